What follows belongs to an exercise in optimizing a design on an open flow for a short achievable clock period and few clock cycles; a production flow would make more cautious choices. Function was checked by simulation only, so behaviour that the tests miss may differ from the original. Order is by start time. A run may have started before the one above it ended, and the first run may already hold edits. The series may have gaps, and a smaller design here may also do less where the tests do not look. No activity file was given, so power comes from the tool's default toggle rates.

--- flow/config.mk ---
export PLATFORM = sky130hd
export DESIGN_NAME = bird
export DESIGN_NICKNAME = bird
export VERILOG_FILES = /design/flow/design.v
export SDC_FILE = /design/flow/constraint.sdc
export NUM_CORES = 4
export LEC_CHECK = 0
export CAP_MARGIN = 20
export CORE_MARGIN = 2
export CORE_UTILIZATION = 40
export SLEW_MARGIN = 20
--- flow/constraint.sdc ---
create_clock -name core_clock -period 7.0 [get_ports {clk}]
set_input_delay 1.4000 -clock core_clock [delete_from_list [all_inputs] [get_ports {clk}]]
set_output_delay 1.4000 -clock core_clock [all_outputs]
set_load 0.01 [all_outputs]
--- flow/design.v ---
module bird (
		input clk,
		input [15:0] data_in,
		output reg [15:0] data_out,
		output reg [15:0] address,
		output memwt,
		input rst
		);
reg [15:0] pc, ir;  
reg [4:0] state;  
reg [15:0] regbank [7:0]; 
reg zeroflag;  
reg [15:0] result;  
localparam	FETCH=4'b0000,
		LDI=4'b0001, 	 
		LD=4'b0010,		 
		ST=4'b0011,		 
		JZ=4'b0100,		 
		JMP=4'b0101,	 
		JMP2=4'b0110,	 
		ALU=4'b0111,	 
		PUSH=4'b1000,	 
		POP1=4'b1001,	 
		CALL=4'b1010,	 
		RET1=4'b1011,	 
		POP2=4'b1100,	 
		RET2=4'b1101,	 
		CALL2=4'b1110;	 
wire zeroresult; 
always @(posedge clk)
	if (rst)
		begin
			state <= FETCH;
			zeroflag <= 0;
			pc <= 0;
		end
	else
	case(state) 
		FETCH: 
			begin
				if ( data_in[15:12]==JZ)  
					if (zeroflag)   
						state <= JMP;
					else
						state <= FETCH;  
			else
				state <= data_in[15:12];  
				ir<=data_in;  
				pc<=pc+1;  
			end
		LDI:
			begin
				regbank[ ir[2:0] ] <= data_in;  
				pc<=pc+1;  
				state <= FETCH;
			end
		LD:
			begin
				regbank[ir[2:0]] <= data_in;
				state <= FETCH;  
				end 
		ST:
			begin
				state <= FETCH;  
			end
		JMP:
            begin
                pc <= pc+data_in;
                state <= FETCH;
            end
		ALU:
			begin
				regbank[ir[2:0]]<=result;
				zeroflag<=zeroresult;
				state <= FETCH;
			end
		PUSH:
			begin
				 regbank[7]<=regbank[7]-1;
				 state <= FETCH;
			end
		POP1:
			begin
				regbank[7]<=regbank[7]+1;
				state <= POP2;
			end
		POP2: 
			begin
				regbank[ir[2:0]] <= data_in;
				state <= FETCH;
			end
		CALL: 
			begin
				regbank[7] <=regbank[7] - 1; 
				state <= CALL2;
			end 
		CALL2:
			begin
				pc <= pc+data_in;
				state <= FETCH;
			end
		RET1:  
			begin 
				regbank[7]<=regbank[7]+1;
				state <= RET2;
			end
		RET2:  
			begin
				pc <= data_in;
				state <= FETCH;
			end
		default:
			begin
				state<= FETCH;
			end
	endcase
always @*
	case (state)
		LD:	address=regbank[ir[5:3]];
		ST:	address=regbank[ir[5:3]];
		PUSH:	address=regbank[7];
		POP2:	address=regbank[7];	 
		CALL:	address=regbank[7];	 
		RET2:	address=regbank[7];	 
		default: address=pc;
	endcase
assign memwt=(state==ST)|| (state==CALL) || (state==PUSH);  
always @*
	case (state)
		CALL: data_out = pc;  
		default: data_out = regbank[ir[8:6]];
	endcase
always @*  
	case (ir[11:9])
		3'h0: result = regbank[ir[8:6]]+regbank[ir[5:3]];  
		3'h1: result = regbank[ir[8:6]]-regbank[ir[5:3]];  
		3'h2: result = regbank[ir[8:6]]&regbank[ir[5:3]];  
		3'h3: result = regbank[ir[8:6]]|regbank[ir[5:3]];  
		3'h4: result = regbank[ir[8:6]]^regbank[ir[5:3]];  
		3'h7: case (ir[8:6])
			3'h0: result = !regbank[ir[5:3]];
			3'h1: result = regbank[ir[5:3]];
			3'h2: result = regbank[ir[5:3]]+1;
			3'h3: result = regbank[ir[5:3]]-1;
			default: result=16'h0000;
		     endcase
		default: result=16'h0000;
	endcase
assign zeroresult = ~|result;
endmodule
--- flow/run.sh ---
#!/bin/bash
# synth_recipe.tcl (not shown) runs the flow's synth.tcl, then flattens the netlist and writes it again
# the make line also repeats each setting of config.mk as NAME=value (left out here)
make -C /OpenROAD-flow-scripts/flow DESIGN_CONFIG=/design/flow/config.mk WORK_HOME=/design/flow/orfs CLKGATE_MAP_FILE= SYNTH_SCRIPT=/design/flow/synth_recipe.tcl finish
==> results of run 1 <==
==> kinds of logic (layout without fill, tap and decap cells) <==
group / after synthesis / count (layout) / synth area share (%)
xor gates and xnor gates: 51 / 51 / 3.59
DFF: 167 / 167 / 38.2
AOI/OAI and AO/OA: 301 / 301 / 15.6
adders and majority gates: 81 / 81 / 8.33
and+or+nand+nor: 347 / 347 / 13.7
buffers and inverters: 122 / 170 / 3.94
muxes: 119 / 119 / 16.7
==> stage by stage <==
stage / utilization, % / power [mW] / setup slack, ns
after detailed placement: 43.9 / 2.88 / 1.21
after floorplan: - / 2.36 / 2.27
after global placement: 43.9 / 2.87 / 1.26
after CTS: 45.9 / 3.85 / 1.16
final: 45.9 / 3.87 / 1.10
after global routing: 45.9 / 4.07 / 0.694
==> flip-flops by register name, summed over array words and instances (netlist names), named ones only <==
| signal | cells |
|---|---|
| pc | 16 |
| zeroflag | 1 |
| state | 4 |
| ir | 12 |
| regbank | 128 |
==> power by group <==
group	leakage, nW	internal (mW)	total (mW)	switching, mW
Combinational	3.44	0.720	1.68	0.962
Clock	0.300	0.491	0.972	0.481
Sequential	1.49	1.13	1.21	0.0881
Total	5.23	2.34	3.87	1.53
==> tightest hold or removal path: cells and delay by family (launching register included) <==
family	cells	cell delay, ns
flip-flops	1	0.32
AND/OR/NAND/NOR	2	0.10
==> area by class of cell <==
type	count	share of cell area, %
Clock inverter	15	1.40
Timing Repair Buffer	86	5.49
Clock buffer	17	3.03
Sequential cell	167	33.8
Inverter	52	1.41
Multi-Input combinational cell	899	51.3
Tap cell	396	3.53
==> routing by layer <==
layer	part of all wire (%)	wire length, µm	GRT usage (%)	vias to the layer above
met5	0	0	0	-
met4	3.5	1390	9.16	0
met3	7.0	2790	3.78	78
met1	42	16700	32.0	5057
met2	48	19200	40.8	476
li1	-	-	-	4617
==> cell usage after synthesis (18+ instances only) <==
master and number:
a21oi_1 79, a22oi_1 32, and3_1 18, clkbuf_1 53, dfxtp_1 27, edfxtp_1 140, ha_1 78, inv_1 48
mux2i_1 46, mux4_2 58, nand2_1 99, nand3_1 20, nor2_1 107, o21ai_0 80, xnor2_1 40
==> cell usage in the layout, fill, tap and decap left out, types with 6 or more instances in the layout <==
cell type,instances
xnor2_1,40
a21o_1,11
nor4_1,8
a31oi_1,12
mux4_1,6
nor3_1,13
or3_1,9
o211ai_1,7
o21ai_0,79
ha_1,78
buf_4,36
xor2_1,11
nor2b_1,12
nor2_1,105
clkbuf_16,17
nand3_1,20
nand2_1,99
dfxtp_1,24
clkdlybuf4s50_1,50
a41oi_1,7
a21oi_1,79
inv_1,48
nand4_1,7
a22oi_1,32
nand2b_1,14
mux4_2,58
mux2i_1,46
edfxtp_1,140
clkinv_8,6
and3_1,17
==> final timing paths <==
check	startpoint	to	slack [ns]	cells past startpoint
max	flip-flop	regbank[2][13]	1.10	17
min	ir[5]	flip-flop	0.45	2
max reg2reg	flip-flop	regbank[2][13]	1.10	17
min reg2reg	ir[5]	flip-flop	0.45	2
==> results by group, run 1 <==
Clock tree
  • Post-CTS Setup Inserts: 0
  • Hold bufs inserted after CTS: 0
  • Root Buffer: clkbuf_16
  • Clock latency on the worst-skew pair: approximately 0.45 ns
  • CTS sink count: 167
  • CTS tree: yes
  • Clock Pin Slew Worst Setup and Hold Paths: 0.07 ns
  • H-tree levels: 4
  • Cts repair resizes: 0
  • Clock Tree Buf Depth: 2
  • Total CTS buffers: 17

Yosys
  • Yosys top cell by area: edfxtp_1
  • Synth unique cells: 86
  • Post-synthesis async set-or-reset flop share: 0%
  • Synth top area share: around a third
  • Post-synthesis sequential element count: 167
  • Main synth FF type: edfxtp_1
  • Largest cells by area after synthesis: edfxtp_1 34%, mux4_2 11%, ha_1 7.9%, dfxtp_1 4.3%, mux2i_1 3.7%
  • Cells after Synth: approximately 1,200
  • Post-synthesis sequential area ratio: between 30% and 40%
  • Ys Warns: 1
  • Avg Cell Area, Syn: about 10 µm²
  • EDFF count, synth: between 100 and 150
  • Cell area after technology mapping: roughly 0.012 mm²
  • Syn Nets: about 1,300

STA
  • Clk_skew: 0.0109 ns
  • Fmax achieved: 169 MHz
  • Period utilization: a little over four fifths
  • RSZ-0062 raised after global routing: no
  • Final slew viol count: 0
  • Final worst path period need: just under 6 ns
  • TNS Setup: 0 ns
  • Final hold violation count: 0
  • Slew @ Worst Pin: around 1.1 ns
  • Setup-failing EPs final: 0
  • Worst hold slack: approximately 0.45 ns
  • Slew HR: a little over a quarter

Critical path
  • Worst path cell trace: buf_4, mux4_2, mux2i_1, nand4_1, nor3_1, nor2_1, xnor2_1, ha_1, and3_1, a21oi_1, o21ai_0, nor2_1, xor2_1, nor2_1, or4_4, mux2i_1, o21ai_0
  • Top delay family on crit path: simple AND/OR/NAND/NOR gates
  • Worst-path fanout max: 17
  • CP max-delay cell: dfxtp_2
  • CP arrival: around 6.0 ns
  • Worst Path Buf+Inv: 1
  • Most common cell on crit path: nor2_1
  • Worst setup EP type: flip-flop
  • Crit path largest cell delay: 0.72 ns
  • Critical Path RT: ~7.1 ns
  • Setup Crit Path Kind: flip-flop to flip-flop
  • CP Launch Type: flip-flop

Final layout
  • Diode count: 0
  • Share of layout cells above drive strength 1: between 10% and 20%
  • Final Cell Area: roughly 0.014 mm²
  • Non-Filler Instances: between 1,500 and 2,000
  • Area Overhead vs Synth: 13.0%
  • Fill cell count: 2,845
  • Reg area: around 0.0047 mm²
  • Multi-input logic area: between 0.007 and 0.008 mm²
  • Final nets: approximately 1,300

Power and ir drop
  • P_leak: 5.23 nW
  • Pwr dens: 275 mW/mm²
  • VDD IR max: roughly 0.2 mV

Floorplan
  • Die Wd: roughly 180 µm
  • Row count: 64
  • # IOs: approximately 50
  • Core area: just over 0.03 mm²
  • Starting density of the core: 40.6%
  • Die area: about 0.033 mm²
  • Die H: ~180 µm

Global routing
  • First-pass GRT wire length: approximately 60,000 µm
  • Grt ovf: 0
  • Pin count of the biggest net entering global routing: 33
  • Initial antenna violation count: 0
  • Total GRT Usage: 24.4%
  • Vias in the first global route: between 9,000 and 10,000

Placed design
  • DP Area: 0.0134 mm²
  • Dpl cells: roughly 1,600
  • HPWL Detailed: ~29,000 µm
  • I/O Buffers: 50
  • RD Place Congestion: approximately 0.9

Routing
  • ANT nets after route: 0
  • Drt pass-1 iters: 5
  • 1st-iter DRT viols: about 1,000
  • DRC Markers: 0
  • Routed WL: roughly 40,000 µm
  • Routed via count: about 10,000
  • Via/cell ratio: ~6.3
  • Drt wl/cell: between 20 and 25 µm

Flow run
  • Max-cap violations: 0

Outcome
  • Outcome: no timing/DRC/antenna violations

Worst hold path
  • Class of the worst hold path: flip-flop to flip-flop
Testbench counts, summed over its fixed seeds: cycles 112,848.
==> inputs of run 2 (changes only) <==
==> flow/design.v (replaced) <==
module bird (
		input clk,
		input [15:0] data_in,
		output reg [15:0] data_out,
		output reg [15:0] address,
		output memwt,
		input rst
		);
reg sF;      
reg sIMM;    
reg sLDD;    
reg sSTW;    
reg sPUSH;   
reg sPOPR;   
reg sCALLW;  
reg sOFF;    
reg sRETR;   
reg sFIX;    
reg fix_ret;
reg [15:0] pc;
reg [127:0] rf;           
reg [15:0] r7p1;          
reg r7s;
reg zf;
reg as_pc, as_p1;
reg [7:0] as_r;
reg ds_pc;
reg [7:0] ds_r;
reg wt_q;
reg [7:0] rd_oh;          
reg exv;
reg [2:0] ex_f, ex_u, ex_rd;
reg [7:0] ex_rd_oh;
reg [15:0] opa, opb, res_q;
reg fwda, fwdb;
localparam CW = 4;
localparam CN = 1 << CW;
reg [CN-1:0] c_v, c_call;
reg [16-CW-1:0] c_tag [0:CN-1];
reg [15:0] c_d [0:CN-1];
reg [15:0] c_d1 [0:CN-1];
function [15:0] rsel(input [127:0] v, input [2:0] i);
	rsel = v[16*i +: 16];
endfunction
function [7:0] oh8(input [2:0] i);
	oh8 = 8'd1 << i;
endfunction
wire [15:0] r7 = rf[127:112];
integer k;
always @* begin
	address = ({16{as_pc}} & pc) | ({16{as_p1}} & r7p1);
	data_out = {16{ds_pc}} & pc;
	for (k = 0; k < 8; k = k + 1) begin
		address = address | ({16{as_r[k]}} & rf[16*k +: 16]);
		data_out = data_out | ({16{ds_r[k]}} & rf[16*k +: 16]);
	end
end
assign memwt = wt_q;
wire [15:0] a = fwda ? res_q : opa;
wire [15:0] b = fwdb ? res_q : opb;
reg [15:0] result;
reg zres;
always @* begin
	case (ex_f)
		3'h0: result = a + b;
		3'h1: result = a - b;
		3'h2: result = a & b;
		3'h3: result = a | b;
		3'h4: result = a ^ b;
		3'h7: case (ex_u)
			3'h0: result = {15'd0, b == 16'd0};
			3'h1: result = b;
			3'h2: result = b + 16'd1;
			3'h3: result = b - 16'd1;
			default: result = 16'h0000;
			endcase
		default: result = 16'h0000;
	endcase
	case (ex_f)
		3'h0: zres = (a ^ b) == {a[14:0] | b[14:0], 1'b0};
		3'h1: zres = a == b;
		3'h2: zres = (a & b) == 16'd0;
		3'h3: zres = (a | b) == 16'd0;
		3'h4: zres = a == b;
		3'h7: case (ex_u)
			3'h0: zres = b != 16'd0;
			3'h1: zres = b == 16'd0;
			3'h2: zres = b == 16'hFFFF;
			3'h3: zres = b == 16'd1;
			default: zres = 1'b1;
			endcase
		default: zres = 1'b1;
	endcase
end
wire zf_now = exv ? zres : zf;
wire [3:0] op = data_in[15:12];
wire isLDI = op == 4'd1;
wire isLD  = op == 4'd2;
wire isST  = op == 4'd3;
wire isJZ  = op == 4'd4;
wire isJMP = op == 4'd5;
wire isALU = op == 4'd7;
wire isPUSH = op == 4'd8;
wire isPOP = op == 4'd9;
wire isCALL = op == 4'd10;
wire isRET = op == 4'd11;
wire [CW-1:0] cidx = r7p1[CW-1:0];
wire chit = c_v[cidx] && c_tag[cidx] == r7p1[15:CW];
wire [15:0] cd = c_d[cidx];
wire [15:0] cd1 = c_d1[cidx];
wire ccall = c_call[cidx];
wire r7busy = r7s | (exv & ex_rd_oh[7]);
wire pop_fast = sF & isPOP & ~r7busy & chit;
wire ret_fast = sF & isRET & ~r7busy & chit & ccall;
wire jz_skip = isJZ & ~zf_now;
wire [2:0] d_rd = data_in[2:0];
wire [2:0] d_ra = data_in[5:3];
wire [2:0] d_rs = data_in[8:6];
reg nF, nIMM, nLDD, nSTW, nPUSH, nPOPR, nCALLW, nOFF, nRETR, nFIX;
always @* begin
	{nF, nIMM, nLDD, nSTW, nPUSH, nPOPR, nCALLW, nOFF, nRETR, nFIX} = 10'd0;
	if (sF) begin
		if (isLDI) nIMM = 1;
		else if (isLD) nLDD = 1;
		else if (isST) nSTW = 1;
		else if (isJZ) begin
			if (zf_now) nOFF = 1; else nF = 1;
		end
		else if (isJMP) nOFF = 1;
		else if (isPUSH) nPUSH = 1;
		else if (isPOP) begin
			if (r7busy) nFIX = 1; else if (chit) nF = 1; else nPOPR = 1;
		end
		else if (isCALL) nCALLW = 1;
		else if (isRET) begin
			if (r7busy) nFIX = 1; else if (chit & ccall) nF = 1; else nRETR = 1;
		end
		else nF = 1;
	end
	else if (sFIX) begin
		if (fix_ret) nRETR = 1; else nPOPR = 1;
	end
	else if (sCALLW) nOFF = 1;
	else nF = 1;
end
integer i;
reg [15:0] wd;
always @(posedge clk) begin
	if (rst) begin
		{sF, sIMM, sLDD, sSTW, sPUSH, sPOPR, sCALLW, sOFF, sRETR, sFIX} <= 10'b1000000000;
		pc <= 16'd0;
		zf <= 1'b0;
		exv <= 1'b0;
		r7s <= 1'b1;
		as_pc <= 1'b1; as_p1 <= 1'b0; as_r <= 8'd0;
		ds_pc <= 1'b0;
		wt_q <= 1'b0;
		c_v <= {CN{1'b0}};
	end else begin
		{sF, sIMM, sLDD, sSTW, sPUSH, sPOPR, sCALLW, sOFF, sRETR, sFIX} <=
			{nF, nIMM, nLDD, nSTW, nPUSH, nPOPR, nCALLW, nOFF, nRETR, nFIX};
		as_pc <= nF | nIMM | nOFF | nFIX;
		as_p1 <= nPOPR | nRETR;
		as_r <= ({8{nLDD | nSTW}} & oh8(d_ra)) | {nPUSH | nCALLW, 7'd0};
		ds_pc <= nCALLW;
		wt_q <= nSTW | nPUSH | nCALLW;
		if (sF) begin
			if (isJZ & ~zf_now) pc <= pc + 16'd2;
			else if (ret_fast) pc <= cd1;
			else pc <= pc + 16'd1;
		end
		else if (sIMM) pc <= pc + 16'd1;
		else if (sOFF) pc <= pc + data_in;
		else if (sRETR) pc <= data_in;
		exv <= sF & isALU;
		if (exv) begin
			zf <= zres;
			res_q <= result;
		end
		if (pop_fast | ret_fast | sPOPR | sRETR) r7p1 <= r7p1 + 16'd1;
		else if (sPUSH | sCALLW) r7p1 <= r7;
		else if (sFIX) r7p1 <= r7 + 16'd1;
		if (sPUSH | sCALLW | sFIX) r7s <= 1'b0;
		else if ((exv & ex_rd_oh[7] & ~pop_fast & ~ret_fast) |
		         ((sIMM | sLDD | sPOPR) & rd_oh[7]) | (pop_fast & d_rd == 3'd7))
			r7s <= 1'b1;
		if (wt_q) begin
			if (sPUSH | sCALLW) begin
				c_v[address[CW-1:0]] <= 1'b1;
				c_tag[address[CW-1:0]] <= address[15:CW];
				c_d[address[CW-1:0]] <= data_out;
				c_d1[address[CW-1:0]] <= pc + 16'd1;
				c_call[address[CW-1:0]] <= sCALLW;
			end else if (c_v[address[CW-1:0]] && c_tag[address[CW-1:0]] == address[15:CW]) begin
				c_d[address[CW-1:0]] <= data_out;
				c_call[address[CW-1:0]] <= 1'b0;
			end
		end
	end
	if (sF) fix_ret <= isRET;
	if (sF) begin
		rd_oh <= oh8(d_rd);
		ds_r <= isCALL ? 8'd0 : oh8(d_rs);
	end
	if (sF & isALU) begin
		ex_f <= data_in[11:9];
		ex_u <= data_in[8:6];
		ex_rd <= d_rd;
		ex_rd_oh <= oh8(d_rd);
		opa <= rsel(rf, d_rs);
		opb <= rsel(rf, d_ra);
		fwda <= exv & (ex_rd == d_rs);
		fwdb <= exv & (ex_rd == d_ra);
	end
	for (i = 0; i < 8; i = i + 1) begin
		if (exv & ex_rd_oh[i] & ~(pop_fast & d_rd == i))
			rf[16*i +: 16] <= result;
		else if (pop_fast & d_rd == i)
			rf[16*i +: 16] <= cd;
		else if ((sIMM | sLDD | sPOPR) & rd_oh[i])
			rf[16*i +: 16] <= data_in;
		else if (i == 7) begin
			if (pop_fast | ret_fast | sPOPR | sRETR) rf[127:112] <= r7p1;
			else if (sPUSH | sCALLW) rf[127:112] <= r7 - 16'd1;
		end
	end
end
endmodule
==> results by group, run 2 <==
Routing
  • Routed WL: 191,000 µm (+380%)
  • DRC Markers: 0 (unchanged)
  • 1st-iter DRT viols: 5,832 (+480%)
  • Routed via count: 38,800 (+280%)
  • Via/cell ratio: 6.53 (+4.3%)
  • ANT nets after route: 0 (unchanged)
  • Drt pass-1 iters: 8 (+3)
  • Drt wl/cell: 32.3 µm (+31%)

Outcome
  • Outcome: no timing/DRC/antenna violations

Global routing
  • Pin count of the biggest net entering global routing: 86 (+160%)
  • Initial antenna violation count: 9 (+9)
  • Total GRT Usage: 27.6% (+3.2 points)
  • First-pass GRT wire length: 273,000 µm (+350%)
  • Grt ovf: 0 (unchanged)
  • Vias in the first global route: 37,200 (+280%)

Critical path
  • Crit path largest cell delay: 0.87 ns (+0.15 ns)
  • Setup Crit Path Kind: flip-flop to flip-flop
  • Worst path cell trace: a22oi_1, nand3_1, nor2_4, inv_2, buf_4, a2111oi_0, or4_1, o21ai_0, a2111o_1, a211oi_1, nand4_1, buf_4, a211oi_4
  • Critical Path RT: 7.36 ns (+0.27 ns)
  • Worst setup EP type: flip-flop
  • CP Launch Type: flip-flop
  • Most common cell on crit path: buf_4
  • CP arrival: 6.29 ns (+0.30 ns)
  • Worst-path fanout max: 42 (+25)
  • CP max-delay cell: a211oi_4

Final layout
  • Reg area: 0.0297 mm² (+520%)
  • Share of layout cells above drive strength 1: 18.2% (+4.8 points)
  • Non-Filler Instances: 5,933 (+260%)
  • Fill cell count: 11,700 (+310%)
  • Diode count: 0 (unchanged)
  • Area Overhead vs Synth: 12.3%
  • Multi-input logic area: 0.0222 mm² (+210%)
  • Commonest non-fill, non-tap cell in the layout: edfxtp_1
  • Commonest cells after routing, fill and taps aside: 948 x edfxtp_1, 283 x nand2_1, 269 x mux4_2
  • Final nets: 4,194 (+220%)
  • Final Core Density: 45.4% (-0.54 points)

Placed design
  • RD Place Congestion: 1.03 (+11%)
  • I/O Buffers: 50 (unchanged)
  • HPWL Detailed: 128,000 µm (+340%)
  • Dpl cells: 5,748 (+260%)

STA
  • Final hold violation count: 0 (unchanged)
  • Clk_skew: 0.0392 ns (+0.0284 ns)
  • Slew HR: 22.7% (-3.4 points)
  • TNS Setup: 0 ns (unchanged)
  • RSZ-0062 raised after global routing: no
  • Period utilization: 84.8% (+0.52 points)
  • Fmax achieved: 168 MHz (-0.61%)
  • Slew @ Worst Pin: 1.16 ns (+0.0482 ns)
  • Final slew viol count: 0 (unchanged)
  • Final worst path period need: 5.94 ns (+0.0363 ns)
  • Setup-failing EPs final: 0 (unchanged)

Yosys
  • EDFF count, synth: 948 (+580%)
  • Main synth FF type: edfxtp_1
  • Avg Cell Area, Syn: 12.9 µm² (+24%)
  • Synth unique cells: 91 (+5.8%)
  • Synth top cells by count: 948 x edfxtp_1, 283 x nand2_1, 269 x mux4_2, 255 x nor2_1, 241 x clkbuf_1
  • Post-synthesis mux area share: 14.9% (-1.8 points)
  • Post-synthesis async set-or-reset flop share: 0% (unchanged)
  • Compound-Gate Fraction of Synth Area: 12.4% (-3.2 points)
  • Synth Area in Adders: 1.92% (-6.4 points)
  • Post-synthesis sequential area ratio: 55.7% (+18 points)
  • Syn Nets: 4,212 (+230%)
  • Post-Synth XOR/XNOR Area: 2.40% (-1.2 points)
  • Combinational family with the most area after synthesis: multiplexers
  • Yosys top cell by area: edfxtp_1
  • Ys Warns: 1 (unchanged)
  • Cell area after technology mapping: 0.0532 mm² (+330%)
  • Count leader, synth: edfxtp_1
  • Synth top area share: 53.5% (+20 points)
  • Post-synthesis simple-gate area fraction: 9.26% (-4.4 points)
  • Post-synthesis sequential element count: 1,007 (+500%)
  • Largest cells by area after synthesis: edfxtp_1 53%, mux4_2 11%, dfxtp_1 2.2%, o21ai_0 2.1%, nand2_1 2.0%
  • Cells after Synth: 4,114 (+250%)

Clock tree
  • Clock latency on the worst-skew pair: 0.75 ns (+0.30 ns)
  • CTS sink count: 1,007 (+500%)
  • Clock Pin Slew Worst Setup and Hold Paths: 0.06 ns (about the same)
  • H-tree levels: 3 (-1)
  • Post-CTS Setup Inserts: 0 (unchanged)
  • Clock Tree Buf Depth: 3 (+1)
  • Hold bufs inserted after CTS: 0 (unchanged)
  • Total CTS buffers: 101 (+84)
  • Cts repair resizes: 0 (unchanged)
  • CTS tree: yes
  • Root Buffer: clkbuf_16

Floorplan
  • Core area: 0.132 mm² (+330%)
  • Starting density of the core: 40.4% (-0.25 points)
  • Die area: 0.136 mm² (+320%)
  • Row count: 133 (+110%)
  • Die H: 369 µm (+100%)
  • Die Wd: 369 µm (+100%)
  • # IOs: 51 (unchanged)

Power and ir drop
  • P_leak: 19.5 nW (+270%)
  • VDD IR max: 0.230 mV (+17%)
  • Pwr dens: 247 mW/mm² (-10%)

Flow run
  • Max-cap violations: 0 (unchanged)

Worst hold path
  • Class of the worst hold path: flip-flop to flip-flop
==> run 2: changes by cell type after synthesis, sizes merged, moves of 58 or more <==
cell,delta
nor3,+86
o22ai,+58
o21ai,+151
xnor2,+63
a211oi,+63
mux4,+205
clkbuf,+188
nor2,+148
nand2,+184
inv,+65
edfxtp,+808
buf,+85
mux2,+68
nand3,+84
==> run 2: metrics by stage <==
step           setup WS, ns  hold WS [ns]  power, mW  cell area (µm²)
2_1_floorplan          1.42         0.443       8.14            53200
3_3_place_gp           1.34         0.465       9.01            56200
3_5_place_dp           1.26         0.471       9.03            56200
4_1_cts                1.28         0.482       14.8            59800
5_1_grt               0.927         0.498       15.2            59800
6_report               1.06         0.486       14.8            59800
==> run 2: worst paths after layout <==
path              slack [ns]  startpoint  cells past startpoint          to
setup / recovery        1.06     as_r[4]                     13  c_d[2][14]
setup reg to reg        1.06     as_r[4]                     13  c_d[2][14]
hold reg to reg         0.49      c_v[0]                      2      c_v[0]
hold / removal          0.49      c_v[0]                      2      c_v[0]
==> run 2: critical path, delay by kind of cell (launching register included) <==
family | cells | cell delay (ns)
AOI/OAI and AO/OA | 6 | 2.72
buffers and inverters | 3 | 0.65
DFF | 1 | 0.63
and+or+nand+nor | 4 | 1.43
==> run 2: routing by layer <==
| metal | up-vias | share of wire [%] | routed length (µm) | GRT usage, % |
|---|---|---|---|---|
| met1 | 19600 | 40 | 76100 | 37.5 |
| met4 | 10 | 5.0 | 9660 | 12.7 |
| met2 | 2409 | 45 | 85300 | 41.8 |
| li1 | 16200 | - | - | - |
| met3 | 508 | 10 | 20100 | 6.72 |
| met5 | - | 0.070 | 133 | 0.356 |
==> run 2: kinds of logic (layout without fill, tap and decap cells) <==
group | after synthesis | in the layout
AND/OR/NAND/NOR | 1024 | 1024
AO/OA/AOI/OAI | 951 | 951
adder cells (fa/ha/maj) | 80 | 80
XOR/XNOR | 146 | 146
flip-flops | 1007 | 1007
multiplexers | 446 | 446
buffers and inverters | 460 | 524
==> run 2: power breakdown <==
group	leakage (nW)	switching (mW)	internal, mW
Sequential	9.11	0.144	6.78
Combinational	8.69	1.35	0.687
Clock	1.70	2.46	3.36
==> run 2: area by class of cell <==
class                           instances  area share (%)
Sequential cell                      1007            49.6
Multi-Input combinational cell       2647            37.1
Clock buffer                          121            4.44
Tap cell                             1755            3.67
Timing Repair Buffer                  222            2.97
Clock inverter                         64            1.46
Inverter                              117           0.739
Testbench counts for the RTL of run 2, summed over its fixed seeds: cycles 82,373.
==> inputs of run 3 (changes only) <==
--- a/flow/config.mk
+++ b/flow/config.mk
@@ -6,6 +6,8 @@
 export NUM_CORES = 4
 export LEC_CHECK = 0
+export ABC_CLOCK_PERIOD_IN_PS = 3000
 export CAP_MARGIN = 20
 export CORE_MARGIN = 2
 export CORE_UTILIZATION = 40
+export SETUP_SLACK_MARGIN = 4
 export SLEW_MARGIN = 20
==> results by group, run 3 <==
Power and ir drop
  • Flop pwr share: 43.7% (-3.1 points)
  • VDD IR max: 0.228 mV (-0.81%)
  • Internal power: 11.3 mW (+4.7%)
  • P_leak: 24.6 nW (+26%)
  • Pwr dens: 219 mW/mm² (-11%)
  • Net Sw Frac: 28.0% (+1.3 points)
  • Combinational share of power: 19.5% (+5.7 points)
  • Clk pwr share: 36.8% (-2.5 points)
  • Switch Pwr: 4.41 mW (+12%)

Global routing
  • Initial antenna violation count: 17 (+8)
  • First-pass GRT wire length: 301,000 µm (+10%)
  • Vias in the first global route: 41,300 (+11%)
  • Total GRT Usage: 30.6% (+3.0 points)
  • Grt ovf: 0 (unchanged)
  • Pin count of the biggest net entering global routing: 53 (-38%)

Floorplan
  • Die Wd: 369 µm (unchanged)
  • # IOs: 51 (unchanged)
  • Row count: 133 (unchanged)
  • Core area: 0.132 mm² (unchanged)
  • Starting density of the core: 40.4% (unchanged)
  • Die area: 0.136 mm² (unchanged)
  • Die H: 369 µm (unchanged)

Worst hold path
  • Hold EP: c_v[15]
  • Min-delay src: c_v[15]
  • Number of instances on the worst hold path: 2 (unchanged)
  • Class of the worst hold path: flip-flop to flip-flop

Yosys
  • Synth unique cells: 91 (unchanged)
  • Avg Cell Area, Syn: 12.9 µm² (unchanged)
  • Synth top cells by count: 948 x edfxtp_1, 283 x nand2_1, 269 x mux4_2, 255 x nor2_1, 241 x clkbuf_1
  • Post-synthesis sequential element count: 1,007 (unchanged)
  • Main synth FF type: edfxtp_1
  • Synth top area share: 53.5% (unchanged)
  • Largest cells by area after synthesis: edfxtp_1 53%, mux4_2 11%, dfxtp_1 2.2%, o21ai_0 2.1%, nand2_1 2.0%
  • Cells after Synth: 4,114 (unchanged)
  • EDFF count, synth: 948 (unchanged)
  • Post-synthesis async set-or-reset flop share: 0% (unchanged)
  • Count leader, synth: edfxtp_1
  • Cell area after technology mapping: 0.0532 mm² (unchanged)
  • Yosys top cell by area: edfxtp_1
  • Ys Warns: 1 (unchanged)
  • Syn Nets: 4,212 (unchanged)
  • Post-synthesis sequential area ratio: 55.7% (unchanged)

Routing
  • ANT nets after route: 0 (unchanged)
  • 1st-iter DRT viols: 6,645 (+14%)
  • Drt wl/cell: 33.2 µm (+2.9%)
  • DRC Markers: 0 (unchanged)
  • Via/cell ratio: 6.69 (+2.4%)
  • Drt pass-1 iters: 12 (+4)
  • Routed via count: 44,200 (+14%)
  • Routed WL: 219,000 µm (+15%)

Critical path
  • CP arrival: 4.79 ns (-1.50 ns)
  • Setup Crit Path Kind: flip-flop to flip-flop
  • Reg2reg end: c_d[7][15]
  • Crit path largest cell delay: 0.48 ns (-0.39 ns)
  • RR Startpoint: rf[19]
  • CP max-delay cell: edfxtp_1
  • Worst-path fanout max: 10 (-76%)
  • Critical Path RT: 7.44 ns (+0.08 ns)
  • CP Launch Type: flip-flop
  • Worst setup EP type: flip-flop
  • Worst path cell trace: a22oi_2, and2_4, buf_4, bufbuf_16, and3_1, a2111oi_4, nor4_2, o221ai_1, a2bb2oi_1, a211oi_2, nand4_1, buf_6, buf_12, a211oi_4, buf_4, buf_12
  • Reg-to-reg setup timing slack: 2.64 ns (+1.58 ns)
  • Path depth of the worst reg2reg path: 16 (+3)

STA
  • Final slew viol count: 0 (unchanged)
  • Slew HR: 20.2% (-2.5 points)
  • Period utilization: 62.3% (-23 points)
  • Final hold violation count: 0 (unchanged)
  • Clk_skew: 0.0621 ns (+0.0229 ns)
  • Slew @ Worst Pin: 1.19 ns (+0.0327 ns)
  • Fmax achieved: 229 MHz (+36%)
  • Final worst path period need: 4.36 ns (-1.58 ns)
  • Setup-failing EPs final: 0 (unchanged)
  • Post-layout worst setup margin: 2.64 ns (+1.58 ns)
  • TNS Setup: 0 ns (unchanged)
  • RSZ-0062 raised after global routing: yes

Clock tree
  • CTS tree: yes
  • Root Buffer: clkbuf_16
  • Clock Pin Slew Worst Setup and Hold Paths: 0.06 ns (about the same)
  • Total CTS buffers: 103 (+2.0%)
  • Clock Tree Buf Depth: 3 (unchanged)
  • Clock latency on the worst-skew pair: 0.78 ns (+0.03 ns)
  • H-tree levels: 3 (unchanged)
  • CTS sink count: 1,007 (unchanged)
  • Hold bufs inserted after CTS: 0 (unchanged)

Final layout
  • Final Cell Area: 0.0719 mm² (+20%)
  • Share of layout cells above drive strength 1: 40.2% (+22 points)
  • Commonest non-fill, non-tap cell in the layout: edfxtp_1
  • Commonest cells after routing, fill and taps aside: 948 x edfxtp_1, 443 x buf_4, 269 x mux4_2
  • Final nets: 4,863 (+16%)
  • Area Overhead vs Synth: 35.0%

Placed design
  • DP Area: 0.0574 mm² (+2.0%)
  • Dpl ws: 1.47 ns (+0.211 ns)
  • HPWL Detailed: 123,000 µm (-3.8%)
  • I/O Buffers: 50 (unchanged)
  • RD Place Congestion: 0.987 (-4.3%)

Flow run
  • Max-cap violations: 0 (unchanged)

Outcome
  • Outcome: no timing/DRC/antenna violations
## run 3: stage by stage
| step | util (%) | power, mW | std cells | hold WS [ns] |
|---|---|---|---|---|
| 2_1_floorplan | - | 8.25 | 4114 | 0.443 |
| 3_3_place_gp | 43.5 | 9.01 | 5761 | 0.480 |
| 3_5_place_dp | 43.5 | 9.02 | 5763 | 0.485 |
| 4_1_cts | 52.5 | 15.4 | 6456 | 0.499 |
| 5_1_grt | 54.5 | 16.1 | 6606 | 0.521 |
| 6_report | 54.5 | 15.7 | 6610 | 0.506 |
## run 3: cell families after synthesis
family,count (synthesis),share of synthesized area (%)
adder cells (fa/ha/maj),80,1.92
XOR/XNOR,146,2.40
buffers and inverters,460,3.46
AND/OR/NAND/NOR,1024,9.26
AO/OA/AOI/OAI,951,12.4
flip-flops,1007,55.7
multiplexers,446,14.9
## run 3: area by class of cell
cell class                 instances  area [µm²]
timing repair buffer             848        9720
timing repair inverter             7        60.1
clock buffer                     120        2650
tap                             1755        2200
fill                           10500       59900
sequential                      1007       29700
inverter                         117         547
multi-input combinational       2681       26100
clock inverter                    71         850
antenna                            4        10.0
## run 3: what timing repair did
action	CTS	global route
resized for setup	910	298
cloned	66	14
pin swaps	247	173
endpoints found under the setup margin	1137	1060
buffers inserted	436	134
## run 3: worst max path at each step
stage                      from          end  slack, ns  cells after the start
floorplan               r7p1[3]    c_d[2][0]       2.84                     13
CTS                     r7p1[1]  c_d[15][15]       2.87                     14
global placement    data_in[14]      rf[123]       1.55                     10
finish                   rf[19]   c_d[7][15]       2.64                     16
detailed placement  data_in[14]      rf[123]       1.47                     10
global route            r7p1[1]    flip-flop       2.68                     14
## run 3: routing by layer
layer	track usage (%)	share of wire, %	wire length (µm)
met5	0	0.060	131
met2	45.5	43	93400
met3	11.3	14	30800
met1	37.6	35	76200
met4	19.3	8.6	18900
## run 3: critical path, delay by kind of cell (launching register included)
kind | cells | cell delay, ns
buffers and inverters | 6 | 1.09
AND/OR/NAND/NOR | 4 | 1.05
AO/OA/AOI/OAI | 6 | 1.38
flip-flops | 1 | 0.48
## run 3: power groups by stage
stage          registers, mW  logic [mW]  clock network [mW]
2_1_floorplan           6.94        1.32                   0
6_report                6.87        3.07                5.79
5_1_grt                 6.87        3.15                6.05
3_3_place_gp            7.01        2.00                   0
4_1_cts                 6.86        2.72                5.82
3_5_place_dp            7.01        2.01                   0
==> inputs of run 4 (changes only) <==
--- a/flow/design.v
+++ b/flow/design.v
@@ -23,8 +23,7 @@
 reg r7s;
 reg zf;
-reg as_pc, as_p1;
-reg [7:0] as_r;
-reg ds_pc;
-reg [7:0] ds_r;
+reg as_pc;
+reg [15:0] aq;            
+reg [15:0] dq;            
 reg wt_q;
 reg [7:0] rd_oh;          
@@ -32,10 +31,8 @@
 reg [2:0] ex_f, ex_u, ex_rd;
 reg [7:0] ex_rd_oh;
-reg [15:0] opa, opb, res_q;
-reg fwda, fwdb;
-localparam CW = 4;
-localparam CN = 1 << CW;
+reg [15:0] opa, opb;       
+localparam CN = 16;
 reg [CN-1:0] c_v, c_call;
-reg [16-CW-1:0] c_tag [0:CN-1];
+reg [15:0] c_a [0:CN-1];
 reg [15:0] c_d [0:CN-1];
 reg [15:0] c_d1 [0:CN-1];
@@ -47,16 +44,11 @@
 endfunction
 wire [15:0] r7 = rf[127:112];
-integer k;
 always @* begin
-	address = ({16{as_pc}} & pc) | ({16{as_p1}} & r7p1);
-	data_out = {16{ds_pc}} & pc;
-	for (k = 0; k < 8; k = k + 1) begin
-		address = address | ({16{as_r[k]}} & rf[16*k +: 16]);
-		data_out = data_out | ({16{ds_r[k]}} & rf[16*k +: 16]);
-	end
+	address = as_pc ? pc : aq;
+	data_out = dq;
 end
 assign memwt = wt_q;
-wire [15:0] a = fwda ? res_q : opa;
-wire [15:0] b = fwdb ? res_q : opb;
+wire [15:0] a = opa;
+wire [15:0] b = opb;
 reg [15:0] result;
 reg zres;
@@ -94,4 +86,7 @@
 end
 wire zf_now = exv ? zres : zf;
+wire [15:0] opa_n = (exv & ex_rd == data_in[8:6]) ? result : rsel(rf, data_in[8:6]);
+wire [15:0] opb_n = (exv & ex_rd == data_in[5:3]) ? result : rsel(rf, data_in[5:3]);
+wire [15:0] r7_n = (exv & ex_rd_oh[7]) ? result : r7;
 wire [3:0] op = data_in[15:12];
 wire isLDI = op == 4'd1;
@@ -105,11 +100,11 @@
 wire isCALL = op == 4'd10;
 wire isRET = op == 4'd11;
-wire [CW-1:0] cidx = r7p1[CW-1:0];
-wire chit = c_v[cidx] && c_tag[cidx] == r7p1[15:CW];
+wire [3:0] cidx = r7p1[3:0];
+wire chit = c_v[cidx];
 wire [15:0] cd = c_d[cidx];
 wire [15:0] cd1 = c_d1[cidx];
 wire ccall = c_call[cidx];
 wire r7busy = r7s | (exv & ex_rd_oh[7]);
-wire pop_fast = sF & isPOP & ~r7busy & chit;
+wire pop_fast = sF & isPOP & ~r7busy & chit & ~(exv & ex_rd == d_rd);
 wire ret_fast = sF & isRET & ~r7busy & chit & ccall;
 wire jz_skip = isJZ & ~zf_now;
@@ -130,5 +125,5 @@
 		else if (isPUSH) nPUSH = 1;
 		else if (isPOP) begin
-			if (r7busy) nFIX = 1; else if (chit) nF = 1; else nPOPR = 1;
+			if (r7busy) nFIX = 1; else if (chit & ~(exv & ex_rd == d_rd)) nF = 1; else nPOPR = 1;
 		end
 		else if (isCALL) nCALLW = 1;
@@ -153,6 +148,5 @@
 		exv <= 1'b0;
 		r7s <= 1'b1;
-		as_pc <= 1'b1; as_p1 <= 1'b0; as_r <= 8'd0;
-		ds_pc <= 1'b0;
+		as_pc <= 1'b1;
 		wt_q <= 1'b0;
 		c_v <= {CN{1'b0}};
@@ -161,7 +155,4 @@
 			{nF, nIMM, nLDD, nSTW, nPUSH, nPOPR, nCALLW, nOFF, nRETR, nFIX};
 		as_pc <= nF | nIMM | nOFF | nFIX;
-		as_p1 <= nPOPR | nRETR;
-		as_r <= ({8{nLDD | nSTW}} & oh8(d_ra)) | {nPUSH | nCALLW, 7'd0};
-		ds_pc <= nCALLW;
 		wt_q <= nSTW | nPUSH | nCALLW;
 		if (sF) begin
@@ -174,8 +165,5 @@
 		else if (sRETR) pc <= data_in;
 		exv <= sF & isALU;
-		if (exv) begin
-			zf <= zres;
-			res_q <= result;
-		end
+		if (exv) zf <= zres;
 		if (pop_fast | ret_fast | sPOPR | sRETR) r7p1 <= r7p1 + 16'd1;
 		else if (sPUSH | sCALLW) r7p1 <= r7;
@@ -185,22 +173,29 @@
 		         ((sIMM | sLDD | sPOPR) & rd_oh[7]) | (pop_fast & d_rd == 3'd7))
 			r7s <= 1'b1;
-		if (wt_q) begin
-			if (sPUSH | sCALLW) begin
-				c_v[address[CW-1:0]] <= 1'b1;
-				c_tag[address[CW-1:0]] <= address[15:CW];
-				c_d[address[CW-1:0]] <= data_out;
-				c_d1[address[CW-1:0]] <= pc + 16'd1;
-				c_call[address[CW-1:0]] <= sCALLW;
-			end else if (c_v[address[CW-1:0]] && c_tag[address[CW-1:0]] == address[15:CW]) begin
-				c_d[address[CW-1:0]] <= data_out;
-				c_call[address[CW-1:0]] <= 1'b0;
-			end
-		end
+		if ((exv & ex_rd_oh[7]) | ((sIMM | sLDD | sPOPR) & rd_oh[7]) | (pop_fast & d_rd == 3'd7))
+			c_v <= {CN{1'b0}};
+		else begin
+			if (sPUSH | sCALLW) c_v[r7[3:0]] <= 1'b1;
+			if (pop_fast | ret_fast | sPOPR | sRETR) c_v[cidx] <= 1'b0;
+			if (sSTW)
+				for (i = 0; i < CN; i = i + 1)
+					if (c_a[i] == aq) c_v[i] <= 1'b0;
+		end
+	end
+	if (sPUSH | sCALLW) begin
+		c_call[r7[3:0]] <= sCALLW;
+		c_a[r7[3:0]] <= r7;
+		c_d[r7[3:0]] <= dq;
+		c_d1[r7[3:0]] <= pc + 16'd1;
 	end
 	if (sF) fix_ret <= isRET;
 	if (sF) begin
 		rd_oh <= oh8(d_rd);
-		ds_r <= isCALL ? 8'd0 : oh8(d_rs);
-	end
+		dq <= isCALL ? pc + 16'd1 : opa_n;
+		if (isLD | isST) aq <= opb_n;
+		else if (isPUSH | isCALL) aq <= r7_n;
+		else aq <= r7p1;
+	end
+	else if (sFIX) aq <= r7 + 16'd1;
 	if (sF & isALU) begin
 		ex_f <= data_in[11:9];
@@ -208,11 +203,9 @@
 		ex_rd <= d_rd;
 		ex_rd_oh <= oh8(d_rd);
-		opa <= rsel(rf, d_rs);
-		opb <= rsel(rf, d_ra);
-		fwda <= exv & (ex_rd == d_rs);
-		fwdb <= exv & (ex_rd == d_ra);
+		opa <= opa_n;
+		opb <= opb_n;
 	end
 	for (i = 0; i < 8; i = i + 1) begin
-		if (exv & ex_rd_oh[i] & ~(pop_fast & d_rd == i))
+		if (exv & ex_rd_oh[i])
 			rf[16*i +: 16] <= result;
 		else if (pop_fast & d_rd == i)
==> results by group, run 4 <==
Critical path
  • RR Startpoint: opa[0]
  • Crit path largest cell delay: 0.46 ns (-0.02 ns)
  • Worst setup EP type: flip-flop
  • Crit path launch: opa[0]
  • Critical Path RT: 7.62 ns (+0.18 ns)
  • Most common cell on crit path: mux2_4
  • Worst-path fanout max: 3 (-7)
  • CP Launch Type: flip-flop
  • CP max-delay cell: or4_4
  • Setup Crit Path Kind: flip-flop to flip-flop
  • CP arrival: 4.11 ns (-0.68 ns)
  • Worst path cell trace: ha_4, fa_2, a21o_1, a41o_1, or4_4, buf_4, a31o_1, a21oi_2, mux2_4, and3_4, mux2i_4, mux2_4

Placed design
  • I/O Buffers: 50 (unchanged)
  • HPWL Detailed: 104,000 µm (-16%)
  • RD Place Congestion: 0.907 (-8.1%)
  • Dpl ws: 1.86 ns (+0.393 ns)

Global routing
  • Grt ovf: 0 (unchanged)
  • First-pass GRT wire length: 260,000 µm (-14%)
  • Initial antenna violation count: 9 (-8)
  • Total GRT Usage: 26.6% (-4.0 points)
  • Pin count of the biggest net entering global routing: 51 (-3.8%)
  • Vias in the first global route: 35,100 (-15%)

Clock tree
  • Clock Tree Buf Depth: 3 (unchanged)
  • Clock latency on the worst-skew pair: 0.76 ns (-0.02 ns)
  • Root Buffer: clkbuf_16
  • H-tree levels: 3 (unchanged)
  • Hold bufs inserted after CTS: 0 (unchanged)
  • CTS sink count: 1,069 (+6.2%)
  • CTS tree: yes
  • Total CTS buffers: 112 (+8.7%)
  • Clock Pin Slew Worst Setup and Hold Paths: 0.06 ns (about the same)

Power and ir drop
  • Clk pwr share: 39.1% (+2.3 points)
  • Switch Pwr: 4.12 mW (-6.6%)
  • Internal power: 11.6 mW (+2.8%)
  • P_leak: 22.8 nW (-7.4%)
  • Flop pwr share: 46.5% (+2.8 points)
  • Total power: 15.8 mW (+0.13%)
  • Pwr dens: 235 mW/mm² (+7.5%)
  • Combinational share of power: 14.4% (-5.1 points)
  • Net Sw Frac: 26.1% (-1.9 points)
  • VDD IR max: 0.213 mV (-6.6%)

Routing
  • DRC Markers: 0 (unchanged)
  • Routed WL: 188,000 µm (-14%)
  • 1st-iter DRT viols: 5,719 (-14%)
  • Via/cell ratio: 6.19 (-7.4%)
  • ANT nets after route: 0 (unchanged)
  • Routed via count: 37,900 (-14%)
  • Drt pass-1 iters: 6 (-6)
  • Drt wl/cell: 30.7 µm (-7.4%)

Final layout
  • Commonest cells after routing, fill and taps aside: 1,018 x edfxtp_1, 348 x xnor2_1, 286 x buf_4
  • Share of layout cells above drive strength 1: 33.5% (-6.7 points)
  • Commonest non-fill, non-tap cell in the layout: edfxtp_1
  • Final nets: 4,363 (-10%)
  • Area Overhead vs Synth: 26.2%

Outcome
  • Outcome: no timing/DRC/antenna violations

STA
  • TNS Setup: 0 ns (unchanged)
  • Clk_skew: 0.0579 ns (-0.00421 ns)
  • Final worst path period need: 3.49 ns (-0.869 ns)
  • Final hold violation count: 0 (unchanged)
  • Slew @ Worst Pin: 1.06 ns (-0.125 ns)
  • Setup-failing EPs final: 0 (unchanged)
  • RSZ-0062 raised after global routing: yes
  • Post-layout worst setup margin: 3.51 ns (+0.869 ns)
  • Slew HR: 28.4% (+8.2 points)
  • Period utilization: 49.8% (-12 points)
  • Fmax achieved: 287 MHz (+25%)
  • Final slew viol count: 0 (unchanged)

Yosys
  • Compound-Gate Fraction of Synth Area: 6.84% (-5.5 points)
  • Synth Area in Adders: 1.95% (+0.030 points)
  • Synth top cells by count: 1,018 x edfxtp_1, 351 x xnor2_1, 289 x nand2_1, 233 x mux4_2, 228 x nor2_1
  • Count leader, synth: edfxtp_1
  • Synth unique cells: 89 (-2.2%)
  • EDFF count, synth: 1,018 (+7.4%)
  • Avg Cell Area, Syn: 13.8 µm² (+6.4%)
  • Largest cells by area after synthesis: edfxtp_1 58%, mux4_2 9.9%, xnor2_1 5.8%, mux2i_1 2.4%, nand2_1 2.0%
  • Cell area after technology mapping: 0.0531 mm² (-0.32%)
  • Ys Warns: 1 (unchanged)
  • Main synth FF type: edfxtp_1
  • Synth top area share: 57.6% (+4.1 points)
  • Post-synthesis sequential element count: 1,069 (+6.2%)
  • Yosys top cell by area: edfxtp_1
  • Syn Nets: 3,954 (-6.1%)
  • Post-Synth XOR/XNOR Area: 6.60% (+4.2 points)
  • Post-synthesis mux area share: 14.1% (-0.79 points)
  • Post-synthesis sequential area ratio: 59.5% (+3.8 points)
  • Cells after Synth: 3,855 (-6.3%)
  • Post-synthesis simple-gate area fraction: 8.31% (-0.95 points)
  • Combinational family with the most area after synthesis: multiplexers
  • Post-synthesis async set-or-reset flop share: 0% (unchanged)

Floorplan
  • Die H: 368 µm (-0.16%)
  • Core area: 0.132 mm² (-0.13%)
  • Starting density of the core: 40.3% (-0.078 points)
  • Row count: 133 (unchanged)
  • # IOs: 51 (unchanged)
  • Die Wd: 368 µm (-0.16%)
  • Die area: 0.136 mm² (-0.31%)

Flow run
  • Max-cap violations: 0 (unchanged)

Worst hold path
  • Min-delay src: c_call[3]
  • Class of the worst hold path: flip-flop to flip-flop
[run 4: cells by family after synthesis]
logic type,Yosys count
flip-flops,1069
AND/OR/NAND/NOR,922
AO/OA/AOI/OAI,586
multiplexers,445
XOR/XNOR,400
buffers and inverters,352
adder cells (fa/ha/maj),81
[run 4: final cells by class]
type                    instances  area, µm²
multi-input cells            2452      22800
well taps                    1755       2200
diodes                          1       2.50
flip-flops and latches       1069      31600
clock inverters                77        850
inverters                      71        289
fillers                     10900      64700
repair buffers                558       6240
clock buffers                 134       2930
[run 4: worst paths after layout]
path,end,slack (ns),cells after the start
setup / recovery,dq[10],3.51,12
hold / removal,c_call[3],0.56,2
setup reg to reg,dq[10],3.51,12
hold reg to reg,c_call[3],0.56,2
[run 4: repair_timing]
action	in CTS	in global routing
cloned	29	15
pin swaps	112	118
endpoints found under the setup margin	1024	833
resized for setup	630	267
setup buffers	251	115
[run 4: worst max-delay path, delay by kind of cell (launching register included)]
kind                       cells  cell delay [ns]
adders and majority gates      2             0.55
muxes                          3             0.78
AOI/OAI and AO/OA              4             0.78
and+or+nand+nor                2             0.68
buffers and inverters          1             0.17
DFF                            1             0.43
[run 4: layer usage]
metal  up-vias  global-route usage (%)  share of wire [%]
li1      15700                       -                  -
met1     19200                    37.7                 39
met2      2492                    39.4                 44
met3       496                    5.98                 12
met4        10                    11.2                5.1
met5         -                       0              0.054
[run 4: per-stage QoR]
stage | instances | utilization [%] | hold WS (ns) | cell area, µm²
2_1_floorplan | 3855 | - | 0.514 | 53900
3_3_place_gp | 5494 | 42.6 | 0.534 | 56100
3_5_place_dp | 5495 | 42.6 | 0.545 | 56100
4_1_cts | 5986 | 49.1 | 0.559 | 64600
5_1_grt | 6116 | 50.9 | 0.590 | 66900
6_report | 6117 | 50.9 | 0.560 | 66900
[run 4: power groups by stage]
stage | logic, mW | registers, mW | clock network [mW]
detailed placement | 1.74 | 7.51 | 0
global placement | 1.73 | 7.51 | 0
floorplan | 1.14 | 7.42 | 0
finish | 2.27 | 7.33 | 6.15
CTS | 2.11 | 7.32 | 6.21
global route | 2.37 | 7.33 | 6.47
Testbench counts for the RTL of run 4, summed over its fixed seeds: cycles 82,427.
==> inputs of run 5 (changes only) <==
==> flow/design.v (replaced) <==
module bird (
		input clk,
		input [15:0] data_in,
		output reg [15:0] data_out,
		output reg [15:0] address,
		output memwt,
		input rst
		);
reg sF;      
reg sIMM;    
reg sLDD;    
reg sSTW;    
reg sPUSH;   
reg sPOPR;   
reg sCALLW;  
reg sOFF;    
reg sRETR;   
reg sFIX;    
reg fix_ret;
reg [15:0] pc;
reg [15:0] rf [0:7];      
reg [15:0] r7p1;          
reg r7s;
reg zf;
reg as_pc;                
reg [15:0] aq;
reg [15:0] dq;
reg wt_q;
reg [7:0] rd_oh;          
reg exv;
reg [2:0] ex_f, ex_u;
reg [7:0] ex_rd_oh;
reg [15:0] opa, opb;      
localparam CN = 16;
reg [CN-1:0] c_v, c_call;
reg [15:0] c_a [0:CN-1];
reg [15:0] c_d [0:CN-1];
reg [15:0] c_d1 [0:CN-1];
wire [15:0] r7 = rf[7];
always @* begin
	address = as_pc ? pc : aq;
	data_out = dq;
end
assign memwt = wt_q;
wire [15:0] a = opa;
wire [15:0] b = opb;
reg [15:0] result;
reg zres;
always @* begin
	case (ex_f)
		3'h0: result = a + b;
		3'h1: result = a - b;
		3'h2: result = a & b;
		3'h3: result = a | b;
		3'h4: result = a ^ b;
		3'h7: case (ex_u)
			3'h0: result = {15'd0, b == 16'd0};
			3'h1: result = b;
			3'h2: result = b + 16'd1;
			3'h3: result = b - 16'd1;
			default: result = 16'h0000;
			endcase
		default: result = 16'h0000;
	endcase
	case (ex_f)
		3'h0: zres = (a ^ b) == {a[14:0] | b[14:0], 1'b0};
		3'h1: zres = a == b;
		3'h2: zres = (a & b) == 16'd0;
		3'h3: zres = (a | b) == 16'd0;
		3'h4: zres = a == b;
		3'h7: case (ex_u)
			3'h0: zres = b != 16'd0;
			3'h1: zres = b == 16'd0;
			3'h2: zres = b == 16'hFFFF;
			3'h3: zres = b == 16'd1;
			default: zres = 1'b1;
			endcase
		default: zres = 1'b1;
	endcase
end
wire zf_now = exv ? zres : zf;
wire [3:0] op = data_in[15:12];
wire isLDI = op == 4'd1;
wire isLD  = op == 4'd2;
wire isST  = op == 4'd3;
wire isJZ  = op == 4'd4;
wire isJMP = op == 4'd5;
wire isALU = op == 4'd7;
wire isPUSH = op == 4'd8;
wire isPOP = op == 4'd9;
wire isCALL = op == 4'd10;
wire isRET = op == 4'd11;
wire [2:0] d_rd = data_in[2:0];
wire [2:0] d_ra = data_in[5:3];
wire [2:0] d_rs = data_in[8:6];
wire [15:0] opa_n = (exv & ex_rd_oh[d_rs]) ? result : rf[d_rs];
wire [15:0] opb_n = (exv & ex_rd_oh[d_ra]) ? result : rf[d_ra];
wire [15:0] r7_n = (exv & ex_rd_oh[7]) ? result : r7;
wire [3:0] cidx = r7p1[3:0];
wire chit = c_v[cidx];
wire [15:0] cd = c_d[cidx];
wire [15:0] cd1 = c_d1[cidx];
wire ccall = c_call[cidx];
wire r7busy = r7s | (exv & ex_rd_oh[7]);
wire popok = sF & ~r7busy & chit;
wire retok = sF & ~r7busy & chit & ccall;
wire [15:0] pc1 = pc + 16'd1;
wire [15:0] pc2 = pc + 16'd2;
wire [15:0] r7p2 = r7p1 + 16'd1;
wire pop_fast = isPOP & popok;
wire ret_fast = isRET & retok;
wire stk_fast = pop_fast | ret_fast;
wire nIMM = sF & isLDI;
wire nLDD = sF & isLD;
wire nSTW = sF & isST;
wire nPUSH = sF & isPUSH;
wire nCALLW = sF & isCALL;
wire nOFF = sF & ((isJZ & zf_now) | isJMP) | sCALLW;
wire nFIX = sF & (isPOP | isRET) & r7busy;
wire nPOPR = sF & isPOP & ~r7busy & ~chit | sFIX & ~fix_ret;
wire nRETR = sF & isRET & ~r7busy & ~(chit & ccall) | sFIX & fix_ret;
wire nF = ~(nIMM | nLDD | nSTW | nPUSH | nCALLW | nOFF | nFIX | nPOPR | nRETR);
integer i;
always @(posedge clk) begin
	if (rst) begin
		{sF, sIMM, sLDD, sSTW, sPUSH, sPOPR, sCALLW, sOFF, sRETR, sFIX} <= 10'b1000000000;
		pc <= 16'd0;
		zf <= 1'b0;
		exv <= 1'b0;
		r7s <= 1'b1;
		as_pc <= 1'b1;
		wt_q <= 1'b0;
		c_v <= {CN{1'b0}};
	end else begin
		{sF, sIMM, sLDD, sSTW, sPUSH, sPOPR, sCALLW, sOFF, sRETR, sFIX} <=
			{nF, nIMM, nLDD, nSTW, nPUSH, nPOPR, nCALLW, nOFF, nRETR, nFIX};
		as_pc <= nF | nIMM | nOFF | nFIX;
		wt_q <= nSTW | nPUSH | nCALLW;
		if (sF)
			pc <= isJZ ? (zf_now ? pc1 : pc2) : ret_fast ? cd1 : pc1;
		else if (sIMM) pc <= pc1;
		else if (sOFF) pc <= pc + data_in;
		else if (sRETR) pc <= data_in;
		exv <= sF & isALU;
		if (exv) zf <= zres;
		if (stk_fast | sPOPR | sRETR) r7p1 <= r7p2;
		else if (sPUSH | sCALLW) r7p1 <= r7;
		else if (sFIX) r7p1 <= r7 + 16'd1;
		if (sPUSH | sCALLW | sFIX) r7s <= 1'b0;
		else if ((exv & ex_rd_oh[7]) | ((sIMM | sLDD | sPOPR) & rd_oh[7]) | (pop_fast & d_rd == 3'd7))
			r7s <= 1'b1;
		if ((exv & ex_rd_oh[7]) | ((sIMM | sLDD | sPOPR) & rd_oh[7]) | (pop_fast & d_rd == 3'd7))
			c_v <= {CN{1'b0}};
		else begin
			if (sPUSH | sCALLW) c_v[r7[3:0]] <= 1'b1;
			if (stk_fast | sPOPR | sRETR) c_v[cidx] <= 1'b0;
			if (sSTW)
				for (i = 0; i < CN; i = i + 1)
					if (c_a[i] == aq) c_v[i] <= 1'b0;
		end
	end
	if (sPUSH | sCALLW) begin
		c_call[r7[3:0]] <= sCALLW;
		c_a[r7[3:0]] <= r7;
		c_d[r7[3:0]] <= dq;
		c_d1[r7[3:0]] <= pc1;
	end
	if (sF) begin
		fix_ret <= isRET;
		rd_oh <= 8'd1 << d_rd;
		dq <= isCALL ? pc1 : opa_n;
		aq <= (isLD | isST) ? opb_n : (isPUSH | isCALL) ? r7_n : r7p1;
	end
	else if (sFIX) aq <= r7 + 16'd1;
	if (sF & isALU) begin
		ex_f <= data_in[11:9];
		ex_u <= data_in[8:6];
		ex_rd_oh <= 8'd1 << d_rd;
		opa <= opa_n;
		opb <= opb_n;
	end
	for (i = 0; i < 8; i = i + 1) begin
		if (pop_fast & d_rd == i)
			rf[i] <= cd;
		else if (exv & ex_rd_oh[i])
			rf[i] <= result;
		else if ((sIMM | sLDD | sPOPR) & rd_oh[i])
			rf[i] <= data_in;
		else if (i == 7) begin
			if (stk_fast | sPOPR | sRETR) rf[7] <= r7p1;
			else if (sPUSH | sCALLW) rf[7] <= r7 - 16'd1;
		end
	end
end
endmodule
==> results by group, run 5 <==
STA
  • Final slew viol count: 0 (unchanged)
  • Final hold violation count: 0 (unchanged)
  • TNS Setup: 0 ns (unchanged)
  • Period utilization: 52.6% (+2.8 points)
  • Fmax achieved: 271 MHz (-5.3%)
  • Slew @ Worst Pin: 1.21 ns (+0.146 ns)
  • RSZ-0062 raised after global routing: yes
  • Post-layout worst setup margin: 3.32 ns (-0.195 ns)
  • Setup-failing EPs final: 0 (unchanged)
  • Slew HR: 19.3% (-9.1 points)
  • Worst hold slack: 0.518 ns (-0.0427 ns)
  • Final worst path period need: 3.68 ns (+0.195 ns)
  • Clk_skew: 0.0367 ns (-0.0212 ns)

Critical path
  • Reg-to-reg setup timing slack: 3.32 ns (-0.20 ns)
  • Worst setup EP type: flip-flop
  • Worst-path fanout max: 3 (unchanged)
  • CP arrival: 4.18 ns (+0.07 ns)
  • Path depth of the worst reg2reg path: 13 (+1)
  • Critical Path RT: 7.49 ns (-0.13 ns)
  • Reg2reg end: dq[15]
  • Setup Crit Path Kind: flip-flop to flip-flop
  • RR Startpoint: opb[8]
  • CP Launch Type: flip-flop

Yosys
  • Avg Cell Area, Syn: 13.0 µm² (-5.7%)
  • Count leader, synth: edfxtp_1
  • Post-synthesis sequential element count: 1,066 (-0.28%)
  • Syn Nets: 4,206 (+6.4%)
  • Synth unique cells: 87 (-2.2%)
  • Ys Warns: 2 (+1)
  • EDFF count, synth: 1,015 (-0.29%)
  • Synth top cells by count: 1,015 x edfxtp_1, 336 x nand2_1, 330 x xnor2_1, 263 x nor2_1, 248 x o21ai_0
  • Synth top area share: 57.2% (-0.43 points)
  • Cells after Synth: 4,107 (+6.5%)
  • Yosys top cell by area: edfxtp_1
  • Post-synthesis async set-or-reset flop share: 0% (unchanged)
  • Main synth FF type: edfxtp_1
  • Largest cells by area after synthesis: edfxtp_1 57%, mux4_2 7.7%, xnor2_1 5.4%, mux2i_1 2.6%, nand2_1 2.4%
  • Post-synthesis sequential area ratio: 59.1% (-0.44 points)
  • Cell area after technology mapping: 0.0533 mm² (+0.46%)

Final layout
  • Non-Filler Instances: 6,286 (+2.8%)
  • Fill cell count: 11,100 (+2.2%)
  • Final nets: 4,531 (+3.9%)
  • Final Cell Area: 0.0665 mm² (-0.61%)
  • Area Overhead vs Synth: 24.8%
  • Commonest cells after routing, fill and taps aside: 1,015 x edfxtp_1, 324 x xnor2_1, 287 x nand2_1
  • Final Core Density: 50.5% (-0.37 points)
  • Commonest non-fill, non-tap cell in the layout: edfxtp_1
  • Share of layout cells above drive strength 1: 28.6% (-4.8 points)

Placed design
  • I/O Buffers: 50 (unchanged)
  • Dpl ws: 1.71 ns (-0.154 ns)
  • DP Area: 0.0565 mm² (+0.63%)
  • HPWL Detailed: 110,000 µm (+5.8%)
  • Dpl cells: 5,727 (+4.2%)
  • RD Place Congestion: 0.969 (+6.8%)

Power and ir drop
  • P_leak: 22.3 nW (-2.1%)
  • Total power: 15.5 mW (-1.8%)
  • VDD IR max: 0.218 mV (+2.4%)
  • Pwr dens: 232 mW/mm² (-1.2%)

Clock tree
  • H-tree levels: 3 (unchanged)
  • Clock Tree Buf Depth: 3 (unchanged)
  • Clock Pin Slew Worst Setup and Hold Paths: 0.06 ns (about the same)
  • Root Buffer: clkbuf_16
  • CTS sink count: 1,066 (-0.28%)
  • CTS tree: yes
  • Clock latency on the worst-skew pair: 0.77 ns (about the same)
  • Total CTS buffers: 111 (-0.89%)

Floorplan
  • Die H: 369 µm (+0.23%)
  • Die Wd: 369 µm (+0.23%)
  • Starting density of the core: 40.4% (+0.13 points)
  • Die area: 0.136 mm² (+0.45%)
  • Row count: 133 (unchanged)
  • Core area: 0.132 mm² (+0.13%)
  • # IOs: 51 (unchanged)

Routing
  • Routed WL: 193,000 µm (+2.6%)
  • Drt pass-1 iters: 6 (unchanged)
  • DRC Markers: 0 (unchanged)
  • ANT nets after route: 0 (unchanged)
  • Via/cell ratio: 6.29 (+1.6%)
  • Drt wl/cell: 30.7 µm (-0.17%)
  • Routed via count: 39,500 (+4.4%)
  • 1st-iter DRT viols: 5,934 (+3.8%)

Worst hold path
  • Min-delay src: r7s
  • Number of instances on the worst hold path: 2 (unchanged)
  • Hold EP: r7s
  • Class of the worst hold path: flip-flop to flip-flop

Global routing
  • Total GRT Usage: 27.5% (+0.92 points)
  • Initial antenna violation count: 8 (-1)
  • Vias in the first global route: 37,600 (+7.1%)
  • Grt ovf: 0 (unchanged)
  • Pin count of the biggest net entering global routing: 49 (-3.9%)
  • First-pass GRT wire length: 272,000 µm (+4.4%)

Flow run
  • Max-cap violations: 0 (unchanged)

Outcome
  • Outcome: no timing/DRC/antenna violations
[run 5: cell types whose count changed after synthesis, moves of 24 or more]
| cell | previous run | this run |
|---|---|---|
| o21ai_0 | 106 | 248 |
| mux4_2 | 233 | 182 |
| o21ai_1 | 53 | 4 |
| nand2_1 | 289 | 336 |
| clkbuf_1 | 209 | 244 |
| nor2_1 | 228 | 263 |
| inv_1 | 68 | 94 |
| buf_2 | 36 | 12 |
| mux2_1 | 24 | 0 |
[run 5: critical path, stage by stage, from the launching register on]
cell and delay [ns]:
edfxtp_1 0.49, inv_2 0.14, ha_4 0.22, or3_4 0.39, or4_4 0.43, or3b_1 0.40
o211ai_1 0.13, buf_4 0.17, a21oi_2 0.05, mux2i_1 0.15, o211ai_1 0.17, buf_6 0.19
o21a_4 0.24, mux2_4 0.26
[run 5: worst max-delay path by stage]
stage / startpoint / end / slack (ns) / cells past startpoint
after floorplan: data_in[13] / rf[7][0] / 3.28 / 9
after global placement: data_in[14] / rf[7][2] / 1.78 / 9
after detailed placement: data_in[14] / rf[7][3] / 1.71 / 9
after CTS: opb[8] / dq[13] / 3.35 / 12
after global routing: opb[8] / dq[15] / 3.27 / 13
final: opb[8] / dq[15] / 3.32 / 13
[run 5: power by group]
part	leakage [nW]	switching (mW)	total, mW	internal, mW
clock	1.75	2.60	5.96	3.36
combinational	10.9	1.34	2.23	0.888
sequential	9.74	0.124	7.28	7.16
total	22.3	4.07	15.5	11.4
[run 5: logic make-up after synthesis]
group | Yosys count | share of synthesized area (%)
DFF | 1066 | 59.1
and+or+nand+nor | 1006 | 8.90
AOI/OAI and AO/OA | 801 | 9.56
buffers and inverters | 404 | 2.94
xor gates and xnor gates | 380 | 6.24
muxes | 369 | 11.3
adders and majority gates | 81 | 1.94
[run 5: what timing repair did]
action / 4_1_cts / 5_1_grt
setup buffers: 261 / 42
resized for setup: 643 / 263
hold buffers: 0 / 0
endpoints found under the setup margin: 615 / 764
gates cloned: 36 / 8
pin swaps: 157 / 109
[run 5: area by class of cell]
| cell class | instances | area [µm²] | share of cell area, % |
|---|---|---|---|
| Inverter | 98 | 397 | 0.596 |
| Sequential cell | 1066 | 31500 | 47.4 |
| Antenna cell | 3 | 7.51 | 0.0113 |
| Tap cell | 1755 | 2200 | 3.30 |
| Multi-Input combinational cell | 2652 | 23100 | 34.7 |
| Clock inverter | 68 | 697 | 1.05 |
| Clock buffer | 141 | 2940 | 4.42 |
| Timing Repair Buffer | 503 | 5690 | 8.55 |
[run 5: routing by layer]
metal | routed length [µm] | vias to the layer above | GRT usage (%)
met5 | 44 | - | 0
met4 | 8120 | 6 | 11.0
met3 | 22000 | 505 | 6.72
met2 | 86600 | 2630 | 42.4
met1 | 76000 | 20000 | 37.4
li1 | - | 16400 | -
Testbench counts for the RTL of run 5, summed over its fixed seeds: cycles 82,373.
==> inputs of run 6 (changes only) <==
--- a/flow/design.v
+++ b/flow/design.v
@@ -29,7 +29,9 @@
 reg [7:0] rd_oh;          
 reg exv;
-reg [2:0] ex_f, ex_u;
 reg [7:0] ex_rd_oh;
 reg [15:0] opa, opb;      
+reg [15:0] opx, opy;      
+reg cin;
+reg s_arith, s_and, s_or, s_xor, s_mov, s_not;   
 localparam CN = 16;
 reg [CN-1:0] c_v, c_call;
@@ -43,40 +45,34 @@
 end
 assign memwt = wt_q;
+function [15:0] ksadd(input [15:0] x, input [15:0] y, input cin);
+	reg [15:0] g, p, gn, pn;
+	integer d, j;
+	begin
+		p = x ^ y;
+		g = x & y;
+		g[0] = g[0] | (p[0] & cin);
+		for (d = 1; d < 16; d = d * 2) begin
+			gn = g; pn = p;
+			for (j = d; j < 16; j = j + 1) begin
+				gn[j] = g[j] | (p[j] & g[j-d]);
+				pn[j] = p[j] & p[j-d];
+			end
+			g = gn; p = pn;
+		end
+		ksadd = (x ^ y) ^ {g[14:0], cin};
+	end
+endfunction
 wire [15:0] a = opa;
 wire [15:0] b = opb;
-reg [15:0] result;
-reg zres;
-always @* begin
-	case (ex_f)
-		3'h0: result = a + b;
-		3'h1: result = a - b;
-		3'h2: result = a & b;
-		3'h3: result = a | b;
-		3'h4: result = a ^ b;
-		3'h7: case (ex_u)
-			3'h0: result = {15'd0, b == 16'd0};
-			3'h1: result = b;
-			3'h2: result = b + 16'd1;
-			3'h3: result = b - 16'd1;
-			default: result = 16'h0000;
-			endcase
-		default: result = 16'h0000;
-	endcase
-	case (ex_f)
-		3'h0: zres = (a ^ b) == {a[14:0] | b[14:0], 1'b0};
-		3'h1: zres = a == b;
-		3'h2: zres = (a & b) == 16'd0;
-		3'h3: zres = (a | b) == 16'd0;
-		3'h4: zres = a == b;
-		3'h7: case (ex_u)
-			3'h0: zres = b != 16'd0;
-			3'h1: zres = b == 16'd0;
-			3'h2: zres = b == 16'hFFFF;
-			3'h3: zres = b == 16'd1;
-			default: zres = 1'b1;
-			endcase
-		default: zres = 1'b1;
-	endcase
-end
+wire [15:0] sum = ksadd(opx, opy, cin);
+wire [15:0] result = ({16{s_arith}} & sum) | ({16{s_and}} & (a & b)) |
+	({16{s_or}} & (a | b)) | ({16{s_xor}} & (a ^ b)) | ({16{s_mov}} & b) |
+	{15'd0, s_not & (b == 16'd0)};
+wire zres = s_arith ? ((opx ^ opy) == {opx[14:0] | opy[14:0], cin}) :
+	s_and ? ((a & b) == 16'd0) :
+	s_or ? ((a | b) == 16'd0) :
+	s_xor ? (a == b) :
+	s_mov ? (b == 16'd0) :
+	s_not ? (b != 16'd0) : 1'b1;
 wire zf_now = exv ? zres : zf;
 wire [3:0] op = data_in[15:12];
@@ -94,4 +90,6 @@
 wire [2:0] d_ra = data_in[5:3];
 wire [2:0] d_rs = data_in[8:6];
+wire [2:0] d_f = data_in[11:9];
+wire [2:0] d_u = data_in[8:6];
 wire [15:0] opa_n = (exv & ex_rd_oh[d_rs]) ? result : rf[d_rs];
 wire [15:0] opb_n = (exv & ex_rd_oh[d_ra]) ? result : rf[d_ra];
@@ -140,5 +138,5 @@
 			pc <= isJZ ? (zf_now ? pc1 : pc2) : ret_fast ? cd1 : pc1;
 		else if (sIMM) pc <= pc1;
-		else if (sOFF) pc <= pc + data_in;
+		else if (sOFF) pc <= ksadd(pc, data_in, 1'b0);
 		else if (sRETR) pc <= data_in;
 		exv <= sF & isALU;
@@ -174,9 +172,16 @@
 	else if (sFIX) aq <= r7 + 16'd1;
 	if (sF & isALU) begin
-		ex_f <= data_in[11:9];
-		ex_u <= data_in[8:6];
 		ex_rd_oh <= 8'd1 << d_rd;
 		opa <= opa_n;
 		opb <= opb_n;
+		opx <= (d_f == 3'd7) ? {16{d_u == 3'd3}} : opa_n;
+		opy <= (d_f == 3'd1) ? ~opb_n : opb_n;
+		cin <= (d_f == 3'd1) | (d_f == 3'd7 & d_u == 3'd2);
+		s_arith <= (d_f == 3'd0) | (d_f == 3'd1) | (d_f == 3'd7 & (d_u == 3'd2 | d_u == 3'd3));
+		s_and <= d_f == 3'd2;
+		s_or <= d_f == 3'd3;
+		s_xor <= d_f == 3'd4;
+		s_mov <= d_f == 3'd7 & d_u == 3'd1;
+		s_not <= d_f == 3'd7 & d_u == 3'd0;
 	end
 	for (i = 0; i < 8; i = i + 1) begin
==> results by group, run 6 <==
Critical path
  • CP arrival: 3.74 ns (-0.44 ns)
  • RR Startpoint: cin
  • CP Launch Type: flip-flop
  • Setup Crit Path Kind: flip-flop to flip-flop
  • Critical Path RT: 7.46 ns (-0.03 ns)
  • Reg2reg end: aq[12]
  • Path depth of the worst reg2reg path: 12 (-1)
  • Crit path launch: cin
  • Worst setup EP type: flip-flop
  • Worst-path fanout max: 5 (+2)
  • Reg-to-reg setup timing slack: 3.73 ns (+0.41 ns)

Clock tree
  • Clock latency on the worst-skew pair: 0.77 ns (about the same)
  • CTS tree: yes
  • Total CTS buffers: 115 (+3.6%)
  • H-tree levels: 3 (unchanged)
  • CTS sink count: 1,099 (+3.1%)
  • Clock Pin Slew Worst Setup and Hold Paths: 0.06 ns (about the same)
  • Clock Tree Buf Depth: 3 (unchanged)
  • Root Buffer: clkbuf_16
  • Hold bufs inserted after CTS: 0 (unchanged)

Routing
  • Routed via count: 37,700 (-4.7%)
  • Via/cell ratio: 6.11 (-2.9%)
  • Drt wl/cell: 29.7 µm (-3.1%)
  • ANT nets after route: 0 (unchanged)
  • Drt pass-1 iters: 9 (+3)
  • Routed WL: 183,000 µm (-4.9%)
  • 1st-iter DRT viols: 5,378 (-9.4%)
  • DRC Markers: 0 (unchanged)

Final layout
  • Commonest non-fill, non-tap cell in the layout: edfxtp_1
  • Commonest cells after routing, fill and taps aside: 1,048 x edfxtp_1, 294 x nand2_1, 250 x xnor2_1
  • Area Overhead vs Synth: 22.3%
  • Non-Filler Instances: 6,164 (-1.9%)
  • Share of layout cells above drive strength 1: 27.0% (-1.7 points)
  • Final nets: 4,408 (-2.7%)

Global routing
  • Pin count of the biggest net entering global routing: 69 (+41%)
  • Grt ovf: 0 (unchanged)
  • Initial antenna violation count: 11 (+3)
  • First-pass GRT wire length: 259,000 µm (-4.6%)
  • Vias in the first global route: 36,200 (-3.9%)
  • Total GRT Usage: 26.2% (-1.3 points)

STA
  • TNS Setup: 0 ns (unchanged)
  • Slew HR: 22.3% (+2.9 points)
  • Final slew viol count: 0 (unchanged)
  • Setup-failing EPs final: 0 (unchanged)
  • Final hold violation count: 0 (unchanged)
  • Worst hold slack: 0.553 ns (+0.0352 ns)
  • Slew @ Worst Pin: 1.17 ns (-0.0441 ns)
  • Fmax achieved: 305 MHz (+13%)
  • RSZ-0062 raised after global routing: yes
  • Final worst path period need: 3.27 ns (-0.410 ns)
  • Period utilization: 46.8% (-5.9 points)
  • Clk_skew: 0.0669 ns (+0.0301 ns)

Yosys
  • Post-synthesis sequential element count: 1,099 (+3.1%)
  • Synth top cells by count: 1,048 x edfxtp_1, 329 x nand2_1, 254 x o21ai_0, 254 x xnor2_1, 234 x clkbuf_1
  • Synth unique cells: 90 (+3.4%)
  • Post-synthesis async set-or-reset flop share: 0% (unchanged)
  • Cells after Synth: 4,050 (-1.4%)
  • Avg Cell Area, Syn: 13.3 µm² (+2.1%)
  • Main synth FF type: edfxtp_1
  • Cell area after technology mapping: 0.0537 mm² (+0.72%)
  • Yosys top cell by area: edfxtp_1
  • Post-synthesis sequential area ratio: 60.5% (+1.4 points)
  • Count leader, synth: edfxtp_1
  • Synth top area share: 58.6% (+1.4 points)
  • Largest cells by area after synthesis: edfxtp_1 59%, mux4_2 7.5%, xnor2_1 4.1%, o21ai_0 2.4%, nand2_1 2.3%
  • Syn Nets: 4,159 (-1.1%)
  • EDFF count, synth: 1,048 (+3.3%)
  • Ys Warns: 2 (unchanged)

Floorplan
  • # IOs: 51 (unchanged)
  • Die H: 370 µm (+0.36%)
  • Row count: 134 (+0.75%)
  • Die area: 0.137 mm² (+0.71%)
  • Core area: 0.133 mm² (+1.1%)
  • Starting density of the core: 40.3% (-0.17 points)
  • Die Wd: 370 µm (+0.36%)

Power and ir drop
  • Pwr dens: 243 mW/mm² (+4.7%)
  • Clk pwr share: 38.9% (+0.4 points)
  • Net Sw Frac: 26.0% (-0.27 points)
  • P_leak: 22.0 nW (-1.6%)
  • Switch Pwr: 4.16 mW (+2.3%)
  • Internal power: 11.8 mW (+3.7%)
  • Combinational share of power: 14.1% (-0.3 points)
  • VDD IR max: 0.236 mV (+8.0%)
  • Flop pwr share: 47.0% (about the same)

Flow run
  • Max-cap violations: 0 (unchanged)

Placed design
  • RD Place Congestion: 0.947 (-2.3%)
  • I/O Buffers: 50 (unchanged)
  • HPWL Detailed: 107,000 µm (-2.7%)
  • Dpl cells: 5,697 (-0.52%)

Worst hold path
  • Hold EP: c_v[12]
  • Number of instances on the worst hold path: 2 (unchanged)
  • Class of the worst hold path: flip-flop to flip-flop
  • Min-delay src: c_v[12]

Outcome
  • Outcome: no timing/DRC/antenna violations
run 6: changes by cell type in the layout (fill, tap and decap cells not counted), moves of 33 or more:
cell,previous run,this run
xor2_1,48,119
o21ai_0,101,136
edfxtp_1,1015,1048
xnor2_1,324,250
buf_6,125,79
mux2i_1,133,85
o211ai_1,30,74
run 6: through the flow:
step           worst slack [ns]  power [mW]  instance area (µm²)  utilization [%]
2_1_floorplan              3.47        8.72                54900                -
5_1_grt                    3.63        16.4                65700             49.3
3_3_place_gp               1.78        9.43                56900             42.7
4_1_cts                    3.74        15.9                64200             48.2
6_report                   3.73        16.0                65700             49.3
3_5_place_dp               1.65        9.45                56900             42.7
run 6: power by group through the flow:
stage / clock (mW) / combinational [mW] / sequential [mW]
CTS: 6.29 / 2.11 / 7.52
floorplan: 0 / 1.11 / 7.62
global route: 6.53 / 2.34 / 7.52
finish: 6.22 / 2.25 / 7.52
detailed placement: 0 / 1.74 / 7.71
global placement: 0 / 1.73 / 7.71
run 6: logic make-up (layout without fill, tap and decap cells):
| kind of cell | after synthesis | in the layout | synth area share [%] |
|---|---|---|---|
| DFF | 1099 | 1099 | 60.5 |
| and+or+nand+nor | 915 | 924 | 7.96 |
| AOI/OAI and AO/OA | 807 | 808 | 9.62 |
| buffers and inverters | 434 | 768 | 3.20 |
| xor gates and xnor gates | 379 | 379 | 6.18 |
| muxes | 325 | 325 | 10.4 |
| adders and majority gates | 91 | 91 | 2.16 |
| other | 0 | 2 | 0 |
run 6: layout make-up:
cell class,instances,area (µm²)
inverters,135,519
well taps,1768,2210
flip-flops and latches,1099,32500
diodes,2,5.00
fillers,11400,67600
repair buffers,421,4610
clock buffers,149,3190
multi-input cells,2527,22000
clock inverters,63,633
run 6: timing repair:
| action | 4_1_cts | 5_1_grt |
|---|---|---|
| setup buffers | 171 | 65 |
| setup endpoints to repair | 1259 | 786 |
| pin swaps | 82 | 106 |
| hold endpoints to repair | 0 | 0 |
| gates resized for setup | 544 | 206 |
| cloned | 14 | 2 |
run 6: how the worst max path moves through the flow:
stage                     to  slack, ns  depth (start not counted)
floorplan                cin       3.47                          4
global placement    rf[7][5]       1.78                          7
detailed placement  rf[7][5]       1.65                          7
CTS                  opx[14]       3.74                         13
global route          aq[12]       3.63                         12
finish                aq[12]       3.73                         12
run 6: critical path, stage by stage, from the launching register on:
cell,delay (ns)
edfxtp_1,0.41
fa_2,0.43
inv_2,0.07
fa_2,0.23
nor2b_2,0.06
o31a_1,0.33
o21a_1,0.26
o21ai_2,0.17
nor3b_2,0.21
o31ai_2,0.09
buf_4,0.18
mux2_4,0.31
o221a_4,0.27
run 6: per-layer routing:
| layer | track usage (%) | up-vias | part of all wire (%) |
|---|---|---|---|
| met3 | 6.47 | 434 | 12 |
| met1 | 35.9 | 19000 | 39 |
| li1 | - | 15900 | - |
| met4 | 10.0 | 10 | 4.2 |
| met2 | 40.2 | 2281 | 45 |
| met5 | 0 | - | 0.057 |
Testbench counts for the RTL of run 6, summed over its fixed seeds: cycles 82,373.
==> inputs of run 7 (changes only) <==
--- a/flow/design.v
+++ b/flow/design.v
@@ -34,9 +34,8 @@
 reg cin;
 reg s_arith, s_and, s_or, s_xor, s_mov, s_not;   
-localparam CN = 16;
+localparam CW = 3;
+localparam CN = 1 << CW;
 reg [CN-1:0] c_v, c_call;
-reg [15:0] c_a [0:CN-1];
 reg [15:0] c_d [0:CN-1];
-reg [15:0] c_d1 [0:CN-1];
 wire [15:0] r7 = rf[7];
 always @* begin
@@ -95,11 +94,10 @@
 wire [15:0] opb_n = (exv & ex_rd_oh[d_ra]) ? result : rf[d_ra];
 wire [15:0] r7_n = (exv & ex_rd_oh[7]) ? result : r7;
-wire [3:0] cidx = r7p1[3:0];
+wire [CW-1:0] cidx = r7p1[CW-1:0];
 wire chit = c_v[cidx];
 wire [15:0] cd = c_d[cidx];
-wire [15:0] cd1 = c_d1[cidx];
 wire ccall = c_call[cidx];
 wire r7busy = r7s | (exv & ex_rd_oh[7]);
-wire popok = sF & ~r7busy & chit;
+wire popok = sF & ~r7busy & chit & ~ccall;
 wire retok = sF & ~r7busy & chit & ccall;
 wire [15:0] pc1 = pc + 16'd1;
@@ -116,5 +114,5 @@
 wire nOFF = sF & ((isJZ & zf_now) | isJMP) | sCALLW;
 wire nFIX = sF & (isPOP | isRET) & r7busy;
-wire nPOPR = sF & isPOP & ~r7busy & ~chit | sFIX & ~fix_ret;
+wire nPOPR = sF & isPOP & ~r7busy & ~(chit & ~ccall) | sFIX & ~fix_ret;
 wire nRETR = sF & isRET & ~r7busy & ~(chit & ccall) | sFIX & fix_ret;
 wire nF = ~(nIMM | nLDD | nSTW | nPUSH | nCALLW | nOFF | nFIX | nPOPR | nRETR);
@@ -136,5 +134,5 @@
 		wt_q <= nSTW | nPUSH | nCALLW;
 		if (sF)
-			pc <= isJZ ? (zf_now ? pc1 : pc2) : ret_fast ? cd1 : pc1;
+			pc <= isJZ ? (zf_now ? pc1 : pc2) : ret_fast ? cd : pc1;
 		else if (sIMM) pc <= pc1;
 		else if (sOFF) pc <= ksadd(pc, data_in, 1'b0);
@@ -151,16 +149,13 @@
 			c_v <= {CN{1'b0}};
 		else begin
-			if (sPUSH | sCALLW) c_v[r7[3:0]] <= 1'b1;
+			if (sPUSH | sCALLW) c_v[r7[CW-1:0]] <= 1'b1;
 			if (stk_fast | sPOPR | sRETR) c_v[cidx] <= 1'b0;
-			if (sSTW)
-				for (i = 0; i < CN; i = i + 1)
-					if (c_a[i] == aq) c_v[i] <= 1'b0;
+			if (sSTW & (aq[15:CW] == r7p1[15:CW] | aq[15:CW] == r7p1[15:CW] + 1'b1))
+				c_v[aq[CW-1:0]] <= 1'b0;
 		end
 	end
 	if (sPUSH | sCALLW) begin
-		c_call[r7[3:0]] <= sCALLW;
-		c_a[r7[3:0]] <= r7;
-		c_d[r7[3:0]] <= dq;
-		c_d1[r7[3:0]] <= pc1;
+		c_call[r7[CW-1:0]] <= sCALLW;
+		c_d[r7[CW-1:0]] <= sCALLW ? pc1 : dq;
 	end
 	if (sF) begin
==> results by group, run 7 <==
Yosys
  • Largest cells by area after synthesis: edfxtp_1 43%, ha_1 4.0%, nand2_1 4.0%, mux4_2 3.9%, o21ai_0 3.7%
  • Synth top area share: 42.5% (-16 points)
  • EDFF count, synth: 400 (-62%)
  • Synth top cells by count: 400 x edfxtp_1, 303 x nand2_1, 240 x nor2_1, 211 x o21ai_0, 207 x clkbuf_1
  • Ys Warns: 2 (unchanged)
  • Count leader, synth: edfxtp_1
  • Main synth FF type: edfxtp_1
  • Post-synthesis async set-or-reset flop share: 0% (unchanged)
  • Yosys top cell by area: edfxtp_1
  • Synth unique cells: 88 (-2.2%)
  • Syn Nets: 2,995 (-28%)
  • Cells after Synth: 2,883 (-29%)
  • Post-synthesis sequential area ratio: 45.5% (-15 points)
  • Post-synthesis sequential element count: 442 (-60%)
  • Cell area after technology mapping: 0.0282 mm² (-47%)
  • Avg Cell Area, Syn: 9.79 µm² (-26%)

Routing
  • Drt pass-1 iters: 7 (-2)
  • Drt wl/cell: 30.1 µm (+1.3%)
  • Met3 wire length: 15,000 µm (-29%)
  • Top routing layer used: met5
  • Wire length on met1: 45,100 µm (-38%)
  • Routed via count: 26,800 (-29%)
  • WL met2: 53,600 µm (-35%)
  • Via/cell ratio: 6.55 (+7.2%)
  • ANT nets after route: 0 (unchanged)
  • 1st-iter DRT viols: 3,612 (-33%)
  • DRC Markers: 0 (unchanged)
  • Routed WL: 123,000 µm (-33%)

Final layout
  • Final nets: 3,218 (-27%)
  • Commonest cells after routing, fill and taps aside: 400 x edfxtp_1, 244 x nand2_1, 207 x buf_4
  • Commonest non-fill, non-tap cell in the layout: edfxtp_1
  • Share of layout cells above drive strength 1: 30.8% (+3.8 points)
  • Diode count: 0 (-2)
  • Area Overhead vs Synth: 32.2%
  • Fill cell count: 6,058 (-47%)
  • Non-Filler Instances: 4,088 (-34%)
  • Final Cell Area: 0.0373 mm² (-43%)

Global routing
  • Vias in the first global route: 25,200 (-30%)
  • First-pass GRT wire length: 173,000 µm (-33%)
  • Initial antenna violation count: 7 (-4)
  • Total GRT Usage: 32.1% (+6.0 points)
  • Pin count of the biggest net entering global routing: 49 (-29%)
  • Grt ovf: 0 (unchanged)

Clock tree
  • Clock Pin Slew Worst Setup and Hold Paths: 0.06 ns (about the same)
  • Clock latency on the worst-skew pair: 0.65 ns (-0.12 ns)
  • H-tree levels: 2 (-1)
  • Hold bufs inserted after CTS: 0 (unchanged)
  • CTS tree: yes
  • Total CTS buffers: 52 (-55%)
  • Clock Tree Buf Depth: 3 (unchanged)
  • CTS sink count: 442 (-60%)
  • Root Buffer: clkbuf_16

STA
  • Final hold violation count: 0 (unchanged)
  • Worst hold slack: 0.549 ns (-0.00413 ns)
  • Final worst path period need: 3.41 ns (+0.135 ns)
  • TNS Setup: 0 ns (unchanged)
  • Slew HR: 25.0% (+2.7 points)
  • Fmax achieved: 293 MHz (-3.9%)
  • RSZ-0062 raised after global routing: yes
  • Final slew viol count: 0 (unchanged)
  • Slew @ Worst Pin: 1.12 ns (-0.0449 ns)
  • Setup-failing EPs final: 0 (unchanged)
  • Clk_skew: 0.0474 ns (-0.0194 ns)
  • Period utilization: 48.7% (+1.9 points)

Placed design
  • I/O Buffers: 50 (unchanged)
  • DP Area: 0.0303 mm² (-47%)
  • HPWL Detailed: 78,000 µm (-27%)
  • Dpl cells: 3,716 (-35%)
  • RD Place Congestion: 0.989 (+4.5%)

Power and ir drop
  • P_leak: 13.5 nW (-39%)
  • Internal power: 5.22 mW (-56%)
  • Flop pwr share: 42.2% (-4.8 points)
  • Clk pwr share: 37.1% (-1.8 points)
  • Net Sw Frac: 30.1% (+4.0 points)
  • Switch Pwr: 2.24 mW (-46%)
  • Pwr dens: 200 mW/mm² (-18%)
  • VDD IR max: 0.249 mV (+5.7%)
  • Combinational share of power: 20.7% (+6.6 points)

Critical path
  • Critical Path RT: 7.49 ns (+0.03 ns)
  • CP Launch Type: input port
  • Path depth of the worst reg2reg path: 13 (+1)
  • CP arrival: 3.90 ns (+0.16 ns)
  • Worst-path fanout max: 23 (+18)
  • Worst setup EP type: flip-flop
  • Setup Crit Path Kind: input port to flip-flop

Outcome
  • Outcome: no timing/DRC/antenna violations

Worst hold path
  • Class of the worst hold path: flip-flop to flip-flop
  • Number of instances on the worst hold path: 2 (unchanged)

Floorplan
  • Die H: 270 µm (-27%)
  • Die area: 0.0727 mm² (-47%)
  • Row count: 97 (-28%)
  • Starting density of the core: 40.4% (+0.10 points)
  • Die Wd: 270 µm (-27%)
  • Core area: 0.0699 mm² (-48%)
  • # IOs: 51 (unchanged)

Flow run
  • Max-cap violations: 0 (unchanged)
## run 7: cell type report
| type | instances | area, µm² | share of cell area [%] |
|---|---|---|---|
| sequential | 442 | 12900 | 34.5 |
| tap | 940 | 1180 | 3.15 |
| multi-input combinational | 2073 | 16700 | 44.8 |
| timing repair buffer | 394 | 4290 | 11.5 |
| clock inverter | 31 | 339 | 0.909 |
| clock buffer | 65 | 1360 | 3.64 |
| inverter | 142 | 563 | 1.51 |
| timing repair inverter | 1 | 7.51 | 0.0201 |
## run 7: routing by layer
layer / GRT usage [%] / up-vias
met4: 19.4 / 8
li1: - / 11200
met2: 49.2 / 1920
met3: 8.88 / 533
met5: 0 / -
met1: 40.6 / 13100
## run 7: path summary, 6_finish.rpt
path                                 start     end  slack [ns]
worst max register to register      opx[0]  aq[14]        3.74
worst max-delay path            data_in[7]  pc[15]        3.59
worst min-delay path                pc[14]  pc[14]        0.55
worst min register to register      pc[14]  pc[14]        0.55
## run 7: cells by family after synthesis
family	synth area share [%]
DFF	45.5
and+or+nand+nor	13.1
adders and majority gates	4.25
muxes	8.02
buffers and inverters	5.20
xor gates and xnor gates	4.59
AOI/OAI and AO/OA	19.3
## run 7: worst max-delay path: stages
cell and delay, ns:
buf_8 0.24, ha_4 0.26, o21a_1 0.11, o21a_2 0.24, nor2b_4 0.13, a311oi_4 0.36
o221ai_2 0.19, o41ai_4 0.31, mux2_4 0.34, a22oi_2 0.20, a22oi_2 0.07
## run 7: power groups by stage
stage	combinational, mW	sequential (mW)	clock, mW
5_1_grt	1.61	3.15	2.87
3_3_place_gp	1.12	3.21	0
2_1_floorplan	0.731	3.12	0
6_report	1.54	3.15	2.77
3_5_place_dp	1.14	3.20	0
4_1_cts	1.39	3.14	2.78
## run 7: what timing repair did
action | in CTS | in global routing
gates cloned | 27 | 6
buffers inserted | 158 | 84
resized for setup | 509 | 266
pin swaps | 121 | 118
setup endpoints to repair | 527 | 334
## run 7: metrics by stage
stage / power, mW / setup slack (ns) / util [%]
after floorplan: 3.85 / 3.28 / -
after global placement: 4.32 / 2.17 / 43.2
after detailed placement: 4.34 / 2.08 / 43.3
after CTS: 7.30 / 3.70 / 50.7
after global routing: 7.63 / 3.55 / 53.4
final: 7.46 / 3.59 / 53.4
Testbench counts for the RTL of run 7, summed over its fixed seeds: cycles 82,373.
==> inputs of run 8 (changes only) <==
--- a/flow/design.v
+++ b/flow/design.v
@@ -162,9 +162,8 @@
 		fix_ret <= isRET;
 		rd_oh <= 8'd1 << d_rd;
-		dq <= isCALL ? pc1 : opa_n;
-		aq <= (isLD | isST) ? opb_n : (isPUSH | isCALL) ? r7_n : r7p1;
 	end
-	else if (sFIX) aq <= r7 + 16'd1;
-	if (sF & isALU) begin
+	dq <= isCALL ? pc1 : opa_n;
+	aq <= sFIX ? r7 + 16'd1 : (isLD | isST) ? opb_n : (isPUSH | isCALL) ? r7_n : r7p1;
+	begin
 		ex_rd_oh <= 8'd1 << d_rd;
 		opa <= opa_n;
==> results by group, run 8 <==
Placed design
  • I/O Buffers: 50 (unchanged)
  • RD Place Congestion: 0.939 (-5.1%)
  • HPWL Detailed: 72,200 µm (-7.4%)
  • Dpl cells: 3,610 (-2.9%)
  • DP Area: 0.0288 mm² (-5.0%)

STA
  • Slew @ Worst Pin: 1.17 ns (+0.0458 ns)
  • Final worst path period need: 3.24 ns (-0.169 ns)
  • RSZ-0062 raised after global routing: yes
  • Final hold violation count: 0 (unchanged)
  • TNS Setup: 0 ns (unchanged)
  • Clk_skew: 0.0475 ns (+0.0000711 ns)
  • Final slew viol count: 0 (unchanged)
  • Period utilization: 46.3% (-2.4 points)
  • Slew HR: 20.7% (-4.3 points)
  • Fmax achieved: 309 MHz (+5.2%)
  • Setup-failing EPs final: 0 (unchanged)

Worst hold path
  • Class of the worst hold path: flip-flop to flip-flop
  • Min-delay src: r7s
  • Number of instances on the worst hold path: 2 (unchanged)

Yosys
  • Syn Nets: 2,968 (-0.90%)
  • Avg Cell Area, Syn: 9.55 µm² (-2.5%)
  • Main synth FF type: edfxtp_1
  • Post-synthesis sequential element count: 442 (unchanged)
  • EDFF count, synth: 289 (-28%)
  • Ys Warns: 2 (unchanged)
  • Synth top area share: 31.8% (-11 points)
  • Post-synthesis simple-gate area fraction: 14.0% (+0.85 points)
  • Largest cells by area after synthesis: edfxtp_1 32%, dfxtp_1 11%, mux4_2 5.7%, o21ai_0 4.8%, nand2_1 4.6%
  • Post-synthesis async set-or-reset flop share: 0% (unchanged)
  • Combinational family with the most area after synthesis: compound AO/OA/AOI/OAI gates
  • Post-synthesis sequential area ratio: 43.1% (-2.5 points)
  • Yosys top cell by area: edfxtp_1
  • Synth Area in Adders: 4.40% (+0.15 points)
  • Post-Synth XOR/XNOR Area: 4.53% (-0.063 points)
  • Post-synthesis mux area share: 10.6% (+2.6 points)
  • Cell area after technology mapping: 0.0273 mm² (-3.4%)
  • Compound-Gate Fraction of Synth Area: 18.4% (-0.93 points)
  • Synth top cells by count: 332 x nand2_1, 289 x edfxtp_1, 260 x o21ai_0, 233 x nor2_1, 177 x clkbuf_1
  • Count leader, synth: nand2_1
  • Cells after Synth: 2,856 (-0.94%)
  • Synth unique cells: 94 (+6.8%)

Global routing
  • Grt ovf: 0 (unchanged)
  • Vias in the first global route: 23,400 (-7.1%)
  • Total GRT Usage: 30.5% (-1.6 points)
  • Initial antenna violation count: 5 (-2)
  • First-pass GRT wire length: 158,000 µm (-8.3%)
  • Pin count of the biggest net entering global routing: 51 (+4.1%)

Critical path
  • RR Startpoint: opx[0]
  • CP Launch Type: input port
  • Setup Crit Path Kind: input port to flip-flop
  • Critical Path RT: 7.52 ns (+0.03 ns)
  • Crit path launch: rst
  • Worst-path fanout max: 18 (-22%)
  • Path depth of the worst reg2reg path: 13 (unchanged)
  • CP arrival: 3.76 ns (-0.14 ns)
  • Worst setup EP type: flip-flop

Routing
  • Drt pass-1 iters: 5 (-2)
  • 1st-iter DRT viols: 3,406 (-5.7%)
  • ANT nets after route: 0 (unchanged)
  • Drt wl/cell: 28.9 µm (-4.1%)
  • Routed via count: 24,600 (-8.0%)
  • Routed WL: 111,000 µm (-9.5%)
  • Via/cell ratio: 6.38 (-2.5%)
  • DRC Markers: 0 (unchanged)

Power and ir drop
  • Total power: 7.61 mW (+2.0%)
  • P_leak: 12.3 nW (-9.3%)
  • VDD IR max: 0.201 mV (-19%)
  • Pwr dens: 226 mW/mm² (+13%)

Clock tree
  • Clock latency on the worst-skew pair: 0.65 ns (about the same)
  • Total CTS buffers: 50 (-3.8%)
  • H-tree levels: 2 (unchanged)
  • CTS tree: yes
  • Root Buffer: clkbuf_16
  • CTS sink count: 442 (unchanged)
  • Hold bufs inserted after CTS: 0 (unchanged)
  • Clock Pin Slew Worst Setup and Hold Paths: 0.06 ns (about the same)
  • Clock Tree Buf Depth: 3 (unchanged)

Final layout
  • Final nets: 3,051 (-5.2%)
  • Commonest cells after routing, fill and taps aside: 305 x nand2_1, 289 x edfxtp_1, 214 x nor2_1
  • Non-Filler Instances: 3,858 (-5.6%)
  • Final Cell Area: 0.0336 mm² (-9.9%)
  • Fill cell count: 6,082 (+0.40%)
  • Share of layout cells above drive strength 1: 22.4% (-8.4 points)
  • Area Overhead vs Synth: 23.2%
  • Commonest non-fill, non-tap cell in the layout: nand2_1

Floorplan
  • # IOs: 51 (unchanged)
  • Starting density of the core: 40.5% (+0.15 points)
  • Row count: 95 (-2.1%)
  • Die area: 0.0703 mm² (-3.4%)
  • Die Wd: 265 µm (-1.7%)
  • Core area: 0.0673 mm² (-3.8%)
  • Die H: 265 µm (-1.7%)

Outcome
  • Outcome: no timing/DRC/antenna violations

Flow run
  • Max-cap violations: 0 (unchanged)
## run 8: what timing repair did
action | 4_1_cts | 5_1_grt
endpoints found under the setup margin | 446 | 217
resized for setup | 340 | 150
pin swaps | 57 | 60
gates cloned | 15 | 6
buffers inserted | 87 | 41
## run 8: power breakdown
group / switching [mW] / total [mW] / internal (mW)
clock network: 1.18 / 2.73 / 1.55
logic: 1.09 / 1.80 / 0.713
registers: 0.163 / 3.08 / 2.92
total: 2.42 / 7.61 / 5.18
## run 8: critical path, stage by stage
cell	delay (ns)
clkdlybuf4s50_1	0.46
buf_4	0.26
inv_1	0.26
nand2_2	0.25
a21oi_2	0.08
o21ai_0	0.15
a31oi_1	0.14
o21ai_2	0.15
nor3b_2	0.07
or4b_1	0.51
## run 8: layer usage
| layer | up-vias | track usage [%] | routed length [µm] |
|---|---|---|---|
| met1 | 12000 | 38.4 | 41600 |
| li1 | 10700 | - | - |
| met3 | 333 | 9.12 | 13800 |
| met2 | 1626 | 46.8 | 49300 |
| met5 | - | 0 | 104 |
| met4 | 6 | 17.5 | 6640 |
## run 8: final timing paths
path              slack, ns  endpoint
setup / recovery       3.76    pc[10]
hold / removal         0.54       r7s
setup reg to reg       3.78    dq[12]
hold reg to reg        0.54       r7s
## run 8: final cells by class
type                       instances  area, µm²  area share (%)
multi-input combinational       2067      15800            47.1
sequential                       442      11800            35.1
timing repair buffer             246       2690            7.99
clock buffer                      75       1480            4.41
tap                              873       1090            3.25
inverter                         132        512            1.52
clock inverter                    19        215           0.640
antenna                            4       10.0          0.0298
## run 8: per-stage QoR
step / util, % / hold WS [ns] / worst slack, ns
4_1_cts: 48.3 / 0.512 / 3.85
3_5_place_dp: 42.8 / 0.487 / 1.81
6_report: 50.0 / 0.536 / 3.76
3_3_place_gp: 42.7 / 0.503 / 1.97
2_1_floorplan: - / 0.459 / 3.41
5_1_grt: 49.9 / 0.572 / 3.74
## run 8: cells by family after synthesis
group                    count (synthesis)
buffers and inverters                  357
adder cells (fa/ha/maj)                 94
AND/OR/NAND/NOR                        838
AO/OA/AOI/OAI                          787
flip-flops                             442
multiplexers                           197
XOR/XNOR                               141
Testbench counts for the RTL of run 8, summed over its fixed seeds: cycles 82,373.
==> inputs of run 9 (changes only) <==
--- a/flow/design.v
+++ b/flow/design.v
@@ -104,4 +104,10 @@
 wire [15:0] pc2 = pc + 16'd2;
 wire [15:0] r7p2 = r7p1 + 16'd1;
+wire [15:0] jks = ksadd({4'd0, pc[11:0]}, {4'd0, data_in[11:0]}, 1'b0);
+wire [12:0] jlo = jks[12:0];
+wire [3:0] pch = pc[15:12];
+wire [3:0] pch_p1 = pch + 4'd1;
+wire [3:0] pch_m1 = pch - 4'd1;
+wire [15:0] jtarget = {data_in[15] ? (jlo[12] ? pch : pch_m1) : (jlo[12] ? pch_p1 : pch), jlo[11:0]};
 wire pop_fast = isPOP & popok;
 wire ret_fast = isRET & retok;
@@ -136,5 +142,5 @@
 			pc <= isJZ ? (zf_now ? pc1 : pc2) : ret_fast ? cd : pc1;
 		else if (sIMM) pc <= pc1;
-		else if (sOFF) pc <= ksadd(pc, data_in, 1'b0);
+		else if (sOFF) pc <= jtarget;
 		else if (sRETR) pc <= data_in;
 		exv <= sF & isALU;
==> results by group, run 9 <==
Outcome
  • Outcome: no timing/DRC/antenna violations

STA
  • Slew HR: 9.24% (-11 points)
  • TNS Setup: 0 ns (unchanged)
  • Clk_skew: 0.0559 ns (+0.00834 ns)
  • Slew @ Worst Pin: 1.33 ns (+0.168 ns)
  • Worst hold slack: 0.520 ns (-0.0162 ns)
  • RSZ-0062 raised after global routing: yes
  • Fmax achieved: 296 MHz (-4.0%)
  • Final slew viol count: 0 (unchanged)
  • Setup-failing EPs final: 0 (unchanged)
  • Period utilization: 48.2% (+1.9 points)
  • Final worst path period need: 3.37 ns (+0.134 ns)
  • Final hold violation count: 0 (unchanged)

Yosys
  • Synth top cells by count: 314 x nand2_1, 289 x edfxtp_1, 217 x nor2_1, 200 x clkbuf_1, 194 x a21oi_1
  • Main synth FF type: edfxtp_1
  • Post-synthesis sequential area ratio: 43.5% (+0.46 points)
  • Syn Nets: 2,967 (-0.034%)
  • Post-synthesis async set-or-reset flop share: 0% (unchanged)
  • Post-synthesis sequential element count: 442 (unchanged)
  • Synth unique cells: 85 (-9.6%)
  • Cell area after technology mapping: 0.0270 mm² (-1.1%)
  • EDFF count, synth: 289 (unchanged)
  • Avg Cell Area, Syn: 9.45 µm² (-1.1%)
  • Synth top area share: 32.2% (+0.34 points)
  • Cells after Synth: 2,856 (unchanged)
  • Ys Warns: 2 (unchanged)
  • Count leader, synth: nand2_1
  • Yosys top cell by area: edfxtp_1
  • Largest cells by area after synthesis: edfxtp_1 32%, dfxtp_1 11%, nand2_1 4.4%, mux4_2 4.2%, ha_1 4.1%

Global routing
  • Total GRT Usage: 32.7% (+2.2 points)
  • Initial antenna violation count: 8 (+3)
  • Vias in the first global route: 24,500 (+4.8%)
  • First-pass GRT wire length: 167,000 µm (+5.6%)
  • Grt ovf: 0 (unchanged)
  • Pin count of the biggest net entering global routing: 48 (-5.9%)

Floorplan
  • Starting density of the core: 40.3% (-0.21 points)
  • Die H: 264 µm (-0.52%)
  • Core area: 0.0669 mm² (-0.53%)
  • Row count: 95 (unchanged)
  • Die Wd: 264 µm (-0.52%)
  • # IOs: 51 (unchanged)
  • Die area: 0.0695 mm² (-1.0%)

Final layout
  • Area Overhead vs Synth: 32.1%
  • Share of layout cells above drive strength 1: 29.3% (+6.9 points)
  • Commonest non-fill, non-tap cell in the layout: edfxtp_1
  • Final nets: 3,119 (+2.2%)
  • Commonest cells after routing, fill and taps aside: 289 x edfxtp_1, 273 x nand2_1, 170 x nor2_1
  • Final Core Density: 53.3% (+3.3 points)

Clock tree
  • Hold bufs inserted after CTS: 0 (unchanged)
  • CTS tree: yes
  • Clock latency on the worst-skew pair: 0.67 ns (+0.02 ns)
  • Total CTS buffers: 51 (+2.0%)
  • CTS sink count: 442 (unchanged)
  • Clock Tree Buf Depth: 3 (unchanged)
  • Root Buffer: clkbuf_16
  • H-tree levels: 2 (unchanged)
  • Clock Pin Slew Worst Setup and Hold Paths: 0.07 ns (about the same)

Routing
  • Routed WL: 120,000 µm (+7.5%)
  • 1st-iter DRT viols: 3,456 (+1.5%)
  • Drt wl/cell: 30.5 µm (+5.6%)
  • Via/cell ratio: 6.63 (+3.8%)
  • DRC Markers: 0 (unchanged)
  • Drt pass-1 iters: 12 (+7)
  • Routed via count: 26,000 (+5.7%)
  • ANT nets after route: 0 (unchanged)

Power and ir drop
  • VDD IR max: 0.229 mV (+13%)
  • Pwr dens: 221 mW/mm² (-2.2%)
  • Net Sw Frac: 32.1% (+0.21 points)
  • Internal power: 5.36 mW (+3.4%)
  • Combinational share of power: 24.8% (+1.1 points)
  • Switch Pwr: 2.53 mW (+4.4%)
  • Clk pwr share: 36.2% (+0.3 points)
  • P_leak: 13.0 nW (+6.0%)
  • Flop pwr share: 38.9% (-1.6 points)

Placed design
  • RD Place Congestion: 0.947 (+0.84%)
  • I/O Buffers: 50 (unchanged)
  • HPWL Detailed: 71,400 µm (-1.1%)

Critical path
  • Worst-path fanout max: 8 (-10)
  • Critical Path RT: 7.40 ns (-0.12 ns)
  • CP Launch Type: flip-flop
  • CP arrival: 3.77 ns (about the same)
  • Setup Crit Path Kind: flip-flop to flip-flop
  • Worst setup EP type: flip-flop

Worst hold path
  • Class of the worst hold path: flip-flop to flip-flop

Flow run
  • Max-cap violations: 0 (unchanged)
[run 9: changes by cell type after synthesis, sizes merged, moves of 16 or more]
| cell | delta |
|---|---|
| nand2 | -18 |
| mux2i | -25 |
| o211ai | +50 |
| a21oi | +34 |
| clkbuf | +23 |
| nor2 | -16 |
| mux2 | +21 |
| o21ai | -30 |
| mux4 | -19 |
[run 9: area by class of cell]
class / count / area [µm²]
sequential: 442 / 11800
fill: 5631 / 31300
tap: 873 / 1090
timing repair buffer: 326 / 3950
clock inverter: 23 / 308
multi-input combinational: 2055 / 16500
antenna: 5 / 12.5
inverter: 132 / 526
clock buffer: 72 / 1480
[run 9: critical path: stages (launching register included)]
cell	delay, ns
edfxtp_1	0.37
buf_6	0.14
mux4_2	0.56
or3b_4	0.43
a2111oi_4	0.35
buf_4	0.18
buf_12	0.10
buf_6	0.09
nand2_4	0.04
or2_4	0.35
buf_12	0.20
mux2_4	0.30
[run 9: power groups by stage]
stage,Clock (mW),Sequential [mW],Combinational (mW)
detailed placement,0,3.11,1.43
CTS,2.86,3.06,1.71
finish,2.86,3.07,1.96
global placement,0,3.11,1.41
global route,2.97,3.08,2.04
floorplan,0,3.03,0.940
[run 9: stage by stage]
| step | total power, mW | cells | setup WS, ns | area [µm²] |
|---|---|---|---|---|
| finish | 7.89 | 3928 | 3.63 | 35600 |
| global route | 8.09 | 3923 | 3.57 | 35600 |
| CTS | 7.63 | 3860 | 3.70 | 34000 |
| detailed placement | 4.55 | 3606 | 1.95 | 28700 |
| global placement | 4.52 | 3606 | 2.00 | 28700 |
| floorplan | 3.97 | 2856 | 3.31 | 27800 |
[run 9: kinds of logic (layout without fill, tap and decap cells)]
family | count (synthesis) | count (layout) | synth area share (%)
AND/OR/NAND/NOR | 809 | 830 | 13.7
AO/OA/AOI/OAI | 806 | 807 | 19.0
flip-flops | 442 | 442 | 43.5
buffers and inverters | 381 | 553 | 5.42
multiplexers | 174 | 174 | 9.06
XOR/XNOR | 151 | 151 | 4.90
adder cells (fa/ha/maj) | 93 | 93 | 4.42
other | 0 | 5 | 0
[run 9: worst paths after layout]
kind,startpoint,end,slack (ns),depth (start not counted)
worst max register to register,r7p1[0],rf[6][15],3.63,11
worst max-delay path,r7p1[0],rf[6][15],3.63,11
worst min-delay path,r7s,r7s,0.52,2
worst min register to register,r7s,r7s,0.52,2
[run 9: layer usage]
metal  global-route usage, %  routed length, µm  up-vias
met5                    1.25                158        -
met4                    19.9               9750       12
met1                    40.1              42800    12500
met2                    48.8              50400     1970
met3                    12.3              16700      627
li1                        -                  -    10900
[run 9: repair_timing]
| item | CTS | global route |
|---|---|---|
| hold endpoints to repair | 0 | 0 |
| resized for setup | 529 | 221 |
| gates cloned | 37 | 7 |
| pin swaps | 110 | 85 |
| setup buffers | 122 | 56 |
| setup endpoints to repair | 498 | 433 |
Testbench counts for the RTL of run 9, summed over its fixed seeds: cycles 82,373.
==> inputs of run 10 (changes only) <==
--- a/flow/design.v
+++ b/flow/design.v
@@ -104,10 +104,4 @@
 wire [15:0] pc2 = pc + 16'd2;
 wire [15:0] r7p2 = r7p1 + 16'd1;
-wire [15:0] jks = ksadd({4'd0, pc[11:0]}, {4'd0, data_in[11:0]}, 1'b0);
-wire [12:0] jlo = jks[12:0];
-wire [3:0] pch = pc[15:12];
-wire [3:0] pch_p1 = pch + 4'd1;
-wire [3:0] pch_m1 = pch - 4'd1;
-wire [15:0] jtarget = {data_in[15] ? (jlo[12] ? pch : pch_m1) : (jlo[12] ? pch_p1 : pch), jlo[11:0]};
 wire pop_fast = isPOP & popok;
 wire ret_fast = isRET & retok;
@@ -142,5 +136,5 @@
 			pc <= isJZ ? (zf_now ? pc1 : pc2) : ret_fast ? cd : pc1;
 		else if (sIMM) pc <= pc1;
-		else if (sOFF) pc <= jtarget;
+		else if (sOFF) pc <= ksadd(pc, data_in, 1'b0);
 		else if (sRETR) pc <= data_in;
 		exv <= sF & isALU;
--- a/flow/config.mk
+++ b/flow/config.mk
@@ -9,5 +9,5 @@
 export CAP_MARGIN = 20
 export CORE_MARGIN = 2
-export CORE_UTILIZATION = 40
-export SETUP_SLACK_MARGIN = 4
+export CORE_UTILIZATION = 35
+export SETUP_SLACK_MARGIN = 5
 export SLEW_MARGIN = 20
==> results by group, run 10 <==
Outcome
  • Outcome: no timing/DRC/antenna violations

Yosys
  • Post-synthesis sequential element count: 442 (unchanged)
  • Synth top cells by count: 332 x nand2_1, 289 x edfxtp_1, 260 x o21ai_0, 233 x nor2_1, 177 x clkbuf_1
  • Synth unique cells: 94 (+11%)
  • Cells after Synth: 2,856 (unchanged)
  • Post-synthesis async set-or-reset flop share: 0% (unchanged)
  • Largest cells by area after synthesis: edfxtp_1 32%, dfxtp_1 11%, mux4_2 5.7%, o21ai_0 4.8%, nand2_1 4.6%
  • EDFF count, synth: 289 (unchanged)
  • Count leader, synth: nand2_1
  • Post-synthesis sequential area ratio: 43.1% (-0.46 points)
  • Synth top area share: 31.8% (-0.34 points)
  • Cell area after technology mapping: 0.0273 mm² (+1.1%)
  • Ys Warns: 2 (unchanged)
  • Yosys top cell by area: edfxtp_1
  • Main synth FF type: edfxtp_1
  • Avg Cell Area, Syn: 9.55 µm² (+1.1%)
  • Syn Nets: 2,968 (+0.034%)

Global routing
  • Vias in the first global route: 25,000 (+1.6%)
  • Pin count of the biggest net entering global routing: 38 (-21%)
  • Grt ovf: 0 (unchanged)
  • Total GRT Usage: 29.0% (-3.8 points)
  • First-pass GRT wire length: 172,000 µm (+2.8%)
  • Initial antenna violation count: 2 (-6)

Floorplan
  • # IOs: 51 (unchanged)
  • Starting density of the core: 35.3% (-5.1 points)
  • Die area: 0.0802 mm² (+15%)
  • Die Wd: 283 µm (+7.4%)
  • Row count: 102 (+7.4%)
  • Die H: 283 µm (+7.4%)
  • Core area: 0.0773 mm² (+16%)

Critical path
  • Worst Path Buf+Inv: 7 (+2)
  • Reg2reg end: rf[0][13]
  • Crit path largest cell delay: 0.42 ns (-0.14 ns)
  • Worst setup EP type: flip-flop
  • Worst path cell trace: fa_2, buf_4, buf_6, buf_6, a211oi_4, buf_4, buf_6, o21ai_4, a211oi_4, buf_4, o41a_4, buf_8, a21oi_1, a21oi_1, o21ai_1
  • Top delay family on crit path: compound AO/OA/AOI/OAI gates
  • Critical Path RT: 7.34 ns (-0.06 ns)
  • Setup Crit Path Kind: flip-flop to flip-flop
  • Reg-to-reg setup timing slack: 3.81 ns (+0.18 ns)
  • CP max-delay cell: fa_2
  • CP Launch Type: flip-flop
  • RR Startpoint: cin
  • Worst-path fanout max: 7 (-1)
  • Path depth of the worst reg2reg path: 15 (+4)
  • CP arrival: 3.53 ns (-0.24 ns)

Clock tree
  • H-tree levels: 2 (unchanged)
  • CTS tree: yes
  • Total CTS buffers: 49 (-3.9%)
  • Clock latency on the worst-skew pair: 0.67 ns (about the same)
  • Clock Pin Slew Worst Setup and Hold Paths: 0.07 ns (about the same)
  • Hold bufs inserted after CTS: 0 (unchanged)
  • Clock Tree Buf Depth: 3 (unchanged)
  • CTS sink count: 442 (unchanged)
  • Root Buffer: clkbuf_16

Routing
  • Routed via count: 26,500 (+1.8%)
  • Met3 wire length: 16,600 µm (-0.59%)
  • Routed WL: 121,000 µm (+1.2%)
  • Via/cell ratio: 6.27 (-5.3%)
  • 1st-iter DRT viols: 3,663 (+6.0%)
  • Wire length on met1: 43,500 µm (+1.8%)
  • WL met2: 51,900 µm (+2.9%)
  • ANT nets after route: 0 (unchanged)
  • Drt pass-1 iters: 9 (-3)
  • DRC Markers: 0 (unchanged)
  • Drt wl/cell: 28.7 µm (-6.0%)
  • Top routing layer used: met5

STA
  • Setup-failing EPs final: 0 (unchanged)
  • TNS Setup: 0 ns (unchanged)
  • Slew HR: 23.3% (+14 points)
  • Slew @ Worst Pin: 1.15 ns (-0.184 ns)
  • Clk_skew: 0.0641 ns (+0.00821 ns)
  • Period utilization: 45.6% (-2.6 points)
  • Final slew viol count: 0 (unchanged)
  • Post-layout worst setup margin: 3.81 ns (+0.184 ns)
  • Worst hold slack: 0.527 ns (+0.00730 ns)
  • Final worst path period need: 3.19 ns (-0.184 ns)
  • Fmax achieved: 314 MHz (+5.8%)
  • RSZ-0062 raised after global routing: yes
  • Final hold violation count: 0 (unchanged)

Final layout
  • Reg area: 0.0118 mm² (+0.23%)
  • Share of layout cells above drive strength 1: 36.3% (+7.0 points)
  • Final nets: 3,256 (+4.4%)
  • Multi-input logic area: 0.0179 mm² (+8.8%)
  • Area Overhead vs Synth: 41.1%
  • Commonest non-fill, non-tap cell in the layout: edfxtp_1
  • Commonest cells after routing, fill and taps aside: 289 x edfxtp_1, 281 x nand2_1, 186 x buf_4
  • Fill cell count: 6,774 (+20%)

Power and ir drop
  • VDD IR max: 0.239 mV (+4.5%)
  • Pwr dens: 211 mW/mm² (-4.5%)
  • P_leak: 14.0 nW (+7.9%)

Worst hold path
  • Number of instances on the worst hold path: 2 (unchanged)
  • Class of the worst hold path: flip-flop to flip-flop
  • Hold EP: r7s
  • Min-delay src: r7s

Placed design
  • I/O Buffers: 50 (unchanged)
  • HPWL Detailed: 71,000 µm (-0.58%)
  • RD Place Congestion: 0.921 (-2.7%)
  • Dpl ws: 1.89 ns (-0.0613 ns)

Flow run
  • Max-cap violations: 0 (unchanged)
run 10: cell type report:
type,instances,share of cell area [%]
timing repair buffer,434,13.4
antenna,1,0.00650
inverter,132,1.44
tap,1040,3.38
sequential,442,30.7
clock inverter,26,0.927
multi-input combinational,2085,46.6
clock buffer,66,3.56
run 10: where the power goes:
group	internal [mW]	leakage [nW]	switching (mW)
clock network	1.62	0.836	1.21
logic	0.965	9.27	1.25
registers	2.92	3.91	0.161
total	5.50	14.0	2.63
run 10: layer usage:
layer  GRT usage (%)  vias to the layer above
met3            9.77                      557
met2            43.5                     2050
met5               0                        -
met4            16.9                        4
li1                -                    11100
met1            36.2                    12800
run 10: cell families after synthesis:
| group | synth area share, % |
|---|---|
| simple gates | 14.0 |
| compound gates | 18.4 |
| flops | 43.1 |
| buf+inv | 5.10 |
| mux | 10.6 |
| xor+xnor | 4.53 |
| fa+ha+maj | 4.40 |
run 10: timing repair:
action / 4_1_cts / 5_1_grt
endpoints found under the setup margin: 711 / 583
pin swaps: 156 / 122
buffers inserted: 242 / 67
cloned: 43 / 1
gates resized for setup: 809 / 243
run 10: through the flow:
step	area [µm²]	util, %	instances	total power, mW
after floorplan	28900	-	2856	4.04
after global placement	29500	38.2	3778	4.55
after detailed placement	29600	38.2	3780	4.56
after CTS	36900	47.7	4157	7.86
after global routing	38500	49.8	4225	8.32
final	38500	49.8	4226	8.13
run 10: how the worst max path moves through the flow:
| stage | slack [ns] | end | from | depth (start not counted) |
|---|---|---|---|---|
| 2_1_floorplan | 3.45 | rf[7][0] | data_in[12] | 10 |
| 3_3_place_gp | 2.02 | rf[7][14] | data_in[15] | 7 |
| 3_5_place_dp | 1.89 | rf[7][11] | data_in[15] | 7 |
| 4_1_cts | 3.87 | aq[12] | cin | 11 |
| 5_1_grt | 3.74 | rf[7][12] | cin | 12 |
| 6_report | 3.81 | rf[0][13] | cin | 15 |
run 10: worst min-delay path, cell delays in order (launching register included):
cell and delay (ns):
dfxtp_1 0.36, o21ai_2 0.07, nand2_1 0.06
Testbench counts for the RTL of run 10, summed over its fixed seeds: cycles 82,373.
==> inputs of run 11 (changes only) <==
--- a/flow/design.v
+++ b/flow/design.v
@@ -104,4 +104,10 @@
 wire [15:0] pc2 = pc + 16'd2;
 wire [15:0] r7p2 = r7p1 + 16'd1;
+wire [15:0] jks = ksadd({4'd0, pc[11:0]}, {4'd0, data_in[11:0]}, 1'b0);
+wire [12:0] jlo = jks[12:0];
+wire [3:0] pch = pc[15:12];
+wire [3:0] pch_p1 = pch + 4'd1;
+wire [3:0] pch_m1 = pch - 4'd1;
+wire [15:0] jtarget = {data_in[15] ? (jlo[12] ? pch : pch_m1) : (jlo[12] ? pch_p1 : pch), jlo[11:0]};
 wire pop_fast = isPOP & popok;
 wire ret_fast = isRET & retok;
@@ -136,5 +142,5 @@
 			pc <= isJZ ? (zf_now ? pc1 : pc2) : ret_fast ? cd : pc1;
 		else if (sIMM) pc <= pc1;
-		else if (sOFF) pc <= ksadd(pc, data_in, 1'b0);
+		else if (sOFF) pc <= jtarget;
 		else if (sRETR) pc <= data_in;
 		exv <= sF & isALU;
==> results by group, run 11 <==
Routing
  • Via/cell ratio: 6.39 (+1.8%)
  • Routed WL: 128,000 µm (+5.9%)
  • Drt pass-1 iters: 21 (+12)
  • ANT nets after route: 0 (unchanged)
  • Routed via count: 27,500 (+3.6%)
  • Drt wl/cell: 29.8 µm (+4.1%)
  • DRC Markers: 0 (unchanged)
  • 1st-iter DRT viols: 4,362 (+19%)

Yosys
  • Count leader, synth: nand2_1
  • Syn Nets: 2,967 (-0.034%)
  • Post-synthesis sequential area ratio: 43.5% (+0.46 points)
  • Yosys top cell by area: edfxtp_1
  • Synth top area share: 32.2% (+0.34 points)
  • Synth top cells by count: 314 x nand2_1, 289 x edfxtp_1, 217 x nor2_1, 200 x clkbuf_1, 194 x a21oi_1
  • Synth unique cells: 85 (-9.6%)
  • Post-synthesis sequential element count: 442 (unchanged)
  • EDFF count, synth: 289 (unchanged)
  • Main synth FF type: edfxtp_1
  • Largest cells by area after synthesis: edfxtp_1 32%, dfxtp_1 11%, nand2_1 4.4%, mux4_2 4.2%, ha_1 4.1%
  • Cell area after technology mapping: 0.0270 mm² (-1.1%)
  • Cells after Synth: 2,856 (unchanged)
  • Ys Warns: 2 (unchanged)
  • Avg Cell Area, Syn: 9.45 µm² (-1.1%)
  • Post-synthesis async set-or-reset flop share: 0% (unchanged)

Critical path
  • Reg-to-reg setup timing slack: 3.55 ns (-0.26 ns)
  • Worst-path fanout max: 8 (+1)
  • RR Startpoint: r7p1[0]
  • Crit path launch: r7p1[0]
  • Worst setup EP type: flip-flop
  • Crit path largest cell delay: 0.55 ns (+0.13 ns)
  • Worst path cell trace: buf_6, mux4_2, or3b_4, a2111oi_4, buf_4, and2_4, buf_12, buf_12, nand2_8, mux2_4
  • Setup Crit Path Kind: flip-flop to flip-flop
  • CP max-delay cell: mux4_2
  • Critical Path RT: 7.38 ns (+0.04 ns)
  • Reg2reg end: rf[0][7]
  • Top delay family on crit path: multiplexers
  • Path depth of the worst reg2reg path: 10 (-5)
  • Worst Path Buf+Inv: 4 (-3)
  • CP arrival: 3.83 ns (+0.30 ns)
  • CP Launch Type: flip-flop
  • Most common cell on crit path: buf_12

Power and ir drop
  • Switch Pwr: 2.69 mW (+2.3%)
  • VDD IR max: 0.264 mV (+10%)
  • P_leak: 14.6 nW (+4.1%)
  • Total power: 8.18 mW (+0.65%)
  • Internal power: 5.49 mW (-0.13%)
  • Pwr dens: 208 mW/mm² (-1.6%)
  • Net Sw Frac: 32.9% (+0.52 points)
  • Clk pwr share: 33.4% (-1.4 points)
  • Combinational share of power: 28.8% (+1.5 points)
  • Flop pwr share: 37.8% (about the same)

Final layout
  • Share of layout cells above drive strength 1: 39.5% (+3.2 points)
  • Final nets: 3,336 (+2.5%)
  • Final Cell Area: 0.0394 mm² (+2.3%)
  • Final Core Density: 51.7% (+2.0 points)
  • Commonest cells after routing, fill and taps aside: 289 x edfxtp_1, 270 x nand2_1, 237 x buf_4
  • Area Overhead vs Synth: 45.9%
  • Commonest non-fill, non-tap cell in the layout: edfxtp_1

STA
  • Slew HR: 19.7% (-3.6 points)
  • Slew @ Worst Pin: 1.20 ns (+0.0528 ns)
  • Final slew viol count: 0 (unchanged)
  • Final worst path period need: 3.45 ns (+0.260 ns)
  • Final hold violation count: 0 (unchanged)
  • RSZ-0062 raised after global routing: yes
  • TNS Setup: 0 ns (unchanged)
  • Fmax achieved: 290 MHz (-7.5%)
  • Period utilization: 49.3% (+3.7 points)
  • Setup-failing EPs final: 0 (unchanged)
  • Clk_skew: 0.0746 ns (+0.0106 ns)
  • Post-layout worst setup margin: 3.55 ns (-0.260 ns)

Clock tree
  • H-tree levels: 2 (unchanged)
  • CTS tree: yes
  • CTS sink count: 442 (unchanged)
  • Total CTS buffers: 50 (+2.0%)
  • Clock Tree Buf Depth: 3 (unchanged)
  • Clock latency on the worst-skew pair: 0.69 ns (+0.02 ns)
  • Clock Pin Slew Worst Setup and Hold Paths: 0.06 ns (about the same)
  • Hold bufs inserted after CTS: 0 (unchanged)
  • Root Buffer: clkbuf_16

Floorplan
  • Row count: 101 (-0.98%)
  • Die Wd: 282 µm (-0.52%)
  • # IOs: 51 (unchanged)
  • Die H: 282 µm (-0.52%)
  • Starting density of the core: 35.5% (+0.21 points)
  • Die area: 0.0793 mm² (-1.0%)
  • Core area: 0.0761 mm² (-1.6%)

Global routing
  • Initial antenna violation count: 11 (+9)
  • Met2 Usage GRT: 43.5% (+0.047 points)
  • Global routing usage on met3: 11.6% (+1.8 points)
  • First-pass GRT wire length: 172,000 µm (-0.28%)
  • Most used routing layer: met2
  • Pin count of the biggest net entering global routing: 47 (+24%)
  • Grt ovf: 0 (unchanged)
  • Total GRT Usage: 29.7% (+0.77 points)
  • Vias in the first global route: 25,000 (+0.15%)
  • Met1 GRT Util: 36.9% (+0.74 points)

Placed design
  • RD Place Congestion: 0.915 (-0.58%)
  • DP Area: 0.0294 mm² (-0.61%)
  • Dpl ws: 1.73 ns (-0.155 ns)
  • HPWL Detailed: 70,300 µm (-1.0%)
  • I/O Buffers: 50 (unchanged)

Worst hold path
  • Hold EP: r7s
  • Min-delay src: r7s
  • Number of instances on the worst hold path: 2 (unchanged)
  • Class of the worst hold path: flip-flop to flip-flop

Flow run
  • Max-cap violations: 0 (unchanged)

Outcome
  • Outcome: no timing/DRC/antenna violations
-- run 11: changes by cell type in the layout (fill, tap and decap cells not counted), sizes merged, moves of 19 or more --
cell,delta
nand2,-19
mux4,-19
buf,+103
a21oi,+35
o21ai,-30
mux2i,-25
mux2,+21
o211ai,+50
-- run 11: how the worst max path moves through the flow --
stage	to	slack [ns]	depth (start not counted)
finish	rf[0][7]	3.55	10
global route	rf[3][11]	3.53	11
CTS	rf[1][7]	3.67	10
detailed placement	r7p1[8]	1.73	7
global placement	r7p1[8]	1.86	7
floorplan	pc[13]	3.31	12
-- run 11: stage by stage --
stage | std cells | hold slack, ns
3_5_place_dp | 3768 | 0.478
4_1_cts | 4164 | 0.490
5_1_grt | 4297 | 0.528
6_report | 4302 | 0.519
3_3_place_gp | 3768 | 0.470
2_1_floorplan | 2856 | 0.446
-- run 11: cell type report --
class | instances | area, µm²
repair buffers | 543 | 6410
well taps | 1030 | 1290
diodes | 5 | 12.5
flip-flops and latches | 442 | 11800
inverters | 132 | 571
multi-input cells | 2056 | 17600
fillers | 6403 | 36700
clock inverters | 28 | 283
clock buffers | 66 | 1390
-- run 11: power by group through the flow --
| stage | registers, mW | logic, mW | clock network [mW] |
|---|---|---|---|
| final | 3.09 | 2.36 | 2.73 |
| after global routing | 3.09 | 2.43 | 2.83 |
| after detailed placement | 3.11 | 1.47 | 0 |
| after global placement | 3.11 | 1.46 | 0 |
| after floorplan | 3.03 | 0.997 | 0 |
| after CTS | 3.07 | 1.98 | 2.72 |
-- run 11: tightest hold or removal path: cells and delay by family, from the launching register on --
kind             cells  cell delay [ns]
flip-flops           1             0.36
AO/OA/AOI/OAI        1             0.08
AND/OR/NAND/NOR      1             0.05
-- run 11: routing by layer --
metal  share of wire [%]  vias up
met2                  41     2277
li1                    -    11300
met1                  35    13100
met5                0.12        -
met4                 8.8       13
met3                  15      763
-- run 11: kinds of logic after synthesis --
group	after synthesis	share of synthesized area (%)
AO/OA/AOI/OAI	806	19.0
XOR/XNOR	151	4.90
adder cells (fa/ha/maj)	93	4.42
buffers and inverters	381	5.42
flip-flops	442	43.5
multiplexers	174	9.06
AND/OR/NAND/NOR	809	13.7
-- run 11: timing repair --
item,4_1_cts,5_1_grt
pin swaps,168,152
buffers inserted,262,125
endpoints found under the setup margin,705,576
resized for setup,801,294
gates cloned,40,8
Testbench counts for the RTL of run 11, summed over its fixed seeds: cycles 82,373.
==> inputs of run 12 (changes only) <==
--- a/flow/design.v
+++ b/flow/design.v
@@ -104,10 +104,4 @@
 wire [15:0] pc2 = pc + 16'd2;
 wire [15:0] r7p2 = r7p1 + 16'd1;
-wire [15:0] jks = ksadd({4'd0, pc[11:0]}, {4'd0, data_in[11:0]}, 1'b0);
-wire [12:0] jlo = jks[12:0];
-wire [3:0] pch = pc[15:12];
-wire [3:0] pch_p1 = pch + 4'd1;
-wire [3:0] pch_m1 = pch - 4'd1;
-wire [15:0] jtarget = {data_in[15] ? (jlo[12] ? pch : pch_m1) : (jlo[12] ? pch_p1 : pch), jlo[11:0]};
 wire pop_fast = isPOP & popok;
 wire ret_fast = isRET & retok;
@@ -142,5 +136,5 @@
 			pc <= isJZ ? (zf_now ? pc1 : pc2) : ret_fast ? cd : pc1;
 		else if (sIMM) pc <= pc1;
-		else if (sOFF) pc <= jtarget;
+		else if (sOFF) pc <= ksadd(pc, data_in, 1'b0);
 		else if (sRETR) pc <= data_in;
 		exv <= sF & isALU;
--- a/flow/config.mk
+++ b/flow/config.mk
@@ -9,5 +9,5 @@
 export CAP_MARGIN = 20
 export CORE_MARGIN = 2
-export CORE_UTILIZATION = 35
+export CORE_UTILIZATION = 30
 export SETUP_SLACK_MARGIN = 5
 export SLEW_MARGIN = 20
==> results by group, run 12 <==
Outcome
  • Outcome: no timing/DRC/antenna violations

Routing
  • Routed WL: 127,000 µm (-1.2%)
  • ANT nets after route: 0 (unchanged)
  • Via/cell ratio: 6.14 (-3.8%)
  • 1st-iter DRT viols: 3,907 (-10%)
  • Wire length on met1: 44,200 µm (-2.1%)
  • DRC Markers: 0 (unchanged)
  • Met3 wire length: 17,700 µm (-7.7%)
  • Routed via count: 27,100 (-1.3%)
  • Drt pass-1 iters: 11 (-48%)
  • WL met2: 53,200 µm (+1.2%)
  • Drt wl/cell: 28.7 µm (-3.8%)
  • Top routing layer used: met5

Final layout
  • Final nets: 3,311 (-0.75%)
  • Share of layout cells above drive strength 1: 39.4% (-0.16 points)
  • Final Cell Area: 0.0397 mm² (+0.92%)
  • Area Overhead vs Synth: 45.7%
  • Non-Filler Instances: 4,416 (+2.6%)
  • Commonest non-fill, non-tap cell in the layout: edfxtp_1
  • Diode count: 0 (-5)
  • Commonest cells after routing, fill and taps aside: 289 x edfxtp_1, 267 x nand2_1, 195 x buf_4

Floorplan
  • Die Wd: 305 µm (+8.5%)
  • Die area: 0.0933 mm² (+18%)
  • Core area: 0.0900 mm² (+18%)
  • Starting density of the core: 30.3% (-5.2 points)
  • Row count: 110 (+8.9%)
  • # IOs: 51 (unchanged)
  • Die H: 305 µm (+8.5%)

Yosys
  • Cells after Synth: 2,856 (unchanged)
  • Yosys top cell by area: edfxtp_1
  • Post-synthesis sequential area ratio: 43.1% (-0.46 points)
  • Ys Warns: 2 (unchanged)
  • Avg Cell Area, Syn: 9.55 µm² (+1.1%)
  • Largest cells by area after synthesis: edfxtp_1 32%, dfxtp_1 11%, mux4_2 5.7%, o21ai_0 4.8%, nand2_1 4.6%
  • Post-synthesis sequential element count: 442 (unchanged)
  • Cell area after technology mapping: 0.0273 mm² (+1.1%)
  • Synth unique cells: 94 (+11%)
  • Syn Nets: 2,968 (+0.034%)
  • EDFF count, synth: 289 (unchanged)
  • Main synth FF type: edfxtp_1
  • Count leader, synth: nand2_1
  • Synth top cells by count: 332 x nand2_1, 289 x edfxtp_1, 260 x o21ai_0, 233 x nor2_1, 177 x clkbuf_1
  • Post-synthesis async set-or-reset flop share: 0% (unchanged)
  • Synth top area share: 31.8% (-0.34 points)

Critical path
  • CP Launch Type: flip-flop
  • Path depth of the worst reg2reg path: 13 (+3)
  • Crit path largest cell delay: 0.47 ns (-0.08 ns)
  • Worst path cell trace: fa_2, inv_2, fa_2, nor2b_4, o31a_4, o2111ai_4, a311oi_4, o21ai_1, or3b_4, buf_6, o21ai_4, buf_6, o21ai_1
  • Setup Crit Path Kind: flip-flop to flip-flop
  • Critical Path RT: 7.47 ns (+0.09 ns)
  • CP max-delay cell: or3b_4
  • Reg2reg end: opx[12]
  • RR Startpoint: cin
  • Worst setup EP type: flip-flop
  • Worst-path fanout max: 4 (-4)
  • Reg-to-reg setup timing slack: 3.78 ns (+0.23 ns)
  • CP arrival: 3.69 ns (-0.14 ns)

STA
  • Clk_skew: 0.0871 ns (+0.0124 ns)
  • Final slew viol count: 0 (unchanged)
  • TNS Setup: 0 ns (unchanged)
  • Worst hold slack: 0.540 ns (+0.0203 ns)
  • Slew HR: 21.3% (+1.7 points)
  • Fmax achieved: 311 MHz (+7.2%)
  • Final worst path period need: 3.22 ns (-0.232 ns)
  • Setup-failing EPs final: 0 (unchanged)
  • RSZ-0062 raised after global routing: yes
  • Final hold violation count: 0 (unchanged)
  • Slew @ Worst Pin: 1.18 ns (-0.0283 ns)
  • Period utilization: 46.0% (-3.3 points)

Global routing
  • Grt ovf: 0 (unchanged)
  • Total GRT Usage: 25.2% (-4.5 points)
  • Initial antenna violation count: 9 (-2)
  • Vias in the first global route: 25,100 (+0.49%)
  • Pin count of the biggest net entering global routing: 47 (unchanged)
  • First-pass GRT wire length: 174,000 µm (+1.4%)

Power and ir drop
  • Pwr dens: 207 mW/mm² (-0.36%)
  • P_leak: 14.4 nW (-1.4%)
  • Switch Pwr: 2.68 mW (-0.19%)
  • Flop pwr share: 37.5% (-0.3 points)
  • Net Sw Frac: 32.6% (-0.25 points)
  • Combinational share of power: 28.8% (about the same)
  • Internal power: 5.54 mW (+0.93%)
  • VDD IR max: 0.221 mV (-16%)
  • Clk pwr share: 33.8% (+0.4 points)

Worst hold path
  • Min-delay src: r7s
  • Hold EP: r7s
  • Number of instances on the worst hold path: 2 (unchanged)
  • Class of the worst hold path: flip-flop to flip-flop

Placed design
  • Dpl cells: 3,911 (+3.8%)
  • HPWL Detailed: 71,400 µm (+1.6%)
  • DP Area: 0.0297 mm² (+1.1%)
  • I/O Buffers: 50 (unchanged)
  • RD Place Congestion: 0.933 (+1.9%)

Clock tree
  • Clock latency on the worst-skew pair: 0.68 ns (about the same)
  • Total CTS buffers: 50 (unchanged)
  • Root Buffer: clkbuf_16
  • CTS tree: yes
  • Clock Pin Slew Worst Setup and Hold Paths: 0.06 ns (about the same)
  • H-tree levels: 2 (unchanged)
  • CTS sink count: 442 (unchanged)
  • Clock Tree Buf Depth: 3 (unchanged)

Flow run
  • Max-cap violations: 0 (unchanged)
run 12: changes by cell type in the layout (fill, tap and decap cells not counted), sizes merged, moves of 19 or more:
cell	previous run	this run
a21oi	196	161
buf	524	472
mux2	59	38
mux2i	65	90
mux4	50	69
nand2	329	348
o211ai	117	67
o21ai	234	264
run 12: logic make-up (layout without fill, tap and decap cells):
group / count (synthesis) / in the layout / synth area share, %
AOI/OAI and AO/OA: 787 / 787 / 18.4
xor gates and xnor gates: 141 / 141 / 4.53
adders and majority gates: 94 / 94 / 4.40
buffers and inverters: 357 / 711 / 5.10
DFF: 442 / 442 / 43.1
muxes: 197 / 197 / 10.6
and+or+nand+nor: 838 / 868 / 14.0
run 12: routing by layer:
metal	track usage, %	vias up
met5	0	-
met4	16.9	16
met3	8.61	679
met2	37.7	2133
met1	30.7	13000
li1	-	11300
run 12: critical path: cells and delay by family, from the launching register on:
kind,cells,cell delay [ns]
fa+ha+maj,2,0.67
flops,1,0.32
compound gates,6,1.15
buf+inv,3,0.39
simple gates,2,0.52
run 12: worst max path at each step:
stage           startpoint        end  slack (ns)  cells after the start
5_1_grt                cin    opy[12]        3.74                     12
6_report               cin    opx[12]        3.78                     13
4_1_cts                cin     pc[10]        3.87                      8
3_5_place_dp   data_in[15]   rf[7][8]        2.25                      8
3_3_place_gp   data_in[13]  rf[7][14]        2.27                      7
2_1_floorplan  data_in[12]   rf[7][0]        3.45                     10
run 12: stage by stage:
step / util [%] / total power, mW / setup WS [ns]
floorplan: - / 4.04 / 3.45
global placement: 33.0 / 4.56 / 2.27
detailed placement: 33.0 / 4.57 / 2.25
CTS: 42.1 / 7.92 / 3.87
global route: 44.1 / 8.42 / 3.74
finish: 44.1 / 8.23 / 3.78
run 12: repair_timing:
action                                  CTS  global route
setup buffers                           284            76
resized for setup                       928           242
hold buffers                              0             0
cloned                                   46             6
endpoints found under the setup margin  681           554
pin swaps                               227           157
run 12: final cells by class:
cell class                 count  area [µm²]
inverter                     132         553
clock buffer                  72        1370
multi-input combinational   2087       18300
clock inverter                21         323
sequential                   442       11800
tap                         1176        1470
timing repair buffer         486        5820
fill                        8064       50300
run 12: power groups by stage:
stage	clock network [mW]	registers [mW]	logic [mW]
6_report	2.78	3.08	2.37
4_1_cts	2.77	3.07	2.07
5_1_grt	2.87	3.09	2.45
3_3_place_gp	0	3.13	1.43
2_1_floorplan	0	3.03	1.00
3_5_place_dp	0	3.13	1.44
Testbench counts for the RTL of run 12, summed over its fixed seeds: cycles 82,373.

## separate check: timing with driven ports
How much do the figures lean on ideal ports? The routed layouts below were timed once more, with nothing changed but the port constraints.
Step 1 sets driving cells, clkbuf_16 on the clock port and buf_2 on the other inputs (assumed; they add their load-dependent delay and slew).
Step 2, shift: input delay + t, output delay - t, t = (earliest + latest rising clock arrival at the registers) / 2. This alone moves slack from input paths to output paths.
Slacks: ideal / step 1 / step 2; pairs: ideal / step 1.
| run | t, ns | setup slack, ns | clock arrival spread, ns | cell pins on the clock port's net |
|---|---|---|---|---|
| run 1 | 0.487 | 1.098 / 1.098 / 1.098 | 0.012 / 0.013 | 1 |
| run 2 | 0.808 | 1.062 / 1.062 / 1.062 | 0.041 / 0.041 | 1 |
| run 3 | 0.814 | 2.642 / 2.642 / 2.263 | 0.062 / 0.062 | 1 |
| run 4 | 0.814 | 3.511 / 3.511 / 2.883 | 0.058 / 0.058 | 1 |
| run 5 | 0.827 | 3.316 / 3.316 / 2.845 | 0.042 / 0.041 | 1 |
| run 6 | 0.810 | 3.726 / 3.726 / 3.073 | 0.067 / 0.067 | 1 |
| run 7 | 0.695 | 3.591 / 3.606 / 2.911 | 0.048 / 0.048 | 1 |
| run 8 | 0.693 | 3.760 / 3.779 / 3.096 | 0.048 / 0.047 | 1 |
| run 9 | 0.703 | 3.627 / 3.627 / 3.044 | 0.058 / 0.057 | 1 |
| run 10 | 0.702 | 3.810 / 3.810 / 3.196 | 0.064 / 0.065 | 1 |
| run 11 | 0.717 | 3.550 / 3.550 / 2.987 | 0.075 / 0.075 | 1 |
| run 12 | 0.701 | 3.782 / 3.782 / 3.152 | 0.090 / 0.090 | 1 |
After both steps every run listed still meets setup and hold. For run 7, which loses most, drivers alone change the setup slack by +0.015 ns; drivers and shift together by -0.680 ns.
